Background: an optimization exercise with open tools, aiming at small area, a short achievable clock period and few clock cycles. Do not read the settings as production practice.
Function was checked by simulation only, so behaviour that the tests miss may differ from the original.
Order is by start time. A run may have started before the one above it ended, and the first run may already hold edits.
The series may have gaps, and a smaller design here may also do less where the tests do not look.
No activity file was given, so power comes from the tool's default toggle rates.

==> design.v <==
module mul32lo(input [31:0] a, input [31:0] b, output [31:0] y);
  wire pp0_0 = a[0] & b[0];
  wire pp0_1 = a[1] & b[0];
  wire pp0_2 = a[2] & b[0];
  wire pp0_3 = a[3] & b[0];
  wire pp0_4 = a[4] & b[0];
  wire pp0_5 = a[5] & b[0];
  wire pp0_6 = a[6] & b[0];
  wire pp0_7 = a[7] & b[0];
  wire pp0_8 = a[8] & b[0];
  wire pp0_9 = a[9] & b[0];
  wire pp0_10 = a[10] & b[0];
  wire pp0_11 = a[11] & b[0];
  wire pp0_12 = a[12] & b[0];
  wire pp0_13 = a[13] & b[0];
  wire pp0_14 = a[14] & b[0];
  wire pp0_15 = a[15] & b[0];
  wire pp0_16 = a[16] & b[0];
  wire pp0_17 = a[17] & b[0];
  wire pp0_18 = a[18] & b[0];
  wire pp0_19 = a[19] & b[0];
  wire pp0_20 = a[20] & b[0];
  wire pp0_21 = a[21] & b[0];
  wire pp0_22 = a[22] & b[0];
  wire pp0_23 = a[23] & b[0];
  wire pp0_24 = a[24] & b[0];
  wire pp0_25 = a[25] & b[0];
  wire pp0_26 = a[26] & b[0];
  wire pp0_27 = a[27] & b[0];
  wire pp0_28 = a[28] & b[0];
  wire pp0_29 = a[29] & b[0];
  wire pp0_30 = a[30] & b[0];
  wire pp0_31 = a[31] & b[0];
  wire pp1_0 = a[0] & b[1];
  wire pp1_1 = a[1] & b[1];
  wire pp1_2 = a[2] & b[1];
  wire pp1_3 = a[3] & b[1];
  wire pp1_4 = a[4] & b[1];
  wire pp1_5 = a[5] & b[1];
  wire pp1_6 = a[6] & b[1];
  wire pp1_7 = a[7] & b[1];
  wire pp1_8 = a[8] & b[1];
  wire pp1_9 = a[9] & b[1];
  wire pp1_10 = a[10] & b[1];
  wire pp1_11 = a[11] & b[1];
  wire pp1_12 = a[12] & b[1];
  wire pp1_13 = a[13] & b[1];
  wire pp1_14 = a[14] & b[1];
  wire pp1_15 = a[15] & b[1];
  wire pp1_16 = a[16] & b[1];
  wire pp1_17 = a[17] & b[1];
  wire pp1_18 = a[18] & b[1];
  wire pp1_19 = a[19] & b[1];
  wire pp1_20 = a[20] & b[1];
  wire pp1_21 = a[21] & b[1];
  wire pp1_22 = a[22] & b[1];
  wire pp1_23 = a[23] & b[1];
  wire pp1_24 = a[24] & b[1];
  wire pp1_25 = a[25] & b[1];
  wire pp1_26 = a[26] & b[1];
  wire pp1_27 = a[27] & b[1];
  wire pp1_28 = a[28] & b[1];
  wire pp1_29 = a[29] & b[1];
  wire pp1_30 = a[30] & b[1];
  wire pp2_0 = a[0] & b[2];
  wire pp2_1 = a[1] & b[2];
  wire pp2_2 = a[2] & b[2];
  wire pp2_3 = a[3] & b[2];
  wire pp2_4 = a[4] & b[2];
  wire pp2_5 = a[5] & b[2];
  wire pp2_6 = a[6] & b[2];
  wire pp2_7 = a[7] & b[2];
  wire pp2_8 = a[8] & b[2];
  wire pp2_9 = a[9] & b[2];
  wire pp2_10 = a[10] & b[2];
  wire pp2_11 = a[11] & b[2];
  wire pp2_12 = a[12] & b[2];
  wire pp2_13 = a[13] & b[2];
  wire pp2_14 = a[14] & b[2];
  wire pp2_15 = a[15] & b[2];
  wire pp2_16 = a[16] & b[2];
  wire pp2_17 = a[17] & b[2];
  wire pp2_18 = a[18] & b[2];
  wire pp2_19 = a[19] & b[2];
  wire pp2_20 = a[20] & b[2];
  wire pp2_21 = a[21] & b[2];
  wire pp2_22 = a[22] & b[2];
  wire pp2_23 = a[23] & b[2];
  wire pp2_24 = a[24] & b[2];
  wire pp2_25 = a[25] & b[2];
  wire pp2_26 = a[26] & b[2];
  wire pp2_27 = a[27] & b[2];
  wire pp2_28 = a[28] & b[2];
  wire pp2_29 = a[29] & b[2];
  wire pp3_0 = a[0] & b[3];
  wire pp3_1 = a[1] & b[3];
  wire pp3_2 = a[2] & b[3];
  wire pp3_3 = a[3] & b[3];
  wire pp3_4 = a[4] & b[3];
  wire pp3_5 = a[5] & b[3];
  wire pp3_6 = a[6] & b[3];
  wire pp3_7 = a[7] & b[3];
  wire pp3_8 = a[8] & b[3];
  wire pp3_9 = a[9] & b[3];
  wire pp3_10 = a[10] & b[3];
  wire pp3_11 = a[11] & b[3];
  wire pp3_12 = a[12] & b[3];
  wire pp3_13 = a[13] & b[3];
  wire pp3_14 = a[14] & b[3];
  wire pp3_15 = a[15] & b[3];
  wire pp3_16 = a[16] & b[3];
  wire pp3_17 = a[17] & b[3];
  wire pp3_18 = a[18] & b[3];
  wire pp3_19 = a[19] & b[3];
  wire pp3_20 = a[20] & b[3];
  wire pp3_21 = a[21] & b[3];
  wire pp3_22 = a[22] & b[3];
  wire pp3_23 = a[23] & b[3];
  wire pp3_24 = a[24] & b[3];
  wire pp3_25 = a[25] & b[3];
  wire pp3_26 = a[26] & b[3];
  wire pp3_27 = a[27] & b[3];
  wire pp3_28 = a[28] & b[3];
  wire pp4_0 = a[0] & b[4];
  wire pp4_1 = a[1] & b[4];
  wire pp4_2 = a[2] & b[4];
  wire pp4_3 = a[3] & b[4];
  wire pp4_4 = a[4] & b[4];
  wire pp4_5 = a[5] & b[4];
  wire pp4_6 = a[6] & b[4];
  wire pp4_7 = a[7] & b[4];
  wire pp4_8 = a[8] & b[4];
  wire pp4_9 = a[9] & b[4];
  wire pp4_10 = a[10] & b[4];
  wire pp4_11 = a[11] & b[4];
  wire pp4_12 = a[12] & b[4];
  wire pp4_13 = a[13] & b[4];
  wire pp4_14 = a[14] & b[4];
  wire pp4_15 = a[15] & b[4];
  wire pp4_16 = a[16] & b[4];
  wire pp4_17 = a[17] & b[4];
  wire pp4_18 = a[18] & b[4];
  wire pp4_19 = a[19] & b[4];
  wire pp4_20 = a[20] & b[4];
  wire pp4_21 = a[21] & b[4];
  wire pp4_22 = a[22] & b[4];
  wire pp4_23 = a[23] & b[4];
  wire pp4_24 = a[24] & b[4];
  wire pp4_25 = a[25] & b[4];
  wire pp4_26 = a[26] & b[4];
  wire pp4_27 = a[27] & b[4];
  wire pp5_0 = a[0] & b[5];
  wire pp5_1 = a[1] & b[5];
  wire pp5_2 = a[2] & b[5];
  wire pp5_3 = a[3] & b[5];
  wire pp5_4 = a[4] & b[5];
  wire pp5_5 = a[5] & b[5];
  wire pp5_6 = a[6] & b[5];
  wire pp5_7 = a[7] & b[5];
  wire pp5_8 = a[8] & b[5];
  wire pp5_9 = a[9] & b[5];
  wire pp5_10 = a[10] & b[5];
  wire pp5_11 = a[11] & b[5];
  wire pp5_12 = a[12] & b[5];
  wire pp5_13 = a[13] & b[5];
  wire pp5_14 = a[14] & b[5];
  wire pp5_15 = a[15] & b[5];
  wire pp5_16 = a[16] & b[5];
  wire pp5_17 = a[17] & b[5];
  wire pp5_18 = a[18] & b[5];
  wire pp5_19 = a[19] & b[5];
  wire pp5_20 = a[20] & b[5];
  wire pp5_21 = a[21] & b[5];
  wire pp5_22 = a[22] & b[5];
  wire pp5_23 = a[23] & b[5];
  wire pp5_24 = a[24] & b[5];
  wire pp5_25 = a[25] & b[5];
  wire pp5_26 = a[26] & b[5];
  wire pp6_0 = a[0] & b[6];
  wire pp6_1 = a[1] & b[6];
  wire pp6_2 = a[2] & b[6];
  wire pp6_3 = a[3] & b[6];
  wire pp6_4 = a[4] & b[6];
  wire pp6_5 = a[5] & b[6];
  wire pp6_6 = a[6] & b[6];
  wire pp6_7 = a[7] & b[6];
  wire pp6_8 = a[8] & b[6];
  wire pp6_9 = a[9] & b[6];
  wire pp6_10 = a[10] & b[6];
  wire pp6_11 = a[11] & b[6];
  wire pp6_12 = a[12] & b[6];
  wire pp6_13 = a[13] & b[6];
  wire pp6_14 = a[14] & b[6];
  wire pp6_15 = a[15] & b[6];
  wire pp6_16 = a[16] & b[6];
  wire pp6_17 = a[17] & b[6];
  wire pp6_18 = a[18] & b[6];
  wire pp6_19 = a[19] & b[6];
  wire pp6_20 = a[20] & b[6];
  wire pp6_21 = a[21] & b[6];
  wire pp6_22 = a[22] & b[6];
  wire pp6_23 = a[23] & b[6];
  wire pp6_24 = a[24] & b[6];
  wire pp6_25 = a[25] & b[6];
  wire pp7_0 = a[0] & b[7];
  wire pp7_1 = a[1] & b[7];
  wire pp7_2 = a[2] & b[7];
  wire pp7_3 = a[3] & b[7];
  wire pp7_4 = a[4] & b[7];
  wire pp7_5 = a[5] & b[7];
  wire pp7_6 = a[6] & b[7];
  wire pp7_7 = a[7] & b[7];
  wire pp7_8 = a[8] & b[7];
  wire pp7_9 = a[9] & b[7];
  wire pp7_10 = a[10] & b[7];
  wire pp7_11 = a[11] & b[7];
  wire pp7_12 = a[12] & b[7];
  wire pp7_13 = a[13] & b[7];
  wire pp7_14 = a[14] & b[7];
  wire pp7_15 = a[15] & b[7];
  wire pp7_16 = a[16] & b[7];
  wire pp7_17 = a[17] & b[7];
  wire pp7_18 = a[18] & b[7];
  wire pp7_19 = a[19] & b[7];
  wire pp7_20 = a[20] & b[7];
  wire pp7_21 = a[21] & b[7];
  wire pp7_22 = a[22] & b[7];
  wire pp7_23 = a[23] & b[7];
  wire pp7_24 = a[24] & b[7];
  wire pp8_0 = a[0] & b[8];
  wire pp8_1 = a[1] & b[8];
  wire pp8_2 = a[2] & b[8];
  wire pp8_3 = a[3] & b[8];
  wire pp8_4 = a[4] & b[8];
  wire pp8_5 = a[5] & b[8];
  wire pp8_6 = a[6] & b[8];
  wire pp8_7 = a[7] & b[8];
  wire pp8_8 = a[8] & b[8];
  wire pp8_9 = a[9] & b[8];
  wire pp8_10 = a[10] & b[8];
  wire pp8_11 = a[11] & b[8];
  wire pp8_12 = a[12] & b[8];
  wire pp8_13 = a[13] & b[8];
  wire pp8_14 = a[14] & b[8];
  wire pp8_15 = a[15] & b[8];
  wire pp8_16 = a[16] & b[8];
  wire pp8_17 = a[17] & b[8];
  wire pp8_18 = a[18] & b[8];
  wire pp8_19 = a[19] & b[8];
  wire pp8_20 = a[20] & b[8];
  wire pp8_21 = a[21] & b[8];
  wire pp8_22 = a[22] & b[8];
  wire pp8_23 = a[23] & b[8];
  wire pp9_0 = a[0] & b[9];
  wire pp9_1 = a[1] & b[9];
  wire pp9_2 = a[2] & b[9];
  wire pp9_3 = a[3] & b[9];
  wire pp9_4 = a[4] & b[9];
  wire pp9_5 = a[5] & b[9];
  wire pp9_6 = a[6] & b[9];
  wire pp9_7 = a[7] & b[9];
  wire pp9_8 = a[8] & b[9];
  wire pp9_9 = a[9] & b[9];
  wire pp9_10 = a[10] & b[9];
  wire pp9_11 = a[11] & b[9];
  wire pp9_12 = a[12] & b[9];
  wire pp9_13 = a[13] & b[9];
  wire pp9_14 = a[14] & b[9];
  wire pp9_15 = a[15] & b[9];
  wire pp9_16 = a[16] & b[9];
  wire pp9_17 = a[17] & b[9];
  wire pp9_18 = a[18] & b[9];
  wire pp9_19 = a[19] & b[9];
  wire pp9_20 = a[20] & b[9];
  wire pp9_21 = a[21] & b[9];
  wire pp9_22 = a[22] & b[9];
  wire pp10_0 = a[0] & b[10];
  wire pp10_1 = a[1] & b[10];
  wire pp10_2 = a[2] & b[10];
  wire pp10_3 = a[3] & b[10];
  wire pp10_4 = a[4] & b[10];
  wire pp10_5 = a[5] & b[10];
  wire pp10_6 = a[6] & b[10];
  wire pp10_7 = a[7] & b[10];
  wire pp10_8 = a[8] & b[10];
  wire pp10_9 = a[9] & b[10];
  wire pp10_10 = a[10] & b[10];
  wire pp10_11 = a[11] & b[10];
  wire pp10_12 = a[12] & b[10];
  wire pp10_13 = a[13] & b[10];
  wire pp10_14 = a[14] & b[10];
  wire pp10_15 = a[15] & b[10];
  wire pp10_16 = a[16] & b[10];
  wire pp10_17 = a[17] & b[10];
  wire pp10_18 = a[18] & b[10];
  wire pp10_19 = a[19] & b[10];
  wire pp10_20 = a[20] & b[10];
  wire pp10_21 = a[21] & b[10];
  wire pp11_0 = a[0] & b[11];
  wire pp11_1 = a[1] & b[11];
  wire pp11_2 = a[2] & b[11];
  wire pp11_3 = a[3] & b[11];
  wire pp11_4 = a[4] & b[11];
  wire pp11_5 = a[5] & b[11];
  wire pp11_6 = a[6] & b[11];
  wire pp11_7 = a[7] & b[11];
  wire pp11_8 = a[8] & b[11];
  wire pp11_9 = a[9] & b[11];
  wire pp11_10 = a[10] & b[11];
  wire pp11_11 = a[11] & b[11];
  wire pp11_12 = a[12] & b[11];
  wire pp11_13 = a[13] & b[11];
  wire pp11_14 = a[14] & b[11];
  wire pp11_15 = a[15] & b[11];
  wire pp11_16 = a[16] & b[11];
  wire pp11_17 = a[17] & b[11];
  wire pp11_18 = a[18] & b[11];
  wire pp11_19 = a[19] & b[11];
  wire pp11_20 = a[20] & b[11];
  wire pp12_0 = a[0] & b[12];
  wire pp12_1 = a[1] & b[12];
  wire pp12_2 = a[2] & b[12];
  wire pp12_3 = a[3] & b[12];
  wire pp12_4 = a[4] & b[12];
  wire pp12_5 = a[5] & b[12];
  wire pp12_6 = a[6] & b[12];
  wire pp12_7 = a[7] & b[12];
  wire pp12_8 = a[8] & b[12];
  wire pp12_9 = a[9] & b[12];
  wire pp12_10 = a[10] & b[12];
  wire pp12_11 = a[11] & b[12];
  wire pp12_12 = a[12] & b[12];
  wire pp12_13 = a[13] & b[12];
  wire pp12_14 = a[14] & b[12];
  wire pp12_15 = a[15] & b[12];
  wire pp12_16 = a[16] & b[12];
  wire pp12_17 = a[17] & b[12];
  wire pp12_18 = a[18] & b[12];
  wire pp12_19 = a[19] & b[12];
  wire pp13_0 = a[0] & b[13];
  wire pp13_1 = a[1] & b[13];
  wire pp13_2 = a[2] & b[13];
  wire pp13_3 = a[3] & b[13];
  wire pp13_4 = a[4] & b[13];
  wire pp13_5 = a[5] & b[13];
  wire pp13_6 = a[6] & b[13];
  wire pp13_7 = a[7] & b[13];
  wire pp13_8 = a[8] & b[13];
  wire pp13_9 = a[9] & b[13];
  wire pp13_10 = a[10] & b[13];
  wire pp13_11 = a[11] & b[13];
  wire pp13_12 = a[12] & b[13];
  wire pp13_13 = a[13] & b[13];
  wire pp13_14 = a[14] & b[13];
  wire pp13_15 = a[15] & b[13];
  wire pp13_16 = a[16] & b[13];
  wire pp13_17 = a[17] & b[13];
  wire pp13_18 = a[18] & b[13];
  wire pp14_0 = a[0] & b[14];
  wire pp14_1 = a[1] & b[14];
  wire pp14_2 = a[2] & b[14];
  wire pp14_3 = a[3] & b[14];
  wire pp14_4 = a[4] & b[14];
  wire pp14_5 = a[5] & b[14];
  wire pp14_6 = a[6] & b[14];
  wire pp14_7 = a[7] & b[14];
  wire pp14_8 = a[8] & b[14];
  wire pp14_9 = a[9] & b[14];
  wire pp14_10 = a[10] & b[14];
  wire pp14_11 = a[11] & b[14];
  wire pp14_12 = a[12] & b[14];
  wire pp14_13 = a[13] & b[14];
  wire pp14_14 = a[14] & b[14];
  wire pp14_15 = a[15] & b[14];
  wire pp14_16 = a[16] & b[14];
  wire pp14_17 = a[17] & b[14];
  wire pp15_0 = a[0] & b[15];
  wire pp15_1 = a[1] & b[15];
  wire pp15_2 = a[2] & b[15];
  wire pp15_3 = a[3] & b[15];
  wire pp15_4 = a[4] & b[15];
  wire pp15_5 = a[5] & b[15];
  wire pp15_6 = a[6] & b[15];
  wire pp15_7 = a[7] & b[15];
  wire pp15_8 = a[8] & b[15];
  wire pp15_9 = a[9] & b[15];
  wire pp15_10 = a[10] & b[15];
  wire pp15_11 = a[11] & b[15];
  wire pp15_12 = a[12] & b[15];
  wire pp15_13 = a[13] & b[15];
  wire pp15_14 = a[14] & b[15];
  wire pp15_15 = a[15] & b[15];
  wire pp15_16 = a[16] & b[15];
  wire pp16_0 = a[0] & b[16];
  wire pp16_1 = a[1] & b[16];
  wire pp16_2 = a[2] & b[16];
  wire pp16_3 = a[3] & b[16];
  wire pp16_4 = a[4] & b[16];
  wire pp16_5 = a[5] & b[16];
  wire pp16_6 = a[6] & b[16];
  wire pp16_7 = a[7] & b[16];
  wire pp16_8 = a[8] & b[16];
  wire pp16_9 = a[9] & b[16];
  wire pp16_10 = a[10] & b[16];
  wire pp16_11 = a[11] & b[16];
  wire pp16_12 = a[12] & b[16];
  wire pp16_13 = a[13] & b[16];
  wire pp16_14 = a[14] & b[16];
  wire pp16_15 = a[15] & b[16];
  wire pp17_0 = a[0] & b[17];
  wire pp17_1 = a[1] & b[17];
  wire pp17_2 = a[2] & b[17];
  wire pp17_3 = a[3] & b[17];
  wire pp17_4 = a[4] & b[17];
  wire pp17_5 = a[5] & b[17];
  wire pp17_6 = a[6] & b[17];
  wire pp17_7 = a[7] & b[17];
  wire pp17_8 = a[8] & b[17];
  wire pp17_9 = a[9] & b[17];
  wire pp17_10 = a[10] & b[17];
  wire pp17_11 = a[11] & b[17];
  wire pp17_12 = a[12] & b[17];
  wire pp17_13 = a[13] & b[17];
  wire pp17_14 = a[14] & b[17];
  wire pp18_0 = a[0] & b[18];
  wire pp18_1 = a[1] & b[18];
  wire pp18_2 = a[2] & b[18];
  wire pp18_3 = a[3] & b[18];
  wire pp18_4 = a[4] & b[18];
  wire pp18_5 = a[5] & b[18];
  wire pp18_6 = a[6] & b[18];
  wire pp18_7 = a[7] & b[18];
  wire pp18_8 = a[8] & b[18];
  wire pp18_9 = a[9] & b[18];
  wire pp18_10 = a[10] & b[18];
  wire pp18_11 = a[11] & b[18];
  wire pp18_12 = a[12] & b[18];
  wire pp18_13 = a[13] & b[18];
  wire pp19_0 = a[0] & b[19];
  wire pp19_1 = a[1] & b[19];
  wire pp19_2 = a[2] & b[19];
  wire pp19_3 = a[3] & b[19];
  wire pp19_4 = a[4] & b[19];
  wire pp19_5 = a[5] & b[19];
  wire pp19_6 = a[6] & b[19];
  wire pp19_7 = a[7] & b[19];
  wire pp19_8 = a[8] & b[19];
  wire pp19_9 = a[9] & b[19];
  wire pp19_10 = a[10] & b[19];
  wire pp19_11 = a[11] & b[19];
  wire pp19_12 = a[12] & b[19];
  wire pp20_0 = a[0] & b[20];
  wire pp20_1 = a[1] & b[20];
  wire pp20_2 = a[2] & b[20];
  wire pp20_3 = a[3] & b[20];
  wire pp20_4 = a[4] & b[20];
  wire pp20_5 = a[5] & b[20];
  wire pp20_6 = a[6] & b[20];
  wire pp20_7 = a[7] & b[20];
  wire pp20_8 = a[8] & b[20];
  wire pp20_9 = a[9] & b[20];
  wire pp20_10 = a[10] & b[20];
  wire pp20_11 = a[11] & b[20];
  wire pp21_0 = a[0] & b[21];
  wire pp21_1 = a[1] & b[21];
  wire pp21_2 = a[2] & b[21];
  wire pp21_3 = a[3] & b[21];
  wire pp21_4 = a[4] & b[21];
  wire pp21_5 = a[5] & b[21];
  wire pp21_6 = a[6] & b[21];
  wire pp21_7 = a[7] & b[21];
  wire pp21_8 = a[8] & b[21];
  wire pp21_9 = a[9] & b[21];
  wire pp21_10 = a[10] & b[21];
  wire pp22_0 = a[0] & b[22];
  wire pp22_1 = a[1] & b[22];
  wire pp22_2 = a[2] & b[22];
  wire pp22_3 = a[3] & b[22];
  wire pp22_4 = a[4] & b[22];
  wire pp22_5 = a[5] & b[22];
  wire pp22_6 = a[6] & b[22];
  wire pp22_7 = a[7] & b[22];
  wire pp22_8 = a[8] & b[22];
  wire pp22_9 = a[9] & b[22];
  wire pp23_0 = a[0] & b[23];
  wire pp23_1 = a[1] & b[23];
  wire pp23_2 = a[2] & b[23];
  wire pp23_3 = a[3] & b[23];
  wire pp23_4 = a[4] & b[23];
  wire pp23_5 = a[5] & b[23];
  wire pp23_6 = a[6] & b[23];
  wire pp23_7 = a[7] & b[23];
  wire pp23_8 = a[8] & b[23];
  wire pp24_0 = a[0] & b[24];
  wire pp24_1 = a[1] & b[24];
  wire pp24_2 = a[2] & b[24];
  wire pp24_3 = a[3] & b[24];
  wire pp24_4 = a[4] & b[24];
  wire pp24_5 = a[5] & b[24];
  wire pp24_6 = a[6] & b[24];
  wire pp24_7 = a[7] & b[24];
  wire pp25_0 = a[0] & b[25];
  wire pp25_1 = a[1] & b[25];
  wire pp25_2 = a[2] & b[25];
  wire pp25_3 = a[3] & b[25];
  wire pp25_4 = a[4] & b[25];
  wire pp25_5 = a[5] & b[25];
  wire pp25_6 = a[6] & b[25];
  wire pp26_0 = a[0] & b[26];
  wire pp26_1 = a[1] & b[26];
  wire pp26_2 = a[2] & b[26];
  wire pp26_3 = a[3] & b[26];
  wire pp26_4 = a[4] & b[26];
  wire pp26_5 = a[5] & b[26];
  wire pp27_0 = a[0] & b[27];
  wire pp27_1 = a[1] & b[27];
  wire pp27_2 = a[2] & b[27];
  wire pp27_3 = a[3] & b[27];
  wire pp27_4 = a[4] & b[27];
  wire pp28_0 = a[0] & b[28];
  wire pp28_1 = a[1] & b[28];
  wire pp28_2 = a[2] & b[28];
  wire pp28_3 = a[3] & b[28];
  wire pp29_0 = a[0] & b[29];
  wire pp29_1 = a[1] & b[29];
  wire pp29_2 = a[2] & b[29];
  wire pp30_0 = a[0] & b[30];
  wire pp30_1 = a[1] & b[30];
  wire pp31_0 = a[0] & b[31];
  wire t1 = pp0_28 ^ pp1_27;
  wire t2 = pp0_28 & pp1_27;
  wire t3 = pp0_29 ^ pp1_28 ^ pp2_27;
  wire t4 = (pp0_29 & pp1_28) | (pp2_27 & (pp0_29 ^ pp1_28));
  wire t5 = pp3_26 ^ pp4_25;
  wire t6 = pp3_26 & pp4_25;
  wire t7 = pp0_30 ^ pp1_29 ^ pp2_28;
  wire t8 = (pp0_30 & pp1_29) | (pp2_28 & (pp0_30 ^ pp1_29));
  wire t9 = pp3_27 ^ pp4_26 ^ pp5_25;
  wire t10 = (pp3_27 & pp4_26) | (pp5_25 & (pp3_27 ^ pp4_26));
  wire t11 = pp6_24 ^ pp7_23;
  wire t12 = pp6_24 & pp7_23;
  wire t13 = pp0_31 ^ pp1_30 ^ pp2_29;
  wire t14 = (pp0_31 & pp1_30) | (pp2_29 & (pp0_31 ^ pp1_30));
  wire t15 = pp3_28 ^ pp4_27 ^ pp5_26;
  wire t16 = (pp3_28 & pp4_27) | (pp5_26 & (pp3_28 ^ pp4_27));
  wire t17 = pp6_25 ^ pp7_24 ^ pp8_23;
  wire t18 = (pp6_25 & pp7_24) | (pp8_23 & (pp6_25 ^ pp7_24));
  wire t19 = pp9_22 ^ pp10_21;
  wire t20 = pp9_22 & pp10_21;
  wire t21 = pp0_19 ^ pp1_18;
  wire t22 = pp0_19 & pp1_18;
  wire t23 = pp0_20 ^ pp1_19 ^ pp2_18;
  wire t24 = (pp0_20 & pp1_19) | (pp2_18 & (pp0_20 ^ pp1_19));
  wire t25 = pp3_17 ^ pp4_16;
  wire t26 = pp3_17 & pp4_16;
  wire t27 = pp0_21 ^ pp1_20 ^ pp2_19;
  wire t28 = (pp0_21 & pp1_20) | (pp2_19 & (pp0_21 ^ pp1_20));
  wire t29 = pp3_18 ^ pp4_17 ^ pp5_16;
  wire t30 = (pp3_18 & pp4_17) | (pp5_16 & (pp3_18 ^ pp4_17));
  wire t31 = pp6_15 ^ pp7_14;
  wire t32 = pp6_15 & pp7_14;
  wire t33 = pp0_22 ^ pp1_21 ^ pp2_20;
  wire t34 = (pp0_22 & pp1_21) | (pp2_20 & (pp0_22 ^ pp1_21));
  wire t35 = pp3_19 ^ pp4_18 ^ pp5_17;
  wire t36 = (pp3_19 & pp4_18) | (pp5_17 & (pp3_19 ^ pp4_18));
  wire t37 = pp6_16 ^ pp7_15 ^ pp8_14;
  wire t38 = (pp6_16 & pp7_15) | (pp8_14 & (pp6_16 ^ pp7_15));
  wire t39 = pp9_13 ^ pp10_12;
  wire t40 = pp9_13 & pp10_12;
  wire t41 = pp0_23 ^ pp1_22 ^ pp2_21;
  wire t42 = (pp0_23 & pp1_22) | (pp2_21 & (pp0_23 ^ pp1_22));
  wire t43 = pp3_20 ^ pp4_19 ^ pp5_18;
  wire t44 = (pp3_20 & pp4_19) | (pp5_18 & (pp3_20 ^ pp4_19));
  wire t45 = pp6_17 ^ pp7_16 ^ pp8_15;
  wire t46 = (pp6_17 & pp7_16) | (pp8_15 & (pp6_17 ^ pp7_16));
  wire t47 = pp9_14 ^ pp10_13 ^ pp11_12;
  wire t48 = (pp9_14 & pp10_13) | (pp11_12 & (pp9_14 ^ pp10_13));
  wire t49 = pp12_11 ^ pp13_10;
  wire t50 = pp12_11 & pp13_10;
  wire t51 = pp0_24 ^ pp1_23 ^ pp2_22;
  wire t52 = (pp0_24 & pp1_23) | (pp2_22 & (pp0_24 ^ pp1_23));
  wire t53 = pp3_21 ^ pp4_20 ^ pp5_19;
  wire t54 = (pp3_21 & pp4_20) | (pp5_19 & (pp3_21 ^ pp4_20));
  wire t55 = pp6_18 ^ pp7_17 ^ pp8_16;
  wire t56 = (pp6_18 & pp7_17) | (pp8_16 & (pp6_18 ^ pp7_17));
  wire t57 = pp9_15 ^ pp10_14 ^ pp11_13;
  wire t58 = (pp9_15 & pp10_14) | (pp11_13 & (pp9_15 ^ pp10_14));
  wire t59 = pp12_12 ^ pp13_11 ^ pp14_10;
  wire t60 = (pp12_12 & pp13_11) | (pp14_10 & (pp12_12 ^ pp13_11));
  wire t61 = pp15_9 ^ pp16_8;
  wire t62 = pp15_9 & pp16_8;
  wire t63 = pp0_25 ^ pp1_24 ^ pp2_23;
  wire t64 = (pp0_25 & pp1_24) | (pp2_23 & (pp0_25 ^ pp1_24));
  wire t65 = pp3_22 ^ pp4_21 ^ pp5_20;
  wire t66 = (pp3_22 & pp4_21) | (pp5_20 & (pp3_22 ^ pp4_21));
  wire t67 = pp6_19 ^ pp7_18 ^ pp8_17;
  wire t68 = (pp6_19 & pp7_18) | (pp8_17 & (pp6_19 ^ pp7_18));
  wire t69 = pp9_16 ^ pp10_15 ^ pp11_14;
  wire t70 = (pp9_16 & pp10_15) | (pp11_14 & (pp9_16 ^ pp10_15));
  wire t71 = pp12_13 ^ pp13_12 ^ pp14_11;
  wire t72 = (pp12_13 & pp13_12) | (pp14_11 & (pp12_13 ^ pp13_12));
  wire t73 = pp15_10 ^ pp16_9 ^ pp17_8;
  wire t74 = (pp15_10 & pp16_9) | (pp17_8 & (pp15_10 ^ pp16_9));
  wire t75 = pp18_7 ^ pp19_6;
  wire t76 = pp18_7 & pp19_6;
  wire t77 = pp0_26 ^ pp1_25 ^ pp2_24;
  wire t78 = (pp0_26 & pp1_25) | (pp2_24 & (pp0_26 ^ pp1_25));
  wire t79 = pp3_23 ^ pp4_22 ^ pp5_21;
  wire t80 = (pp3_23 & pp4_22) | (pp5_21 & (pp3_23 ^ pp4_22));
  wire t81 = pp6_20 ^ pp7_19 ^ pp8_18;
  wire t82 = (pp6_20 & pp7_19) | (pp8_18 & (pp6_20 ^ pp7_19));
  wire t83 = pp9_17 ^ pp10_16 ^ pp11_15;
  wire t84 = (pp9_17 & pp10_16) | (pp11_15 & (pp9_17 ^ pp10_16));
  wire t85 = pp12_14 ^ pp13_13 ^ pp14_12;
  wire t86 = (pp12_14 & pp13_13) | (pp14_12 & (pp12_14 ^ pp13_13));
  wire t87 = pp15_11 ^ pp16_10 ^ pp17_9;
  wire t88 = (pp15_11 & pp16_10) | (pp17_9 & (pp15_11 ^ pp16_10));
  wire t89 = pp18_8 ^ pp19_7 ^ pp20_6;
  wire t90 = (pp18_8 & pp19_7) | (pp20_6 & (pp18_8 ^ pp19_7));
  wire t91 = pp21_5 ^ pp22_4;
  wire t92 = pp21_5 & pp22_4;
  wire t93 = pp0_27 ^ pp1_26 ^ pp2_25;
  wire t94 = (pp0_27 & pp1_26) | (pp2_25 & (pp0_27 ^ pp1_26));
  wire t95 = pp3_24 ^ pp4_23 ^ pp5_22;
  wire t96 = (pp3_24 & pp4_23) | (pp5_22 & (pp3_24 ^ pp4_23));
  wire t97 = pp6_21 ^ pp7_20 ^ pp8_19;
  wire t98 = (pp6_21 & pp7_20) | (pp8_19 & (pp6_21 ^ pp7_20));
  wire t99 = pp9_18 ^ pp10_17 ^ pp11_16;
  wire t100 = (pp9_18 & pp10_17) | (pp11_16 & (pp9_18 ^ pp10_17));
  wire t101 = pp12_15 ^ pp13_14 ^ pp14_13;
  wire t102 = (pp12_15 & pp13_14) | (pp14_13 & (pp12_15 ^ pp13_14));
  wire t103 = pp15_12 ^ pp16_11 ^ pp17_10;
  wire t104 = (pp15_12 & pp16_11) | (pp17_10 & (pp15_12 ^ pp16_11));
  wire t105 = pp18_9 ^ pp19_8 ^ pp20_7;
  wire t106 = (pp18_9 & pp19_8) | (pp20_7 & (pp18_9 ^ pp19_8));
  wire t107 = pp21_6 ^ pp22_5 ^ pp23_4;
  wire t108 = (pp21_6 & pp22_5) | (pp23_4 & (pp21_6 ^ pp22_5));
  wire t109 = pp24_3 ^ pp25_2;
  wire t110 = pp24_3 & pp25_2;
  wire t111 = pp2_26 ^ pp3_25 ^ pp4_24;
  wire t112 = (pp2_26 & pp3_25) | (pp4_24 & (pp2_26 ^ pp3_25));
  wire t113 = pp5_23 ^ pp6_22 ^ pp7_21;
  wire t114 = (pp5_23 & pp6_22) | (pp7_21 & (pp5_23 ^ pp6_22));
  wire t115 = pp8_20 ^ pp9_19 ^ pp10_18;
  wire t116 = (pp8_20 & pp9_19) | (pp10_18 & (pp8_20 ^ pp9_19));
  wire t117 = pp11_17 ^ pp12_16 ^ pp13_15;
  wire t118 = (pp11_17 & pp12_16) | (pp13_15 & (pp11_17 ^ pp12_16));
  wire t119 = pp14_14 ^ pp15_13 ^ pp16_12;
  wire t120 = (pp14_14 & pp15_13) | (pp16_12 & (pp14_14 ^ pp15_13));
  wire t121 = pp17_11 ^ pp18_10 ^ pp19_9;
  wire t122 = (pp17_11 & pp18_10) | (pp19_9 & (pp17_11 ^ pp18_10));
  wire t123 = pp20_8 ^ pp21_7 ^ pp22_6;
  wire t124 = (pp20_8 & pp21_7) | (pp22_6 & (pp20_8 ^ pp21_7));
  wire t125 = pp23_5 ^ pp24_4 ^ pp25_3;
  wire t126 = (pp23_5 & pp24_4) | (pp25_3 & (pp23_5 ^ pp24_4));
  wire t127 = pp26_2 ^ pp27_1 ^ pp28_0;
  wire t128 = (pp26_2 & pp27_1) | (pp28_0 & (pp26_2 ^ pp27_1));
  wire t129 = pp5_24 ^ pp6_23 ^ pp7_22;
  wire t130 = (pp5_24 & pp6_23) | (pp7_22 & (pp5_24 ^ pp6_23));
  wire t131 = pp8_21 ^ pp9_20 ^ pp10_19;
  wire t132 = (pp8_21 & pp9_20) | (pp10_19 & (pp8_21 ^ pp9_20));
  wire t133 = pp11_18 ^ pp12_17 ^ pp13_16;
  wire t134 = (pp11_18 & pp12_17) | (pp13_16 & (pp11_18 ^ pp12_17));
  wire t135 = pp14_15 ^ pp15_14 ^ pp16_13;
  wire t136 = (pp14_15 & pp15_14) | (pp16_13 & (pp14_15 ^ pp15_14));
  wire t137 = pp17_12 ^ pp18_11 ^ pp19_10;
  wire t138 = (pp17_12 & pp18_11) | (pp19_10 & (pp17_12 ^ pp18_11));
  wire t139 = pp20_9 ^ pp21_8 ^ pp22_7;
  wire t140 = (pp20_9 & pp21_8) | (pp22_7 & (pp20_9 ^ pp21_8));
  wire t141 = pp23_6 ^ pp24_5 ^ pp25_4;
  wire t142 = (pp23_6 & pp24_5) | (pp25_4 & (pp23_6 ^ pp24_5));
  wire t143 = pp26_3 ^ pp27_2 ^ pp28_1;
  wire t144 = (pp26_3 & pp27_2) | (pp28_1 & (pp26_3 ^ pp27_2));
  wire t145 = pp29_0 ^ t2 ^ t3;
  wire t146 = (pp29_0 & t2) | (t3 & (pp29_0 ^ t2));
  wire t147 = pp8_22 ^ pp9_21 ^ pp10_20;
  wire t148 = (pp8_22 & pp9_21) | (pp10_20 & (pp8_22 ^ pp9_21));
  wire t149 = pp11_19 ^ pp12_18 ^ pp13_17;
  wire t150 = (pp11_19 & pp12_18) | (pp13_17 & (pp11_19 ^ pp12_18));
  wire t151 = pp14_16 ^ pp15_15 ^ pp16_14;
  wire t152 = (pp14_16 & pp15_15) | (pp16_14 & (pp14_16 ^ pp15_15));
  wire t153 = pp17_13 ^ pp18_12 ^ pp19_11;
  wire t154 = (pp17_13 & pp18_12) | (pp19_11 & (pp17_13 ^ pp18_12));
  wire t155 = pp20_10 ^ pp21_9 ^ pp22_8;
  wire t156 = (pp20_10 & pp21_9) | (pp22_8 & (pp20_10 ^ pp21_9));
  wire t157 = pp23_7 ^ pp24_6 ^ pp25_5;
  wire t158 = (pp23_7 & pp24_6) | (pp25_5 & (pp23_7 ^ pp24_6));
  wire t159 = pp26_4 ^ pp27_3 ^ pp28_2;
  wire t160 = (pp26_4 & pp27_3) | (pp28_2 & (pp26_4 ^ pp27_3));
  wire t161 = pp29_1 ^ pp30_0 ^ t4;
  wire t162 = (pp29_1 & pp30_0) | (t4 & (pp29_1 ^ pp30_0));
  wire t163 = t6 ^ t7 ^ t9;
  wire t164 = (t6 & t7) | (t9 & (t6 ^ t7));
  wire t165 = pp11_20 ^ pp12_19 ^ pp13_18;
  wire t166 = (pp11_20 & pp12_19) | (pp13_18 & (pp11_20 ^ pp12_19));
  wire t167 = pp14_17 ^ pp15_16 ^ pp16_15;
  wire t168 = (pp14_17 & pp15_16) | (pp16_15 & (pp14_17 ^ pp15_16));
  wire t169 = pp17_14 ^ pp18_13 ^ pp19_12;
  wire t170 = (pp17_14 & pp18_13) | (pp19_12 & (pp17_14 ^ pp18_13));
  wire t171 = pp20_11 ^ pp21_10 ^ pp22_9;
  wire t172 = (pp20_11 & pp21_10) | (pp22_9 & (pp20_11 ^ pp21_10));
  wire t173 = pp23_8 ^ pp24_7 ^ pp25_6;
  wire t174 = (pp23_8 & pp24_7) | (pp25_6 & (pp23_8 ^ pp24_7));
  wire t175 = pp26_5 ^ pp27_4 ^ pp28_3;
  wire t176 = (pp26_5 & pp27_4) | (pp28_3 & (pp26_5 ^ pp27_4));
  wire t177 = pp29_2 ^ pp30_1 ^ pp31_0;
  wire t178 = (pp29_2 & pp30_1) | (pp31_0 & (pp29_2 ^ pp30_1));
  wire t179 = t8 ^ t10 ^ t12;
  wire t180 = (t8 & t10) | (t12 & (t8 ^ t10));
  wire t181 = t13 ^ t15 ^ t17;
  wire t182 = (t13 & t15) | (t17 & (t13 ^ t15));
  wire t183 = pp0_13 ^ pp1_12;
  wire t184 = pp0_13 & pp1_12;
  wire t185 = pp0_14 ^ pp1_13 ^ pp2_12;
  wire t186 = (pp0_14 & pp1_13) | (pp2_12 & (pp0_14 ^ pp1_13));
  wire t187 = pp3_11 ^ pp4_10;
  wire t188 = pp3_11 & pp4_10;
  wire t189 = pp0_15 ^ pp1_14 ^ pp2_13;
  wire t190 = (pp0_15 & pp1_14) | (pp2_13 & (pp0_15 ^ pp1_14));
  wire t191 = pp3_12 ^ pp4_11 ^ pp5_10;
  wire t192 = (pp3_12 & pp4_11) | (pp5_10 & (pp3_12 ^ pp4_11));
  wire t193 = pp6_9 ^ pp7_8;
  wire t194 = pp6_9 & pp7_8;
  wire t195 = pp0_16 ^ pp1_15 ^ pp2_14;
  wire t196 = (pp0_16 & pp1_15) | (pp2_14 & (pp0_16 ^ pp1_15));
  wire t197 = pp3_13 ^ pp4_12 ^ pp5_11;
  wire t198 = (pp3_13 & pp4_12) | (pp5_11 & (pp3_13 ^ pp4_12));
  wire t199 = pp6_10 ^ pp7_9 ^ pp8_8;
  wire t200 = (pp6_10 & pp7_9) | (pp8_8 & (pp6_10 ^ pp7_9));
  wire t201 = pp9_7 ^ pp10_6;
  wire t202 = pp9_7 & pp10_6;
  wire t203 = pp0_17 ^ pp1_16 ^ pp2_15;
  wire t204 = (pp0_17 & pp1_16) | (pp2_15 & (pp0_17 ^ pp1_16));
  wire t205 = pp3_14 ^ pp4_13 ^ pp5_12;
  wire t206 = (pp3_14 & pp4_13) | (pp5_12 & (pp3_14 ^ pp4_13));
  wire t207 = pp6_11 ^ pp7_10 ^ pp8_9;
  wire t208 = (pp6_11 & pp7_10) | (pp8_9 & (pp6_11 ^ pp7_10));
  wire t209 = pp9_8 ^ pp10_7 ^ pp11_6;
  wire t210 = (pp9_8 & pp10_7) | (pp11_6 & (pp9_8 ^ pp10_7));
  wire t211 = pp12_5 ^ pp13_4;
  wire t212 = pp12_5 & pp13_4;
  wire t213 = pp0_18 ^ pp1_17 ^ pp2_16;
  wire t214 = (pp0_18 & pp1_17) | (pp2_16 & (pp0_18 ^ pp1_17));
  wire t215 = pp3_15 ^ pp4_14 ^ pp5_13;
  wire t216 = (pp3_15 & pp4_14) | (pp5_13 & (pp3_15 ^ pp4_14));
  wire t217 = pp6_12 ^ pp7_11 ^ pp8_10;
  wire t218 = (pp6_12 & pp7_11) | (pp8_10 & (pp6_12 ^ pp7_11));
  wire t219 = pp9_9 ^ pp10_8 ^ pp11_7;
  wire t220 = (pp9_9 & pp10_8) | (pp11_7 & (pp9_9 ^ pp10_8));
  wire t221 = pp12_6 ^ pp13_5 ^ pp14_4;
  wire t222 = (pp12_6 & pp13_5) | (pp14_4 & (pp12_6 ^ pp13_5));
  wire t223 = pp15_3 ^ pp16_2;
  wire t224 = pp15_3 & pp16_2;
  wire t225 = pp2_17 ^ pp3_16 ^ pp4_15;
  wire t226 = (pp2_17 & pp3_16) | (pp4_15 & (pp2_17 ^ pp3_16));
  wire t227 = pp5_14 ^ pp6_13 ^ pp7_12;
  wire t228 = (pp5_14 & pp6_13) | (pp7_12 & (pp5_14 ^ pp6_13));
  wire t229 = pp8_11 ^ pp9_10 ^ pp10_9;
  wire t230 = (pp8_11 & pp9_10) | (pp10_9 & (pp8_11 ^ pp9_10));
  wire t231 = pp11_8 ^ pp12_7 ^ pp13_6;
  wire t232 = (pp11_8 & pp12_7) | (pp13_6 & (pp11_8 ^ pp12_7));
  wire t233 = pp14_5 ^ pp15_4 ^ pp16_3;
  wire t234 = (pp14_5 & pp15_4) | (pp16_3 & (pp14_5 ^ pp15_4));
  wire t235 = pp17_2 ^ pp18_1 ^ pp19_0;
  wire t236 = (pp17_2 & pp18_1) | (pp19_0 & (pp17_2 ^ pp18_1));
  wire t237 = pp5_15 ^ pp6_14 ^ pp7_13;
  wire t238 = (pp5_15 & pp6_14) | (pp7_13 & (pp5_15 ^ pp6_14));
  wire t239 = pp8_12 ^ pp9_11 ^ pp10_10;
  wire t240 = (pp8_12 & pp9_11) | (pp10_10 & (pp8_12 ^ pp9_11));
  wire t241 = pp11_9 ^ pp12_8 ^ pp13_7;
  wire t242 = (pp11_9 & pp12_8) | (pp13_7 & (pp11_9 ^ pp12_8));
  wire t243 = pp14_6 ^ pp15_5 ^ pp16_4;
  wire t244 = (pp14_6 & pp15_5) | (pp16_4 & (pp14_6 ^ pp15_5));
  wire t245 = pp17_3 ^ pp18_2 ^ pp19_1;
  wire t246 = (pp17_3 & pp18_2) | (pp19_1 & (pp17_3 ^ pp18_2));
  wire t247 = pp20_0 ^ t22 ^ t23;
  wire t248 = (pp20_0 & t22) | (t23 & (pp20_0 ^ t22));
  wire t249 = pp8_13 ^ pp9_12 ^ pp10_11;
  wire t250 = (pp8_13 & pp9_12) | (pp10_11 & (pp8_13 ^ pp9_12));
  wire t251 = pp11_10 ^ pp12_9 ^ pp13_8;
  wire t252 = (pp11_10 & pp12_9) | (pp13_8 & (pp11_10 ^ pp12_9));
  wire t253 = pp14_7 ^ pp15_6 ^ pp16_5;
  wire t254 = (pp14_7 & pp15_6) | (pp16_5 & (pp14_7 ^ pp15_6));
  wire t255 = pp17_4 ^ pp18_3 ^ pp19_2;
  wire t256 = (pp17_4 & pp18_3) | (pp19_2 & (pp17_4 ^ pp18_3));
  wire t257 = pp20_1 ^ pp21_0 ^ t24;
  wire t258 = (pp20_1 & pp21_0) | (t24 & (pp20_1 ^ pp21_0));
  wire t259 = t26 ^ t27 ^ t29;
  wire t260 = (t26 & t27) | (t29 & (t26 ^ t27));
  wire t261 = pp11_11 ^ pp12_10 ^ pp13_9;
  wire t262 = (pp11_11 & pp12_10) | (pp13_9 & (pp11_11 ^ pp12_10));
  wire t263 = pp14_8 ^ pp15_7 ^ pp16_6;
  wire t264 = (pp14_8 & pp15_7) | (pp16_6 & (pp14_8 ^ pp15_7));
  wire t265 = pp17_5 ^ pp18_4 ^ pp19_3;
  wire t266 = (pp17_5 & pp18_4) | (pp19_3 & (pp17_5 ^ pp18_4));
  wire t267 = pp20_2 ^ pp21_1 ^ pp22_0;
  wire t268 = (pp20_2 & pp21_1) | (pp22_0 & (pp20_2 ^ pp21_1));
  wire t269 = t28 ^ t30 ^ t32;
  wire t270 = (t28 & t30) | (t32 & (t28 ^ t30));
  wire t271 = t33 ^ t35 ^ t37;
  wire t272 = (t33 & t35) | (t37 & (t33 ^ t35));
  wire t273 = pp14_9 ^ pp15_8 ^ pp16_7;
  wire t274 = (pp14_9 & pp15_8) | (pp16_7 & (pp14_9 ^ pp15_8));
  wire t275 = pp17_6 ^ pp18_5 ^ pp19_4;
  wire t276 = (pp17_6 & pp18_5) | (pp19_4 & (pp17_6 ^ pp18_5));
  wire t277 = pp20_3 ^ pp21_2 ^ pp22_1;
  wire t278 = (pp20_3 & pp21_2) | (pp22_1 & (pp20_3 ^ pp21_2));
  wire t279 = pp23_0 ^ t34 ^ t36;
  wire t280 = (pp23_0 & t34) | (t36 & (pp23_0 ^ t34));
  wire t281 = t38 ^ t40 ^ t41;
  wire t282 = (t38 & t40) | (t41 & (t38 ^ t40));
  wire t283 = t43 ^ t45 ^ t47;
  wire t284 = (t43 & t45) | (t47 & (t43 ^ t45));
  wire t285 = pp17_7 ^ pp18_6 ^ pp19_5;
  wire t286 = (pp17_7 & pp18_6) | (pp19_5 & (pp17_7 ^ pp18_6));
  wire t287 = pp20_4 ^ pp21_3 ^ pp22_2;
  wire t288 = (pp20_4 & pp21_3) | (pp22_2 & (pp20_4 ^ pp21_3));
  wire t289 = pp23_1 ^ pp24_0 ^ t42;
  wire t290 = (pp23_1 & pp24_0) | (t42 & (pp23_1 ^ pp24_0));
  wire t291 = t44 ^ t46 ^ t48;
  wire t292 = (t44 & t46) | (t48 & (t44 ^ t46));
  wire t293 = t50 ^ t51 ^ t53;
  wire t294 = (t50 & t51) | (t53 & (t50 ^ t51));
  wire t295 = t55 ^ t57 ^ t59;
  wire t296 = (t55 & t57) | (t59 & (t55 ^ t57));
  wire t297 = pp20_5 ^ pp21_4 ^ pp22_3;
  wire t298 = (pp20_5 & pp21_4) | (pp22_3 & (pp20_5 ^ pp21_4));
  wire t299 = pp23_2 ^ pp24_1 ^ pp25_0;
  wire t300 = (pp23_2 & pp24_1) | (pp25_0 & (pp23_2 ^ pp24_1));
  wire t301 = t52 ^ t54 ^ t56;
  wire t302 = (t52 & t54) | (t56 & (t52 ^ t54));
  wire t303 = t58 ^ t60 ^ t62;
  wire t304 = (t58 & t60) | (t62 & (t58 ^ t60));
  wire t305 = t63 ^ t65 ^ t67;
  wire t306 = (t63 & t65) | (t67 & (t63 ^ t65));
  wire t307 = t69 ^ t71 ^ t73;
  wire t308 = (t69 & t71) | (t73 & (t69 ^ t71));
  wire t309 = pp23_3 ^ pp24_2 ^ pp25_1;
  wire t310 = (pp23_3 & pp24_2) | (pp25_1 & (pp23_3 ^ pp24_2));
  wire t311 = pp26_0 ^ t64 ^ t66;
  wire t312 = (pp26_0 & t64) | (t66 & (pp26_0 ^ t64));
  wire t313 = t68 ^ t70 ^ t72;
  wire t314 = (t68 & t70) | (t72 & (t68 ^ t70));
  wire t315 = t74 ^ t76 ^ t77;
  wire t316 = (t74 & t76) | (t77 & (t74 ^ t76));
  wire t317 = t79 ^ t81 ^ t83;
  wire t318 = (t79 & t81) | (t83 & (t79 ^ t81));
  wire t319 = t85 ^ t87 ^ t89;
  wire t320 = (t85 & t87) | (t89 & (t85 ^ t87));
  wire t321 = pp26_1 ^ pp27_0 ^ t78;
  wire t322 = (pp26_1 & pp27_0) | (t78 & (pp26_1 ^ pp27_0));
  wire t323 = t80 ^ t82 ^ t84;
  wire t324 = (t80 & t82) | (t84 & (t80 ^ t82));
  wire t325 = t86 ^ t88 ^ t90;
  wire t326 = (t86 & t88) | (t90 & (t86 ^ t88));
  wire t327 = t92 ^ t93 ^ t95;
  wire t328 = (t92 & t93) | (t95 & (t92 ^ t93));
  wire t329 = t97 ^ t99 ^ t101;
  wire t330 = (t97 & t99) | (t101 & (t97 ^ t99));
  wire t331 = t103 ^ t105 ^ t107;
  wire t332 = (t103 & t105) | (t107 & (t103 ^ t105));
  wire t333 = t1 ^ t94 ^ t96;
  wire t334 = (t1 & t94) | (t96 & (t1 ^ t94));
  wire t335 = t98 ^ t100 ^ t102;
  wire t336 = (t98 & t100) | (t102 & (t98 ^ t100));
  wire t337 = t104 ^ t106 ^ t108;
  wire t338 = (t104 & t106) | (t108 & (t104 ^ t106));
  wire t339 = t110 ^ t111 ^ t113;
  wire t340 = (t110 & t111) | (t113 & (t110 ^ t111));
  wire t341 = t115 ^ t117 ^ t119;
  wire t342 = (t115 & t117) | (t119 & (t115 ^ t117));
  wire t343 = t121 ^ t123 ^ t125;
  wire t344 = (t121 & t123) | (t125 & (t121 ^ t123));
  wire t345 = t5 ^ t112 ^ t114;
  wire t346 = (t5 & t112) | (t114 & (t5 ^ t112));
  wire t347 = t116 ^ t118 ^ t120;
  wire t348 = (t116 & t118) | (t120 & (t116 ^ t118));
  wire t349 = t122 ^ t124 ^ t126;
  wire t350 = (t122 & t124) | (t126 & (t122 ^ t124));
  wire t351 = t128 ^ t129 ^ t131;
  wire t352 = (t128 & t129) | (t131 & (t128 ^ t129));
  wire t353 = t133 ^ t135 ^ t137;
  wire t354 = (t133 & t135) | (t137 & (t133 ^ t135));
  wire t355 = t139 ^ t141 ^ t143;
  wire t356 = (t139 & t141) | (t143 & (t139 ^ t141));
  wire t357 = t11 ^ t130 ^ t132;
  wire t358 = (t11 & t130) | (t132 & (t11 ^ t130));
  wire t359 = t134 ^ t136 ^ t138;
  wire t360 = (t134 & t136) | (t138 & (t134 ^ t136));
  wire t361 = t140 ^ t142 ^ t144;
  wire t362 = (t140 & t142) | (t144 & (t140 ^ t142));
  wire t363 = t146 ^ t147 ^ t149;
  wire t364 = (t146 & t147) | (t149 & (t146 ^ t147));
  wire t365 = t151 ^ t153 ^ t155;
  wire t366 = (t151 & t153) | (t155 & (t151 ^ t153));
  wire t367 = t157 ^ t159 ^ t161;
  wire t368 = (t157 & t159) | (t161 & (t157 ^ t159));
  wire t369 = t19 ^ t148 ^ t150;
  wire t370 = (t19 & t148) | (t150 & (t19 ^ t148));
  wire t371 = t152 ^ t154 ^ t156;
  wire t372 = (t152 & t154) | (t156 & (t152 ^ t154));
  wire t373 = t158 ^ t160 ^ t162;
  wire t374 = (t158 & t160) | (t162 & (t158 ^ t160));
  wire t375 = t164 ^ t165 ^ t167;
  wire t376 = (t164 & t165) | (t167 & (t164 ^ t165));
  wire t377 = t169 ^ t171 ^ t173;
  wire t378 = (t169 & t171) | (t173 & (t169 ^ t171));
  wire t379 = t175 ^ t177 ^ t179;
  wire t380 = (t175 & t177) | (t179 & (t175 ^ t177));
  wire t381 = pp0_9 ^ pp1_8;
  wire t382 = pp0_9 & pp1_8;
  wire t383 = pp0_10 ^ pp1_9 ^ pp2_8;
  wire t384 = (pp0_10 & pp1_9) | (pp2_8 & (pp0_10 ^ pp1_9));
  wire t385 = pp3_7 ^ pp4_6;
  wire t386 = pp3_7 & pp4_6;
  wire t387 = pp0_11 ^ pp1_10 ^ pp2_9;
  wire t388 = (pp0_11 & pp1_10) | (pp2_9 & (pp0_11 ^ pp1_10));
  wire t389 = pp3_8 ^ pp4_7 ^ pp5_6;
  wire t390 = (pp3_8 & pp4_7) | (pp5_6 & (pp3_8 ^ pp4_7));
  wire t391 = pp6_5 ^ pp7_4;
  wire t392 = pp6_5 & pp7_4;
  wire t393 = pp0_12 ^ pp1_11 ^ pp2_10;
  wire t394 = (pp0_12 & pp1_11) | (pp2_10 & (pp0_12 ^ pp1_11));
  wire t395 = pp3_9 ^ pp4_8 ^ pp5_7;
  wire t396 = (pp3_9 & pp4_8) | (pp5_7 & (pp3_9 ^ pp4_8));
  wire t397 = pp6_6 ^ pp7_5 ^ pp8_4;
  wire t398 = (pp6_6 & pp7_5) | (pp8_4 & (pp6_6 ^ pp7_5));
  wire t399 = pp9_3 ^ pp10_2;
  wire t400 = pp9_3 & pp10_2;
  wire t401 = pp2_11 ^ pp3_10 ^ pp4_9;
  wire t402 = (pp2_11 & pp3_10) | (pp4_9 & (pp2_11 ^ pp3_10));
  wire t403 = pp5_8 ^ pp6_7 ^ pp7_6;
  wire t404 = (pp5_8 & pp6_7) | (pp7_6 & (pp5_8 ^ pp6_7));
  wire t405 = pp8_5 ^ pp9_4 ^ pp10_3;
  wire t406 = (pp8_5 & pp9_4) | (pp10_3 & (pp8_5 ^ pp9_4));
  wire t407 = pp11_2 ^ pp12_1 ^ pp13_0;
  wire t408 = (pp11_2 & pp12_1) | (pp13_0 & (pp11_2 ^ pp12_1));
  wire t409 = pp5_9 ^ pp6_8 ^ pp7_7;
  wire t410 = (pp5_9 & pp6_8) | (pp7_7 & (pp5_9 ^ pp6_8));
  wire t411 = pp8_6 ^ pp9_5 ^ pp10_4;
  wire t412 = (pp8_6 & pp9_5) | (pp10_4 & (pp8_6 ^ pp9_5));
  wire t413 = pp11_3 ^ pp12_2 ^ pp13_1;
  wire t414 = (pp11_3 & pp12_2) | (pp13_1 & (pp11_3 ^ pp12_2));
  wire t415 = pp14_0 ^ t184 ^ t185;
  wire t416 = (pp14_0 & t184) | (t185 & (pp14_0 ^ t184));
  wire t417 = pp8_7 ^ pp9_6 ^ pp10_5;
  wire t418 = (pp8_7 & pp9_6) | (pp10_5 & (pp8_7 ^ pp9_6));
  wire t419 = pp11_4 ^ pp12_3 ^ pp13_2;
  wire t420 = (pp11_4 & pp12_3) | (pp13_2 & (pp11_4 ^ pp12_3));
  wire t421 = pp14_1 ^ pp15_0 ^ t186;
  wire t422 = (pp14_1 & pp15_0) | (t186 & (pp14_1 ^ pp15_0));
  wire t423 = t188 ^ t189 ^ t191;
  wire t424 = (t188 & t189) | (t191 & (t188 ^ t189));
  wire t425 = pp11_5 ^ pp12_4 ^ pp13_3;
  wire t426 = (pp11_5 & pp12_4) | (pp13_3 & (pp11_5 ^ pp12_4));
  wire t427 = pp14_2 ^ pp15_1 ^ pp16_0;
  wire t428 = (pp14_2 & pp15_1) | (pp16_0 & (pp14_2 ^ pp15_1));
  wire t429 = t190 ^ t192 ^ t194;
  wire t430 = (t190 & t192) | (t194 & (t190 ^ t192));
  wire t431 = t195 ^ t197 ^ t199;
  wire t432 = (t195 & t197) | (t199 & (t195 ^ t197));
  wire t433 = pp14_3 ^ pp15_2 ^ pp16_1;
  wire t434 = (pp14_3 & pp15_2) | (pp16_1 & (pp14_3 ^ pp15_2));
  wire t435 = pp17_0 ^ t196 ^ t198;
  wire t436 = (pp17_0 & t196) | (t198 & (pp17_0 ^ t196));
  wire t437 = t200 ^ t202 ^ t203;
  wire t438 = (t200 & t202) | (t203 & (t200 ^ t202));
  wire t439 = t205 ^ t207 ^ t209;
  wire t440 = (t205 & t207) | (t209 & (t205 ^ t207));
  wire t441 = pp17_1 ^ pp18_0 ^ t204;
  wire t442 = (pp17_1 & pp18_0) | (t204 & (pp17_1 ^ pp18_0));
  wire t443 = t206 ^ t208 ^ t210;
  wire t444 = (t206 & t208) | (t210 & (t206 ^ t208));
  wire t445 = t212 ^ t213 ^ t215;
  wire t446 = (t212 & t213) | (t215 & (t212 ^ t213));
  wire t447 = t217 ^ t219 ^ t221;
  wire t448 = (t217 & t219) | (t221 & (t217 ^ t219));
  wire t449 = t21 ^ t214 ^ t216;
  wire t450 = (t21 & t214) | (t216 & (t21 ^ t214));
  wire t451 = t218 ^ t220 ^ t222;
  wire t452 = (t218 & t220) | (t222 & (t218 ^ t220));
  wire t453 = t224 ^ t225 ^ t227;
  wire t454 = (t224 & t225) | (t227 & (t224 ^ t225));
  wire t455 = t229 ^ t231 ^ t233;
  wire t456 = (t229 & t231) | (t233 & (t229 ^ t231));
  wire t457 = t25 ^ t226 ^ t228;
  wire t458 = (t25 & t226) | (t228 & (t25 ^ t226));
  wire t459 = t230 ^ t232 ^ t234;
  wire t460 = (t230 & t232) | (t234 & (t230 ^ t232));
  wire t461 = t236 ^ t237 ^ t239;
  wire t462 = (t236 & t237) | (t239 & (t236 ^ t237));
  wire t463 = t241 ^ t243 ^ t245;
  wire t464 = (t241 & t243) | (t245 & (t241 ^ t243));
  wire t465 = t31 ^ t238 ^ t240;
  wire t466 = (t31 & t238) | (t240 & (t31 ^ t238));
  wire t467 = t242 ^ t244 ^ t246;
  wire t468 = (t242 & t244) | (t246 & (t242 ^ t244));
  wire t469 = t248 ^ t249 ^ t251;
  wire t470 = (t248 & t249) | (t251 & (t248 ^ t249));
  wire t471 = t253 ^ t255 ^ t257;
  wire t472 = (t253 & t255) | (t257 & (t253 ^ t255));
  wire t473 = t39 ^ t250 ^ t252;
  wire t474 = (t39 & t250) | (t252 & (t39 ^ t250));
  wire t475 = t254 ^ t256 ^ t258;
  wire t476 = (t254 & t256) | (t258 & (t254 ^ t256));
  wire t477 = t260 ^ t261 ^ t263;
  wire t478 = (t260 & t261) | (t263 & (t260 ^ t261));
  wire t479 = t265 ^ t267 ^ t269;
  wire t480 = (t265 & t267) | (t269 & (t265 ^ t267));
  wire t481 = t49 ^ t262 ^ t264;
  wire t482 = (t49 & t262) | (t264 & (t49 ^ t262));
  wire t483 = t266 ^ t268 ^ t270;
  wire t484 = (t266 & t268) | (t270 & (t266 ^ t268));
  wire t485 = t272 ^ t273 ^ t275;
  wire t486 = (t272 & t273) | (t275 & (t272 ^ t273));
  wire t487 = t277 ^ t279 ^ t281;
  wire t488 = (t277 & t279) | (t281 & (t277 ^ t279));
  wire t489 = t61 ^ t274 ^ t276;
  wire t490 = (t61 & t274) | (t276 & (t61 ^ t274));
  wire t491 = t278 ^ t280 ^ t282;
  wire t492 = (t278 & t280) | (t282 & (t278 ^ t280));
  wire t493 = t284 ^ t285 ^ t287;
  wire t494 = (t284 & t285) | (t287 & (t284 ^ t285));
  wire t495 = t289 ^ t291 ^ t293;
  wire t496 = (t289 & t291) | (t293 & (t289 ^ t291));
  wire t497 = t75 ^ t286 ^ t288;
  wire t498 = (t75 & t286) | (t288 & (t75 ^ t286));
  wire t499 = t290 ^ t292 ^ t294;
  wire t500 = (t290 & t292) | (t294 & (t290 ^ t292));
  wire t501 = t296 ^ t297 ^ t299;
  wire t502 = (t296 & t297) | (t299 & (t296 ^ t297));
  wire t503 = t301 ^ t303 ^ t305;
  wire t504 = (t301 & t303) | (t305 & (t301 ^ t303));
  wire t505 = t91 ^ t298 ^ t300;
  wire t506 = (t91 & t298) | (t300 & (t91 ^ t298));
  wire t507 = t302 ^ t304 ^ t306;
  wire t508 = (t302 & t304) | (t306 & (t302 ^ t304));
  wire t509 = t308 ^ t309 ^ t311;
  wire t510 = (t308 & t309) | (t311 & (t308 ^ t309));
  wire t511 = t313 ^ t315 ^ t317;
  wire t512 = (t313 & t315) | (t317 & (t313 ^ t315));
  wire t513 = t109 ^ t310 ^ t312;
  wire t514 = (t109 & t310) | (t312 & (t109 ^ t310));
  wire t515 = t314 ^ t316 ^ t318;
  wire t516 = (t314 & t316) | (t318 & (t314 ^ t316));
  wire t517 = t320 ^ t321 ^ t323;
  wire t518 = (t320 & t321) | (t323 & (t320 ^ t321));
  wire t519 = t325 ^ t327 ^ t329;
  wire t520 = (t325 & t327) | (t329 & (t325 ^ t327));
  wire t521 = t127 ^ t322 ^ t324;
  wire t522 = (t127 & t322) | (t324 & (t127 ^ t322));
  wire t523 = t326 ^ t328 ^ t330;
  wire t524 = (t326 & t328) | (t330 & (t326 ^ t328));
  wire t525 = t332 ^ t333 ^ t335;
  wire t526 = (t332 & t333) | (t335 & (t332 ^ t333));
  wire t527 = t337 ^ t339 ^ t341;
  wire t528 = (t337 & t339) | (t341 & (t337 ^ t339));
  wire t529 = t145 ^ t334 ^ t336;
  wire t530 = (t145 & t334) | (t336 & (t145 ^ t334));
  wire t531 = t338 ^ t340 ^ t342;
  wire t532 = (t338 & t340) | (t342 & (t338 ^ t340));
  wire t533 = t344 ^ t345 ^ t347;
  wire t534 = (t344 & t345) | (t347 & (t344 ^ t345));
  wire t535 = t349 ^ t351 ^ t353;
  wire t536 = (t349 & t351) | (t353 & (t349 ^ t351));
  wire t537 = t163 ^ t346 ^ t348;
  wire t538 = (t163 & t346) | (t348 & (t163 ^ t346));
  wire t539 = t350 ^ t352 ^ t354;
  wire t540 = (t350 & t352) | (t354 & (t350 ^ t352));
  wire t541 = t356 ^ t357 ^ t359;
  wire t542 = (t356 & t357) | (t359 & (t356 ^ t357));
  wire t543 = t361 ^ t363 ^ t365;
  wire t544 = (t361 & t363) | (t365 & (t361 ^ t363));
  wire t545 = t181 ^ t358 ^ t360;
  wire t546 = (t181 & t358) | (t360 & (t181 ^ t358));
  wire t547 = t362 ^ t364 ^ t366;
  wire t548 = (t362 & t364) | (t366 & (t362 ^ t364));
  wire t549 = t368 ^ t369 ^ t371;
  wire t550 = (t368 & t369) | (t371 & (t368 ^ t369));
  wire t551 = t373 ^ t375 ^ t377;
  wire t552 = (t373 & t375) | (t377 & (t373 ^ t375));
  wire t553 = pp0_6 ^ pp1_5;
  wire t554 = pp0_6 & pp1_5;
  wire t555 = pp0_7 ^ pp1_6 ^ pp2_5;
  wire t556 = (pp0_7 & pp1_6) | (pp2_5 & (pp0_7 ^ pp1_6));
  wire t557 = pp3_4 ^ pp4_3;
  wire t558 = pp3_4 & pp4_3;
  wire t559 = pp0_8 ^ pp1_7 ^ pp2_6;
  wire t560 = (pp0_8 & pp1_7) | (pp2_6 & (pp0_8 ^ pp1_7));
  wire t561 = pp3_5 ^ pp4_4 ^ pp5_3;
  wire t562 = (pp3_5 & pp4_4) | (pp5_3 & (pp3_5 ^ pp4_4));
  wire t563 = pp6_2 ^ pp7_1;
  wire t564 = pp6_2 & pp7_1;
  wire t565 = pp2_7 ^ pp3_6 ^ pp4_5;
  wire t566 = (pp2_7 & pp3_6) | (pp4_5 & (pp2_7 ^ pp3_6));
  wire t567 = pp5_4 ^ pp6_3 ^ pp7_2;
  wire t568 = (pp5_4 & pp6_3) | (pp7_2 & (pp5_4 ^ pp6_3));
  wire t569 = pp8_1 ^ pp9_0 ^ t381;
  wire t570 = (pp8_1 & pp9_0) | (t381 & (pp8_1 ^ pp9_0));
  wire t571 = pp5_5 ^ pp6_4 ^ pp7_3;
  wire t572 = (pp5_5 & pp6_4) | (pp7_3 & (pp5_5 ^ pp6_4));
  wire t573 = pp8_2 ^ pp9_1 ^ pp10_0;
  wire t574 = (pp8_2 & pp9_1) | (pp10_0 & (pp8_2 ^ pp9_1));
  wire t575 = t382 ^ t383 ^ t385;
  wire t576 = (t382 & t383) | (t385 & (t382 ^ t383));
  wire t577 = pp8_3 ^ pp9_2 ^ pp10_1;
  wire t578 = (pp8_3 & pp9_2) | (pp10_1 & (pp8_3 ^ pp9_2));
  wire t579 = pp11_0 ^ t384 ^ t386;
  wire t580 = (pp11_0 & t384) | (t386 & (pp11_0 ^ t384));
  wire t581 = t387 ^ t389 ^ t391;
  wire t582 = (t387 & t389) | (t391 & (t387 ^ t389));
  wire t583 = pp11_1 ^ pp12_0 ^ t388;
  wire t584 = (pp11_1 & pp12_0) | (t388 & (pp11_1 ^ pp12_0));
  wire t585 = t390 ^ t392 ^ t393;
  wire t586 = (t390 & t392) | (t393 & (t390 ^ t392));
  wire t587 = t395 ^ t397 ^ t399;
  wire t588 = (t395 & t397) | (t399 & (t395 ^ t397));
  wire t589 = t183 ^ t394 ^ t396;
  wire t590 = (t183 & t394) | (t396 & (t183 ^ t394));
  wire t591 = t398 ^ t400 ^ t401;
  wire t592 = (t398 & t400) | (t401 & (t398 ^ t400));
  wire t593 = t403 ^ t405 ^ t407;
  wire t594 = (t403 & t405) | (t407 & (t403 ^ t405));
  wire t595 = t187 ^ t402 ^ t404;
  wire t596 = (t187 & t402) | (t404 & (t187 ^ t402));
  wire t597 = t406 ^ t408 ^ t409;
  wire t598 = (t406 & t408) | (t409 & (t406 ^ t408));
  wire t599 = t411 ^ t413 ^ t415;
  wire t600 = (t411 & t413) | (t415 & (t411 ^ t413));
  wire t601 = t193 ^ t410 ^ t412;
  wire t602 = (t193 & t410) | (t412 & (t193 ^ t410));
  wire t603 = t414 ^ t416 ^ t417;
  wire t604 = (t414 & t416) | (t417 & (t414 ^ t416));
  wire t605 = t419 ^ t421 ^ t423;
  wire t606 = (t419 & t421) | (t423 & (t419 ^ t421));
  wire t607 = t201 ^ t418 ^ t420;
  wire t608 = (t201 & t418) | (t420 & (t201 ^ t418));
  wire t609 = t422 ^ t424 ^ t425;
  wire t610 = (t422 & t424) | (t425 & (t422 ^ t424));
  wire t611 = t427 ^ t429 ^ t431;
  wire t612 = (t427 & t429) | (t431 & (t427 ^ t429));
  wire t613 = t211 ^ t426 ^ t428;
  wire t614 = (t211 & t426) | (t428 & (t211 ^ t426));
  wire t615 = t430 ^ t432 ^ t433;
  wire t616 = (t430 & t432) | (t433 & (t430 ^ t432));
  wire t617 = t435 ^ t437 ^ t439;
  wire t618 = (t435 & t437) | (t439 & (t435 ^ t437));
  wire t619 = t223 ^ t434 ^ t436;
  wire t620 = (t223 & t434) | (t436 & (t223 ^ t434));
  wire t621 = t438 ^ t440 ^ t441;
  wire t622 = (t438 & t440) | (t441 & (t438 ^ t440));
  wire t623 = t443 ^ t445 ^ t447;
  wire t624 = (t443 & t445) | (t447 & (t443 ^ t445));
  wire t625 = t235 ^ t442 ^ t444;
  wire t626 = (t235 & t442) | (t444 & (t235 ^ t442));
  wire t627 = t446 ^ t448 ^ t449;
  wire t628 = (t446 & t448) | (t449 & (t446 ^ t448));
  wire t629 = t451 ^ t453 ^ t455;
  wire t630 = (t451 & t453) | (t455 & (t451 ^ t453));
  wire t631 = t247 ^ t450 ^ t452;
  wire t632 = (t247 & t450) | (t452 & (t247 ^ t450));
  wire t633 = t454 ^ t456 ^ t457;
  wire t634 = (t454 & t456) | (t457 & (t454 ^ t456));
  wire t635 = t459 ^ t461 ^ t463;
  wire t636 = (t459 & t461) | (t463 & (t459 ^ t461));
  wire t637 = t259 ^ t458 ^ t460;
  wire t638 = (t259 & t458) | (t460 & (t259 ^ t458));
  wire t639 = t462 ^ t464 ^ t465;
  wire t640 = (t462 & t464) | (t465 & (t462 ^ t464));
  wire t641 = t467 ^ t469 ^ t471;
  wire t642 = (t467 & t469) | (t471 & (t467 ^ t469));
  wire t643 = t271 ^ t466 ^ t468;
  wire t644 = (t271 & t466) | (t468 & (t271 ^ t466));
  wire t645 = t470 ^ t472 ^ t473;
  wire t646 = (t470 & t472) | (t473 & (t470 ^ t472));
  wire t647 = t475 ^ t477 ^ t479;
  wire t648 = (t475 & t477) | (t479 & (t475 ^ t477));
  wire t649 = t283 ^ t474 ^ t476;
  wire t650 = (t283 & t474) | (t476 & (t283 ^ t474));
  wire t651 = t478 ^ t480 ^ t481;
  wire t652 = (t478 & t480) | (t481 & (t478 ^ t480));
  wire t653 = t483 ^ t485 ^ t487;
  wire t654 = (t483 & t485) | (t487 & (t483 ^ t485));
  wire t655 = t295 ^ t482 ^ t484;
  wire t656 = (t295 & t482) | (t484 & (t295 ^ t482));
  wire t657 = t486 ^ t488 ^ t489;
  wire t658 = (t486 & t488) | (t489 & (t486 ^ t488));
  wire t659 = t491 ^ t493 ^ t495;
  wire t660 = (t491 & t493) | (t495 & (t491 ^ t493));
  wire t661 = t307 ^ t490 ^ t492;
  wire t662 = (t307 & t490) | (t492 & (t307 ^ t490));
  wire t663 = t494 ^ t496 ^ t497;
  wire t664 = (t494 & t496) | (t497 & (t494 ^ t496));
  wire t665 = t499 ^ t501 ^ t503;
  wire t666 = (t499 & t501) | (t503 & (t499 ^ t501));
  wire t667 = t319 ^ t498 ^ t500;
  wire t668 = (t319 & t498) | (t500 & (t319 ^ t498));
  wire t669 = t502 ^ t504 ^ t505;
  wire t670 = (t502 & t504) | (t505 & (t502 ^ t504));
  wire t671 = t507 ^ t509 ^ t511;
  wire t672 = (t507 & t509) | (t511 & (t507 ^ t509));
  wire t673 = t331 ^ t506 ^ t508;
  wire t674 = (t331 & t506) | (t508 & (t331 ^ t506));
  wire t675 = t510 ^ t512 ^ t513;
  wire t676 = (t510 & t512) | (t513 & (t510 ^ t512));
  wire t677 = t515 ^ t517 ^ t519;
  wire t678 = (t515 & t517) | (t519 & (t515 ^ t517));
  wire t679 = t343 ^ t514 ^ t516;
  wire t680 = (t343 & t514) | (t516 & (t343 ^ t514));
  wire t681 = t518 ^ t520 ^ t521;
  wire t682 = (t518 & t520) | (t521 & (t518 ^ t520));
  wire t683 = t523 ^ t525 ^ t527;
  wire t684 = (t523 & t525) | (t527 & (t523 ^ t525));
  wire t685 = t355 ^ t522 ^ t524;
  wire t686 = (t355 & t522) | (t524 & (t355 ^ t522));
  wire t687 = t526 ^ t528 ^ t529;
  wire t688 = (t526 & t528) | (t529 & (t526 ^ t528));
  wire t689 = t531 ^ t533 ^ t535;
  wire t690 = (t531 & t533) | (t535 & (t531 ^ t533));
  wire t691 = t367 ^ t530 ^ t532;
  wire t692 = (t367 & t530) | (t532 & (t367 ^ t530));
  wire t693 = t534 ^ t536 ^ t537;
  wire t694 = (t534 & t536) | (t537 & (t534 ^ t536));
  wire t695 = t539 ^ t541 ^ t543;
  wire t696 = (t539 & t541) | (t543 & (t539 ^ t541));
  wire t697 = t379 ^ t538 ^ t540;
  wire t698 = (t379 & t538) | (t540 & (t379 ^ t538));
  wire t699 = t542 ^ t544 ^ t545;
  wire t700 = (t542 & t544) | (t545 & (t542 ^ t544));
  wire t701 = t547 ^ t549 ^ t551;
  wire t702 = (t547 & t549) | (t551 & (t547 ^ t549));
  wire t703 = pp0_4 ^ pp1_3;
  wire t704 = pp0_4 & pp1_3;
  wire t705 = pp0_5 ^ pp1_4 ^ pp2_3;
  wire t706 = (pp0_5 & pp1_4) | (pp2_3 & (pp0_5 ^ pp1_4));
  wire t707 = pp3_2 ^ pp4_1;
  wire t708 = pp3_2 & pp4_1;
  wire t709 = pp2_4 ^ pp3_3 ^ pp4_2;
  wire t710 = (pp2_4 & pp3_3) | (pp4_2 & (pp2_4 ^ pp3_3));
  wire t711 = pp5_1 ^ pp6_0 ^ t553;
  wire t712 = (pp5_1 & pp6_0) | (t553 & (pp5_1 ^ pp6_0));
  wire t713 = pp5_2 ^ pp6_1 ^ pp7_0;
  wire t714 = (pp5_2 & pp6_1) | (pp7_0 & (pp5_2 ^ pp6_1));
  wire t715 = t554 ^ t555 ^ t557;
  wire t716 = (t554 & t555) | (t557 & (t554 ^ t555));
  wire t717 = pp8_0 ^ t556 ^ t558;
  wire t718 = (pp8_0 & t556) | (t558 & (pp8_0 ^ t556));
  wire t719 = t559 ^ t561 ^ t563;
  wire t720 = (t559 & t561) | (t563 & (t559 ^ t561));
  wire t721 = t560 ^ t562 ^ t564;
  wire t722 = (t560 & t562) | (t564 & (t560 ^ t562));
  wire t723 = t565 ^ t567 ^ t569;
  wire t724 = (t565 & t567) | (t569 & (t565 ^ t567));
  wire t725 = t566 ^ t568 ^ t570;
  wire t726 = (t566 & t568) | (t570 & (t566 ^ t568));
  wire t727 = t571 ^ t573 ^ t575;
  wire t728 = (t571 & t573) | (t575 & (t571 ^ t573));
  wire t729 = t572 ^ t574 ^ t576;
  wire t730 = (t572 & t574) | (t576 & (t572 ^ t574));
  wire t731 = t577 ^ t579 ^ t581;
  wire t732 = (t577 & t579) | (t581 & (t577 ^ t579));
  wire t733 = t578 ^ t580 ^ t582;
  wire t734 = (t578 & t580) | (t582 & (t578 ^ t580));
  wire t735 = t583 ^ t585 ^ t587;
  wire t736 = (t583 & t585) | (t587 & (t583 ^ t585));
  wire t737 = t584 ^ t586 ^ t588;
  wire t738 = (t584 & t586) | (t588 & (t584 ^ t586));
  wire t739 = t589 ^ t591 ^ t593;
  wire t740 = (t589 & t591) | (t593 & (t589 ^ t591));
  wire t741 = t590 ^ t592 ^ t594;
  wire t742 = (t590 & t592) | (t594 & (t590 ^ t592));
  wire t743 = t595 ^ t597 ^ t599;
  wire t744 = (t595 & t597) | (t599 & (t595 ^ t597));
  wire t745 = t596 ^ t598 ^ t600;
  wire t746 = (t596 & t598) | (t600 & (t596 ^ t598));
  wire t747 = t601 ^ t603 ^ t605;
  wire t748 = (t601 & t603) | (t605 & (t601 ^ t603));
  wire t749 = t602 ^ t604 ^ t606;
  wire t750 = (t602 & t604) | (t606 & (t602 ^ t604));
  wire t751 = t607 ^ t609 ^ t611;
  wire t752 = (t607 & t609) | (t611 & (t607 ^ t609));
  wire t753 = t608 ^ t610 ^ t612;
  wire t754 = (t608 & t610) | (t612 & (t608 ^ t610));
  wire t755 = t613 ^ t615 ^ t617;
  wire t756 = (t613 & t615) | (t617 & (t613 ^ t615));
  wire t757 = t614 ^ t616 ^ t618;
  wire t758 = (t614 & t616) | (t618 & (t614 ^ t616));
  wire t759 = t619 ^ t621 ^ t623;
  wire t760 = (t619 & t621) | (t623 & (t619 ^ t621));
  wire t761 = t620 ^ t622 ^ t624;
  wire t762 = (t620 & t622) | (t624 & (t620 ^ t622));
  wire t763 = t625 ^ t627 ^ t629;
  wire t764 = (t625 & t627) | (t629 & (t625 ^ t627));
  wire t765 = t626 ^ t628 ^ t630;
  wire t766 = (t626 & t628) | (t630 & (t626 ^ t628));
  wire t767 = t631 ^ t633 ^ t635;
  wire t768 = (t631 & t633) | (t635 & (t631 ^ t633));
  wire t769 = t632 ^ t634 ^ t636;
  wire t770 = (t632 & t634) | (t636 & (t632 ^ t634));
  wire t771 = t637 ^ t639 ^ t641;
  wire t772 = (t637 & t639) | (t641 & (t637 ^ t639));
  wire t773 = t638 ^ t640 ^ t642;
  wire t774 = (t638 & t640) | (t642 & (t638 ^ t640));
  wire t775 = t643 ^ t645 ^ t647;
  wire t776 = (t643 & t645) | (t647 & (t643 ^ t645));
  wire t777 = t644 ^ t646 ^ t648;
  wire t778 = (t644 & t646) | (t648 & (t644 ^ t646));
  wire t779 = t649 ^ t651 ^ t653;
  wire t780 = (t649 & t651) | (t653 & (t649 ^ t651));
  wire t781 = t650 ^ t652 ^ t654;
  wire t782 = (t650 & t652) | (t654 & (t650 ^ t652));
  wire t783 = t655 ^ t657 ^ t659;
  wire t784 = (t655 & t657) | (t659 & (t655 ^ t657));
  wire t785 = t656 ^ t658 ^ t660;
  wire t786 = (t656 & t658) | (t660 & (t656 ^ t658));
  wire t787 = t661 ^ t663 ^ t665;
  wire t788 = (t661 & t663) | (t665 & (t661 ^ t663));
  wire t789 = t662 ^ t664 ^ t666;
  wire t790 = (t662 & t664) | (t666 & (t662 ^ t664));
  wire t791 = t667 ^ t669 ^ t671;
  wire t792 = (t667 & t669) | (t671 & (t667 ^ t669));
  wire t793 = t668 ^ t670 ^ t672;
  wire t794 = (t668 & t670) | (t672 & (t668 ^ t670));
  wire t795 = t673 ^ t675 ^ t677;
  wire t796 = (t673 & t675) | (t677 & (t673 ^ t675));
  wire t797 = t674 ^ t676 ^ t678;
  wire t798 = (t674 & t676) | (t678 & (t674 ^ t676));
  wire t799 = t679 ^ t681 ^ t683;
  wire t800 = (t679 & t681) | (t683 & (t679 ^ t681));
  wire t801 = t680 ^ t682 ^ t684;
  wire t802 = (t680 & t682) | (t684 & (t680 ^ t682));
  wire t803 = t685 ^ t687 ^ t689;
  wire t804 = (t685 & t687) | (t689 & (t685 ^ t687));
  wire t805 = t686 ^ t688 ^ t690;
  wire t806 = (t686 & t688) | (t690 & (t686 ^ t688));
  wire t807 = t691 ^ t693 ^ t695;
  wire t808 = (t691 & t693) | (t695 & (t691 ^ t693));
  wire t809 = t692 ^ t694 ^ t696;
  wire t810 = (t692 & t694) | (t696 & (t692 ^ t694));
  wire t811 = t697 ^ t699 ^ t701;
  wire t812 = (t697 & t699) | (t701 & (t697 ^ t699));
  wire t813 = pp0_3 ^ pp1_2;
  wire t814 = pp0_3 & pp1_2;
  wire t815 = pp2_2 ^ pp3_1 ^ pp4_0;
  wire t816 = (pp2_2 & pp3_1) | (pp4_0 & (pp2_2 ^ pp3_1));
  wire t817 = pp5_0 ^ t704 ^ t705;
  wire t818 = (pp5_0 & t704) | (t705 & (pp5_0 ^ t704));
  wire t819 = t706 ^ t708 ^ t709;
  wire t820 = (t706 & t708) | (t709 & (t706 ^ t708));
  wire t821 = t710 ^ t712 ^ t713;
  wire t822 = (t710 & t712) | (t713 & (t710 ^ t712));
  wire t823 = t714 ^ t716 ^ t717;
  wire t824 = (t714 & t716) | (t717 & (t714 ^ t716));
  wire t825 = t718 ^ t720 ^ t721;
  wire t826 = (t718 & t720) | (t721 & (t718 ^ t720));
  wire t827 = t722 ^ t724 ^ t725;
  wire t828 = (t722 & t724) | (t725 & (t722 ^ t724));
  wire t829 = t726 ^ t728 ^ t729;
  wire t830 = (t726 & t728) | (t729 & (t726 ^ t728));
  wire t831 = t730 ^ t732 ^ t733;
  wire t832 = (t730 & t732) | (t733 & (t730 ^ t732));
  wire t833 = t734 ^ t736 ^ t737;
  wire t834 = (t734 & t736) | (t737 & (t734 ^ t736));
  wire t835 = t738 ^ t740 ^ t741;
  wire t836 = (t738 & t740) | (t741 & (t738 ^ t740));
  wire t837 = t742 ^ t744 ^ t745;
  wire t838 = (t742 & t744) | (t745 & (t742 ^ t744));
  wire t839 = t746 ^ t748 ^ t749;
  wire t840 = (t746 & t748) | (t749 & (t746 ^ t748));
  wire t841 = t750 ^ t752 ^ t753;
  wire t842 = (t750 & t752) | (t753 & (t750 ^ t752));
  wire t843 = t754 ^ t756 ^ t757;
  wire t844 = (t754 & t756) | (t757 & (t754 ^ t756));
  wire t845 = t758 ^ t760 ^ t761;
  wire t846 = (t758 & t760) | (t761 & (t758 ^ t760));
  wire t847 = t762 ^ t764 ^ t765;
  wire t848 = (t762 & t764) | (t765 & (t762 ^ t764));
  wire t849 = t766 ^ t768 ^ t769;
  wire t850 = (t766 & t768) | (t769 & (t766 ^ t768));
  wire t851 = t770 ^ t772 ^ t773;
  wire t852 = (t770 & t772) | (t773 & (t770 ^ t772));
  wire t853 = t774 ^ t776 ^ t777;
  wire t854 = (t774 & t776) | (t777 & (t774 ^ t776));
  wire t855 = t778 ^ t780 ^ t781;
  wire t856 = (t778 & t780) | (t781 & (t778 ^ t780));
  wire t857 = t782 ^ t784 ^ t785;
  wire t858 = (t782 & t784) | (t785 & (t782 ^ t784));
  wire t859 = t786 ^ t788 ^ t789;
  wire t860 = (t786 & t788) | (t789 & (t786 ^ t788));
  wire t861 = t790 ^ t792 ^ t793;
  wire t862 = (t790 & t792) | (t793 & (t790 ^ t792));
  wire t863 = t794 ^ t796 ^ t797;
  wire t864 = (t794 & t796) | (t797 & (t794 ^ t796));
  wire t865 = t798 ^ t800 ^ t801;
  wire t866 = (t798 & t800) | (t801 & (t798 ^ t800));
  wire t867 = t802 ^ t804 ^ t805;
  wire t868 = (t802 & t804) | (t805 & (t802 ^ t804));
  wire t869 = t806 ^ t808 ^ t809;
  wire t870 = (t806 & t808) | (t809 & (t806 ^ t808));
  wire t871 = pp0_2 ^ pp1_1;
  wire t872 = pp0_2 & pp1_1;
  wire t873 = pp2_1 ^ pp3_0 ^ t813;
  wire t874 = (pp2_1 & pp3_0) | (t813 & (pp2_1 ^ pp3_0));
  wire t875 = t703 ^ t814 ^ t815;
  wire t876 = (t703 & t814) | (t815 & (t703 ^ t814));
  wire t877 = t707 ^ t816 ^ t817;
  wire t878 = (t707 & t816) | (t817 & (t707 ^ t816));
  wire t879 = t711 ^ t818 ^ t819;
  wire t880 = (t711 & t818) | (t819 & (t711 ^ t818));
  wire t881 = t715 ^ t820 ^ t821;
  wire t882 = (t715 & t820) | (t821 & (t715 ^ t820));
  wire t883 = t719 ^ t822 ^ t823;
  wire t884 = (t719 & t822) | (t823 & (t719 ^ t822));
  wire t885 = t723 ^ t824 ^ t825;
  wire t886 = (t723 & t824) | (t825 & (t723 ^ t824));
  wire t887 = t727 ^ t826 ^ t827;
  wire t888 = (t727 & t826) | (t827 & (t727 ^ t826));
  wire t889 = t731 ^ t828 ^ t829;
  wire t890 = (t731 & t828) | (t829 & (t731 ^ t828));
  wire t891 = t735 ^ t830 ^ t831;
  wire t892 = (t735 & t830) | (t831 & (t735 ^ t830));
  wire t893 = t739 ^ t832 ^ t833;
  wire t894 = (t739 & t832) | (t833 & (t739 ^ t832));
  wire t895 = t743 ^ t834 ^ t835;
  wire t896 = (t743 & t834) | (t835 & (t743 ^ t834));
  wire t897 = t747 ^ t836 ^ t837;
  wire t898 = (t747 & t836) | (t837 & (t747 ^ t836));
  wire t899 = t751 ^ t838 ^ t839;
  wire t900 = (t751 & t838) | (t839 & (t751 ^ t838));
  wire t901 = t755 ^ t840 ^ t841;
  wire t902 = (t755 & t840) | (t841 & (t755 ^ t840));
  wire t903 = t759 ^ t842 ^ t843;
  wire t904 = (t759 & t842) | (t843 & (t759 ^ t842));
  wire t905 = t763 ^ t844 ^ t845;
  wire t906 = (t763 & t844) | (t845 & (t763 ^ t844));
  wire t907 = t767 ^ t846 ^ t847;
  wire t908 = (t767 & t846) | (t847 & (t767 ^ t846));
  wire t909 = t771 ^ t848 ^ t849;
  wire t910 = (t771 & t848) | (t849 & (t771 ^ t848));
  wire t911 = t775 ^ t850 ^ t851;
  wire t912 = (t775 & t850) | (t851 & (t775 ^ t850));
  wire t913 = t779 ^ t852 ^ t853;
  wire t914 = (t779 & t852) | (t853 & (t779 ^ t852));
  wire t915 = t783 ^ t854 ^ t855;
  wire t916 = (t783 & t854) | (t855 & (t783 ^ t854));
  wire t917 = t787 ^ t856 ^ t857;
  wire t918 = (t787 & t856) | (t857 & (t787 ^ t856));
  wire t919 = t791 ^ t858 ^ t859;
  wire t920 = (t791 & t858) | (t859 & (t791 ^ t858));
  wire t921 = t795 ^ t860 ^ t861;
  wire t922 = (t795 & t860) | (t861 & (t795 ^ t860));
  wire t923 = t799 ^ t862 ^ t863;
  wire t924 = (t799 & t862) | (t863 & (t799 ^ t862));
  wire t925 = t803 ^ t864 ^ t865;
  wire t926 = (t803 & t864) | (t865 & (t803 ^ t864));
  wire t927 = t807 ^ t866 ^ t867;
  wire t928 = (t807 & t866) | (t867 & (t807 ^ t866));
  wire t929 = t811 ^ t868 ^ t869;
  wire t930 = (t811 & t868) | (t869 & (t811 ^ t868));
  wire [31:0] ra = {t928, t926, t924, t922, t920, t918, t916, t914, t912, t910, t908, t906, t904, t902, t900, t898, t896, t894, t892, t890, t888, t886, t884, t882, t880, t878, t876, t874, t872, pp2_0, pp0_1, pp0_0};
  wire [31:0] rb = {t929, t927, t925, t923, t921, t919, t917, t915, t913, t911, t909, t907, t905, t903, t901, t899, t897, t895, t893, t891, t889, t887, t885, t883, t881, t879, t877, t875, t873, t871, pp1_0, 1'b0};
  assign y = ra + rb;
endmodule
module CPU
(
    clk_i,
    rst_i,
    start_i,
    mem_data_i,
    mem_ack_i,
    mem_data_o,
    mem_addr_o,
    mem_enable_o,
    mem_write_o,
    inst_addr_o,
    inst_i,
    wb_en_o,
    wb_addr_o,
    wb_data_o
);
input               clk_i;
input               rst_i;
input               start_i;
input   [255:0]     mem_data_i;
input               mem_ack_i;
output  [255:0]     mem_data_o;
output  [31:0]      mem_addr_o;
output              mem_enable_o;
output              mem_write_o;
output  [31:0]      inst_addr_o;
input   [31:0]      inst_i;
output              wb_en_o;
output  [4:0]       wb_addr_o;
output  [31:0]      wb_data_o;
localparam OP_R = 6'h00, OP_BEQ = 6'h04, OP_ADDI = 6'h08, OP_LW = 6'h23, OP_SW = 6'h2b;
localparam A_ADD = 3'd0, A_SUB = 3'd1, A_AND = 3'd2, A_OR = 3'd3, A_MUL = 3'd4;
wire        mem_stall;       
wire        lu_stall;        
reg  [31:0] pc;
wire [31:0] pc4 = pc + 32'd4;
wire [5:0]  if_op = inst_i[31:26];
wire        if_jump = !(if_op == OP_R || if_op == OP_BEQ || if_op == OP_ADDI ||
                        if_op == OP_LW || if_op == OP_SW);
reg  [31:0] ifid_inst;
reg  [31:0] ifid_pc4;
wire [5:0]  id_op = ifid_inst[31:26];
wire [4:0]  id_rs = ifid_inst[25:21];
wire [4:0]  id_rt = ifid_inst[20:16];
wire [4:0]  id_rd = ifid_inst[15:11];
wire [5:0]  id_funct = ifid_inst[5:0];
wire        id_rtype = (id_op == OP_R);
wire        id_addi  = (id_op == OP_ADDI);
wire        id_lw    = (id_op == OP_LW);
wire        id_sw    = (id_op == OP_SW);
wire        id_beq   = (id_op == OP_BEQ);
wire        id_regwrite = id_rtype | id_addi | id_lw;
wire [4:0]  id_dst   = id_rtype ? id_rd : id_rt;
wire        id_use_rs = id_rtype | id_addi | id_lw | id_sw | id_beq;
wire        id_use_rt = id_rtype | id_sw | id_beq;
wire [31:0] id_imm   = {{16{ifid_inst[15]}}, ifid_inst[15:0]};
reg  [2:0]  id_aluop;
always @(*) begin
    id_aluop = A_ADD;
    if (id_rtype) begin
        case (id_funct)
            6'b100010: id_aluop = A_SUB;
            6'b100100: id_aluop = A_AND;
            6'b100101: id_aluop = A_OR;
            6'b011000: id_aluop = A_MUL;
            default:   id_aluop = A_ADD;
        endcase
    end
end
reg  [31:0] rf [1:31];
reg         memwb_wen;
reg  [4:0]  memwb_rd;
reg  [31:0] memwb_data;
wire [31:0] rf_rs = (id_rs == 5'd0) ? 32'd0 :
                    (memwb_wen && memwb_rd == id_rs) ? memwb_data : rf[id_rs];
wire [31:0] rf_rt = (id_rt == 5'd0) ? 32'd0 :
                    (memwb_wen && memwb_rd == id_rt) ? memwb_data : rf[id_rt];
genvar gi, gw;
generate
    for (gi = 1; gi < 32; gi = gi + 1) begin : g_rf
        always @(posedge clk_i)
            if (memwb_wen && memwb_rd == gi)
                rf[gi] <= memwb_data;
    end
endgenerate
wire        id_taken = id_beq && (rf_rs == rf_rt);
wire [31:0] id_target = ifid_pc4 + {id_imm[29:0], 2'b00};
reg         idex_regwrite, idex_lw, idex_sw, idex_alusrc;
reg  [2:0]  idex_aluop;
reg  [4:0]  idex_dst, idex_rs, idex_rt;
reg  [31:0] idex_a, idex_b, idex_imm;
assign lu_stall = idex_lw && (idex_dst != 5'd0) &&
                  ((id_use_rs && id_rs == idex_dst) || (id_use_rt && id_rt == idex_dst));
reg         exmem_regwrite, exmem_lw, exmem_sw;
reg  [4:0]  exmem_dst;
reg  [31:0] exmem_alu, exmem_sd;
wire        fwd_m_a = exmem_regwrite && (exmem_dst != 5'd0) && (exmem_dst == idex_rs);
wire        fwd_m_b = exmem_regwrite && (exmem_dst != 5'd0) && (exmem_dst == idex_rt);
wire        fwd_w_a = memwb_wen && (memwb_rd == idex_rs);
wire        fwd_w_b = memwb_wen && (memwb_rd == idex_rt);
wire [31:0] ex_a = fwd_m_a ? exmem_alu : fwd_w_a ? memwb_data : idex_a;
wire [31:0] ex_b = fwd_m_b ? exmem_alu : fwd_w_b ? memwb_data : idex_b;
wire [31:0] ex_op2 = idex_alusrc ? idex_imm : ex_b;
wire [31:0] ex_mul;
mul32lo u_mul (.a(ex_a), .b(ex_b), .y(ex_mul));
reg  [31:0] ex_res;
always @(*) begin
    case (idex_aluop)
        A_SUB:   ex_res = ex_a - ex_b;
        A_AND:   ex_res = ex_a & ex_b;
        A_OR:    ex_res = ex_a | ex_b;
        A_MUL:   ex_res = ex_mul;
        default: ex_res = ex_a + ex_op2;
    endcase
end
always @(posedge clk_i or negedge rst_i) begin
    if (!rst_i) begin
        pc <= 32'd0;
    end else if (!start_i) begin
        if (!mem_stall) pc <= 32'd0;
    end else if (!mem_stall && !lu_stall) begin
        if (id_taken)
            pc <= id_target;
        else if (if_jump)
            pc <= {pc4[31:28], inst_i[25:0], 2'b00};
        else
            pc <= pc4;
    end
end
always @(posedge clk_i or negedge rst_i) begin
    if (!rst_i) begin
        ifid_inst <= 32'd0;
    end else if (!mem_stall && !lu_stall) begin
        ifid_inst <= id_taken ? 32'd0 : inst_i;
    end
end
always @(posedge clk_i) begin
    if (!mem_stall && !lu_stall)
        ifid_pc4 <= pc4;
end
always @(posedge clk_i or negedge rst_i) begin
    if (!rst_i) begin
        idex_regwrite <= 1'b0;
        idex_lw       <= 1'b0;
        idex_sw       <= 1'b0;
    end else if (!mem_stall) begin
        idex_regwrite <= id_regwrite && !lu_stall;
        idex_lw       <= id_lw && !lu_stall;
        idex_sw       <= id_sw && !lu_stall;
    end
end
always @(posedge clk_i) begin
    if (!mem_stall) begin
        idex_alusrc <= id_addi | id_lw | id_sw;
        idex_aluop  <= id_aluop;
        idex_dst    <= id_dst;
        idex_rs     <= id_rs;
        idex_rt     <= id_rt;
        idex_a      <= rf_rs;
        idex_b      <= rf_rt;
        idex_imm    <= id_imm;
    end else begin
        idex_a      <= ex_a;
        idex_b      <= ex_b;
    end
end
always @(posedge clk_i or negedge rst_i) begin
    if (!rst_i) begin
        exmem_regwrite <= 1'b0;
        exmem_lw       <= 1'b0;
        exmem_sw       <= 1'b0;
    end else if (!mem_stall) begin
        exmem_regwrite <= idex_regwrite;
        exmem_lw       <= idex_lw;
        exmem_sw       <= idex_sw;
    end
end
always @(posedge clk_i) begin
    if (!mem_stall) begin
        exmem_dst <= idex_dst;
        exmem_alu <= ex_res;
        exmem_sd  <= ex_b;
    end
end
wire [4:0]  m_idx = exmem_alu[9:5];
wire [2:0]  m_off = exmem_alu[4:2];
wire [21:0] m_tag = exmem_alu[31:10];
wire        m_req = exmem_lw | exmem_sw;
reg  [21:0] tag_q [0:31];
reg  [31:0] valid_q, dirty_q;
wire [255:0] line_q [0:31];
wire [255:0] line_rd = line_q[m_idx];
wire [21:0]  tag_rd  = tag_q[m_idx];
wire         valid_rd = valid_q[m_idx];
wire         dirty_rd = dirty_q[m_idx];
wire         hit = valid_rd && (tag_rd == m_tag);
localparam S_IDLE = 2'd0, S_WBACK = 2'd1, S_READ = 2'd2;
reg  [1:0]   state;
reg          mem_en_q, mem_we_q;
reg  [26:0]  mem_line_q;
reg  [255:0] mem_data_q;
wire         fill = (state == S_READ) && mem_ack_i;
wire         m_miss = m_req && !hit;
assign mem_stall = m_req && !(state == S_IDLE && hit) && !fill;
always @(posedge clk_i or negedge rst_i) begin
    if (!rst_i) begin
        state    <= S_IDLE;
        mem_en_q <= 1'b0;
        mem_we_q <= 1'b0;
    end else begin
        case (state)
            S_IDLE:
                if (m_miss) begin
                    mem_en_q <= 1'b1;
                    if (valid_rd && dirty_rd) begin
                        mem_we_q <= 1'b1;
                        state    <= S_WBACK;
                    end else begin
                        mem_we_q <= 1'b0;
                        state    <= S_READ;
                    end
                end
            S_WBACK:
                if (mem_ack_i) begin
                    mem_we_q <= 1'b0;
                    state    <= S_READ;
                end
            S_READ:
                if (mem_ack_i) begin
                    mem_en_q <= 1'b0;
                    state    <= S_IDLE;
                end
            default: state <= S_IDLE;
        endcase
    end
end
always @(posedge clk_i) begin
    if (state == S_IDLE) begin
        mem_line_q <= (valid_rd && dirty_rd) ? {tag_rd, m_idx} : exmem_alu[31:5];
        mem_data_q <= line_rd;
    end else if (state == S_WBACK && mem_ack_i) begin
        mem_line_q <= exmem_alu[31:5];
    end
end
assign mem_enable_o = mem_en_q;
assign mem_write_o  = mem_we_q;
assign mem_addr_o   = {mem_line_q, 5'b0};
assign mem_data_o   = mem_data_q;
wire [31:0]  m_wdata [0:7];
wire [7:0]   m_wsel;
generate
    for (gw = 0; gw < 8; gw = gw + 1) begin : g_wd
        wire st_word = exmem_sw && (m_off == gw);
        assign m_wdata[gw] = (fill && !st_word) ? mem_data_i[gw*32 +: 32] : exmem_sd;
        assign m_wsel[gw]  = fill || (exmem_sw && state == S_IDLE && hit && m_off == gw);
    end
    for (gi = 0; gi < 32; gi = gi + 1) begin : g_line
        wire sel = (m_idx == gi);
        for (gw = 0; gw < 8; gw = gw + 1) begin : g_word
            reg [31:0] d;
            always @(posedge clk_i)
                if (sel && m_wsel[gw])
                    d <= m_wdata[gw];
            assign line_q[gi][gw*32 +: 32] = d;
        end
        always @(posedge clk_i)
            if (sel && fill)
                tag_q[gi] <= m_tag;
    end
endgenerate
always @(posedge clk_i or negedge rst_i) begin
    if (!rst_i) begin
        valid_q <= 32'd0;
        dirty_q <= 32'd0;
    end else if (fill) begin
        valid_q[m_idx] <= 1'b1;
        dirty_q[m_idx] <= exmem_sw;
    end else if (exmem_sw && state == S_IDLE && hit) begin
        dirty_q[m_idx] <= 1'b1;
    end
end
wire [255:0] ld_line = fill ? mem_data_i : line_rd;
wire [31:0]  ld_word = ld_line[m_off*32 +: 32];
always @(posedge clk_i or negedge rst_i) begin
    if (!rst_i)
        memwb_wen <= 1'b0;
    else
        memwb_wen <= exmem_regwrite && (exmem_dst != 5'd0) && !mem_stall;
end
always @(posedge clk_i) begin
    memwb_rd   <= exmem_dst;
    memwb_data <= exmem_lw ? ld_word : exmem_alu;
end
assign inst_addr_o = pc;
assign wb_en_o     = memwb_wen;
assign wb_addr_o   = memwb_rd;
assign wb_data_o   = memwb_data;
endmodule
==> run.sh <==
#!/bin/bash
# synth_recipe.tcl (not shown) runs the flow's synth.tcl, then flattens the netlist and writes it again
# the make line also repeats each setting of config.mk as NAME=value (left out here)
make -C /OpenROAD-flow-scripts/flow DESIGN_CONFIG=/design/flow/config.mk WORK_HOME=/design/flow/orfs CLKGATE_MAP_FILE= SYNTH_SCRIPT=/design/flow/synth_recipe.tcl finish
==> config.mk <==
export PLATFORM = sky130hd
export DESIGN_NAME = CPU
export DESIGN_NICKNAME = CPU
export VERILOG_FILES = /design/flow/design.v
export SDC_FILE = /design/flow/constraint.sdc
export NUM_CORES = 4
export LEC_CHECK = 0
export ABC_CLOCK_PERIOD_IN_PS = 5000
export CAP_MARGIN = 20
export CELL_PAD_IN_SITES_DETAIL_PLACEMENT = 2
export CELL_PAD_IN_SITES_GLOBAL_PLACEMENT = 2
export CORE_MARGIN = 2
export CORE_UTILIZATION = 50
export PLACE_DENSITY = 0.6
export SLEW_MARGIN = 20
export SYNTH_MEMORY_MAX_BITS = 16384
==> constraint.sdc <==
create_clock -name core_clock -period 20.0 [get_ports {clk_i}]
set_input_delay 4.0000 -clock core_clock [delete_from_list [all_inputs] [get_ports {clk_i}]]
set_output_delay 4.0000 -clock core_clock [all_outputs]
set_load 0.01 [all_outputs]
==> results.cfg, run 1 <==
[logic_synthesis]
synthArstFlopShare_pct = 1.32
ys_seq_elements = 10500
avgSynthCellArea_um2 = 16.5
ys.flop_type = edfxtp_1
netlist_instances = 25200
synth.distinct_cells = 107
yosysWarnings = 35
ys_seq_area_share_pct = 75.8
netlist.area_leader.share_pct = 74.5
netlist_area_um2 = 415000
synth.area.top_cells = edfxtp_1 75%, a22oi_1 4.9%, fa_1 2.0%
yosysTopAreaCell = edfxtp_1
synth-edff-count = 10300

[die]
start_util_pct = 50.2
rows = 334
die_x_um = 915
die_h_um = 915
ioPinCount = 652

[run_status]
error = [ERROR DPL-0033] detailed placement checks failed during check placement.
outcome = aborted with a tool error
haltStage = detailed placement (3_5_place_dp)

[placement]
port_buffers = 646
gp_congestion = 0.992
dp_hpwl_um = 1750000
## kinds of logic after synthesis
kind of cell	after synthesis	synth area share [%]
and+or+nand+nor	4471	5.37
adders and majority gates	544	2.37
xor gates and xnor gates	270	0.583
muxes	616	1.82
other	1	0.000903
AOI/OAI and AO/OA	6451	11.9
DFF	10500	75.8
buffers and inverters	2272	2.13
## how the worst max path moves through the flow
stage          slack (ns)  cells past startpoint            end          from
2_1_floorplan        7.92                      6       mem_we_q      state[1]
3_3_place_gp         9.02                     29  exmem_alu[31]  exmem_dst[0]
## metrics by stage
stage	setup slack (ns)	instances	hold WS, ns
after global placement	9.02	36300	0.434
after floorplan	7.92	25200	0.423
## synthesized netlist by cell type (all sizes together), types with 21 or more instances
master / number
a2111oi: 103
a211oi: 29
a21o: 65
a21oi: 595
a221oi: 836
a222oi: 293
a22o: 887
a22oi: 2732
a2bb2oi: 44
a31o: 49
a31oi: 75
a32oi: 27
and2: 58
and3: 294
buf: 575
clkbuf: 1147
dfrtp: 139
dfxtp: 101
edfxtp: 10300
fa: 409
ha: 127
inv: 532
mux2: 319
mux2i: 219
mux4: 78
nand2: 808
nand2b: 36
nand3: 471
nand4: 903
nor2: 1200
nor2b: 52
nor3: 375
nor3b: 21
nor4: 80
o211ai: 66
o21a: 26
o21ai: 329
o21bai: 25
o221ai: 29
o22ai: 84
o31ai: 24
or4: 39
xnor2: 203
xor2: 63
Testbench counts, summed over its fixed seeds: cycles 142,849.
==> inputs of run 2 (changes only) <==
--- a/design.v
+++ b/design.v
@@ -1,3 +1,3 @@
-module mul32lo(input [31:0] a, input [31:0] b, output [31:0] y);
+module mul32cs(input [31:0] a, input [31:0] b, output [31:0] ra, output [31:0] rb);
   wire pp0_0 = a[0] & b[0];
   wire pp0_1 = a[1] & b[0];
@@ -1458,7 +1458,6 @@
   wire t929 = t811 ^ t868 ^ t869;
   wire t930 = (t811 & t868) | (t869 & (t811 ^ t868));
-  wire [31:0] ra = {t928, t926, t924, t922, t920, t918, t916, t914, t912, t910, t908, t906, t904, t902, t900, t898, t896, t894, t892, t890, t888, t886, t884, t882, t880, t878, t876, t874, t872, pp2_0, pp0_1, pp0_0};
-  wire [31:0] rb = {t929, t927, t925, t923, t921, t919, t917, t915, t913, t911, t909, t907, t905, t903, t901, t899, t897, t895, t893, t891, t889, t887, t885, t883, t881, t879, t877, t875, t873, t871, pp1_0, 1'b0};
-  assign y = ra + rb;
+  assign ra = {t928, t926, t924, t922, t920, t918, t916, t914, t912, t910, t908, t906, t904, t902, t900, t898, t896, t894, t892, t890, t888, t886, t884, t882, t880, t878, t876, t874, t872, pp2_0, pp0_1, pp0_0};
+  assign rb = {t929, t927, t925, t923, t921, t919, t917, t915, t913, t911, t909, t907, t905, t903, t901, t899, t897, t895, t893, t891, t889, t887, t885, t883, t881, t879, t877, t875, t873, t871, pp1_0, 1'b0};
 endmodule
 module CPU
@@ -1496,4 +1495,5 @@
 localparam A_ADD = 3'd0, A_SUB = 3'd1, A_AND = 3'd2, A_OR = 3'd3, A_MUL = 3'd4;
 wire        mem_stall;       
+wire        ex_hold;         
 wire        lu_stall;        
 reg  [31:0] pc;
@@ -1502,4 +1502,6 @@
 wire        if_jump = !(if_op == OP_R || if_op == OP_BEQ || if_op == OP_ADDI ||
                         if_op == OP_LW || if_op == OP_SW);
+wire        if_bself = (if_op == OP_BEQ) && (inst_i[25:21] == inst_i[20:16]);
+wire [31:0] if_btarget = pc4 + {{14{inst_i[15]}}, inst_i[15:0], 2'b00};
 reg  [31:0] ifid_inst;
 reg  [31:0] ifid_pc4;
@@ -1550,22 +1552,30 @@
 wire        id_taken = id_beq && (rf_rs == rf_rt);
 wire [31:0] id_target = ifid_pc4 + {id_imm[29:0], 2'b00};
-reg         idex_regwrite, idex_lw, idex_sw, idex_alusrc;
+reg         idex_regwrite, idex_lw, idex_sw, idex_mul, idex_alusrc;
 reg  [2:0]  idex_aluop;
 reg  [4:0]  idex_dst, idex_rs, idex_rt;
 reg  [31:0] idex_a, idex_b, idex_imm;
-assign lu_stall = idex_lw && (idex_dst != 5'd0) &&
+reg         idex_fm_a, idex_fm_b, idex_fw_a, idex_fw_b, idex_fr_a, idex_fr_b;
+assign lu_stall = (idex_lw || idex_mul) && (idex_dst != 5'd0) &&
                   ((id_use_rs && id_rs == idex_dst) || (id_use_rt && id_rt == idex_dst));
-reg         exmem_regwrite, exmem_lw, exmem_sw;
+reg         exmem_regwrite, exmem_lw, exmem_sw, exmem_mul;
+reg  [31:0] exmem_ra, exmem_rb;
 reg  [4:0]  exmem_dst;
-reg  [31:0] exmem_alu, exmem_sd;
-wire        fwd_m_a = exmem_regwrite && (exmem_dst != 5'd0) && (exmem_dst == idex_rs);
-wire        fwd_m_b = exmem_regwrite && (exmem_dst != 5'd0) && (exmem_dst == idex_rt);
-wire        fwd_w_a = memwb_wen && (memwb_rd == idex_rs);
-wire        fwd_w_b = memwb_wen && (memwb_rd == idex_rt);
-wire [31:0] ex_a = fwd_m_a ? exmem_alu : fwd_w_a ? memwb_data : idex_a;
-wire [31:0] ex_b = fwd_m_b ? exmem_alu : fwd_w_b ? memwb_data : idex_b;
+reg  [31:0] exmem_alu;
+reg  [31:0] exmem_addr, exmem_sd;
+reg         exmem_msw;
+reg         exmem_hit;
+reg  [31:0] exmem_sel;    
+reg  [31:0] exmem_selh;   
+reg  [31:0] exmem_wsel;   
+wire        id_fm_a = idex_regwrite && (idex_dst != 5'd0) && (idex_dst == id_rs);
+wire        id_fm_b = idex_regwrite && (idex_dst != 5'd0) && (idex_dst == id_rt);
+wire        id_fw_a = exmem_regwrite && (exmem_dst != 5'd0) && (exmem_dst == id_rs);
+wire        id_fw_b = exmem_regwrite && (exmem_dst != 5'd0) && (exmem_dst == id_rt);
+wire [31:0] ex_a = ({32{idex_fm_a}} & exmem_alu) | ({32{idex_fw_a}} & memwb_data) | ({32{idex_fr_a}} & idex_a);
+wire [31:0] ex_b = ({32{idex_fm_b}} & exmem_alu) | ({32{idex_fw_b}} & memwb_data) | ({32{idex_fr_b}} & idex_b);
 wire [31:0] ex_op2 = idex_alusrc ? idex_imm : ex_b;
-wire [31:0] ex_mul;
-mul32lo u_mul (.a(ex_a), .b(ex_b), .y(ex_mul));
+wire [31:0] ex_ra, ex_rb;
+mul32cs u_mul (.a(ex_a), .b(ex_b), .ra(ex_ra), .rb(ex_rb));
 reg  [31:0] ex_res;
 always @(*) begin
@@ -1574,5 +1584,4 @@
         A_AND:   ex_res = ex_a & ex_b;
         A_OR:    ex_res = ex_a | ex_b;
-        A_MUL:   ex_res = ex_mul;
         default: ex_res = ex_a + ex_op2;
     endcase
@@ -1583,7 +1592,9 @@
     end else if (!start_i) begin
         if (!mem_stall) pc <= 32'd0;
-    end else if (!mem_stall && !lu_stall) begin
+    end else if (!mem_stall && !ex_hold && !lu_stall) begin
         if (id_taken)
             pc <= id_target;
+        else if (if_bself)
+            pc <= if_btarget;
         else if (if_jump)
             pc <= {pc4[31:28], inst_i[25:0], 2'b00};
@@ -1595,10 +1606,10 @@
     if (!rst_i) begin
         ifid_inst <= 32'd0;
-    end else if (!mem_stall && !lu_stall) begin
-        ifid_inst <= id_taken ? 32'd0 : inst_i;
+    end else if (!mem_stall && !ex_hold && !lu_stall) begin
+        ifid_inst <= (id_taken || if_bself) ? 32'd0 : inst_i;
     end
 end
 always @(posedge clk_i) begin
-    if (!mem_stall && !lu_stall)
+    if (!mem_stall && !ex_hold && !lu_stall)
         ifid_pc4 <= pc4;
 end
@@ -1608,12 +1619,14 @@
         idex_lw       <= 1'b0;
         idex_sw       <= 1'b0;
-    end else if (!mem_stall) begin
+        idex_mul      <= 1'b0;
+    end else if (!mem_stall && !ex_hold) begin
         idex_regwrite <= id_regwrite && !lu_stall;
         idex_lw       <= id_lw && !lu_stall;
         idex_sw       <= id_sw && !lu_stall;
+        idex_mul      <= (id_aluop == A_MUL) && !lu_stall;
     end
 end
 always @(posedge clk_i) begin
-    if (!mem_stall) begin
+    if (!mem_stall && !ex_hold) begin
         idex_alusrc <= id_addi | id_lw | id_sw;
         idex_aluop  <= id_aluop;
@@ -1624,7 +1637,19 @@
         idex_b      <= rf_rt;
         idex_imm    <= id_imm;
+        idex_fm_a   <= id_fm_a;
+        idex_fm_b   <= id_fm_b;
+        idex_fw_a   <= id_fw_a && !id_fm_a;
+        idex_fw_b   <= id_fw_b && !id_fm_b;
+        idex_fr_a   <= !id_fw_a && !id_fm_a;
+        idex_fr_b   <= !id_fw_b && !id_fm_b;
     end else begin
         idex_a      <= ex_a;
         idex_b      <= ex_b;
+        idex_fm_a   <= 1'b0;
+        idex_fm_b   <= 1'b0;
+        idex_fw_a   <= 1'b0;
+        idex_fw_b   <= 1'b0;
+        idex_fr_a   <= 1'b1;
+        idex_fr_b   <= 1'b1;
     end
 end
@@ -1634,8 +1659,10 @@
         exmem_lw       <= 1'b0;
         exmem_sw       <= 1'b0;
+        exmem_mul      <= 1'b0;
     end else if (!mem_stall) begin
-        exmem_regwrite <= idex_regwrite;
-        exmem_lw       <= idex_lw;
-        exmem_sw       <= idex_sw;
+        exmem_regwrite <= idex_regwrite && !ex_hold;
+        exmem_lw       <= idex_lw && !ex_hold;
+        exmem_sw       <= idex_sw && !ex_hold;
+        exmem_mul      <= idex_mul && !ex_hold;
     end
 end
@@ -1644,27 +1671,72 @@
         exmem_dst <= idex_dst;
         exmem_alu <= ex_res;
-        exmem_sd  <= ex_b;
+        exmem_ra  <= ex_ra;
+        exmem_rb  <= ex_rb;
     end
 end
-wire [4:0]  m_idx = exmem_alu[9:5];
-wire [2:0]  m_off = exmem_alu[4:2];
-wire [21:0] m_tag = exmem_alu[31:10];
-wire        m_req = exmem_lw | exmem_sw;
+wire [4:0]  m_idx = exmem_addr[9:5];
+wire [2:0]  m_off = exmem_addr[4:2];
+wire [21:0] m_tag = exmem_addr[31:10];
 reg  [21:0] tag_q [0:31];
 reg  [31:0] valid_q, dirty_q;
 wire [255:0] line_q [0:31];
-wire [255:0] line_rd = line_q[m_idx];
-wire [21:0]  tag_rd  = tag_q[m_idx];
-wire         valid_rd = valid_q[m_idx];
-wire         dirty_rd = dirty_q[m_idx];
-wire         hit = valid_rd && (tag_rd == m_tag);
-localparam S_IDLE = 2'd0, S_WBACK = 2'd1, S_READ = 2'd2;
+reg  [255:0] line_rd;
+integer li;
+always @(*) begin
+    line_rd = 256'd0;
+    for (li = 0; li < 32; li = li + 1)
+        line_rd = line_rd | {{128{exmem_selh[li]}} & line_q[li][255:128],
+                             {128{exmem_sel[li]}} & line_q[li][127:0]};
+end
+localparam S_IDLE = 2'd0, S_WBACK = 2'd2, S_READ = 2'd3;
 reg  [1:0]   state;
 reg          mem_en_q, mem_we_q;
-reg  [26:0]  mem_line_q;
-reg  [255:0] mem_data_q;
+reg  [21:0]  exmem_vtag;    
 wire         fill = (state == S_READ) && mem_ack_i;
-wire         m_miss = m_req && !hit;
-assign mem_stall = m_req && !(state == S_IDLE && hit) && !fill;
+wire         busy = (state != S_IDLE);
+assign mem_stall = exmem_lw && !exmem_hit && !fill;
+wire [31:0] e_addr = ex_a + idex_imm;
+wire [4:0]  e_idx  = e_addr[9:5];
+wire [21:0] e_tag  = e_addr[31:10];
+wire        e_req  = idex_lw | idex_sw;
+wire        m_pend = exmem_lw | exmem_sw | busy;
+wire        e_same = m_pend && (e_idx == m_idx);
+assign ex_hold = e_req && busy && !fill;
+wire        e_adv  = !mem_stall && !ex_hold && e_req;
+wire [21:0] e_ltag  = e_same ? m_tag : tag_q[e_idx];
+wire        e_valid = e_same | valid_q[e_idx];
+wire        e_dirty = e_same ? (exmem_msw | (dirty_q[e_idx] & !busy)) : dirty_q[e_idx];
+wire [31:0] e_match;
+generate
+    for (gi = 0; gi < 32; gi = gi + 1) begin : g_match
+        assign e_match[gi] = valid_q[gi] && (tag_q[gi] == e_tag);
+    end
+endgenerate
+wire        e_hit   = e_same ? (m_tag == e_tag) : e_match[e_idx];
+wire        e_wback = e_valid && e_dirty;
+wire        e_miss_in = e_adv && !e_hit;
+always @(posedge clk_i or negedge rst_i) begin
+    if (!rst_i) begin
+        exmem_hit <= 1'b0;
+    end else if (e_adv) begin
+        exmem_hit <= e_hit;
+    end
+end
+always @(posedge clk_i)
+    if (e_adv) begin
+        exmem_sel  <= 32'd1 << e_idx;
+        exmem_addr <= e_addr;
+        exmem_sd   <= ex_b;
+        exmem_msw  <= idex_sw;
+        exmem_vtag <= e_ltag;
+    end
+always @(posedge clk_i or negedge rst_i)
+    if (!rst_i) begin
+        exmem_wsel <= 32'd0;
+        exmem_selh <= 32'd0;
+    end else if (e_adv) begin
+        exmem_wsel <= 32'd1 << e_idx;
+        exmem_selh <= 32'd1 << e_idx;
+    end
 always @(posedge clk_i or negedge rst_i) begin
     if (!rst_i) begin
@@ -1672,17 +1744,10 @@
         mem_en_q <= 1'b0;
         mem_we_q <= 1'b0;
+    end else if (e_miss_in) begin
+        mem_en_q <= 1'b1;
+        mem_we_q <= e_wback;
+        state    <= e_wback ? S_WBACK : S_READ;
     end else begin
         case (state)
-            S_IDLE:
-                if (m_miss) begin
-                    mem_en_q <= 1'b1;
-                    if (valid_rd && dirty_rd) begin
-                        mem_we_q <= 1'b1;
-                        state    <= S_WBACK;
-                    end else begin
-                        mem_we_q <= 1'b0;
-                        state    <= S_READ;
-                    end
-                end
             S_WBACK:
                 if (mem_ack_i) begin
@@ -1699,26 +1764,19 @@
     end
 end
-always @(posedge clk_i) begin
-    if (state == S_IDLE) begin
-        mem_line_q <= (valid_rd && dirty_rd) ? {tag_rd, m_idx} : exmem_alu[31:5];
-        mem_data_q <= line_rd;
-    end else if (state == S_WBACK && mem_ack_i) begin
-        mem_line_q <= exmem_alu[31:5];
-    end
-end
 assign mem_enable_o = mem_en_q;
 assign mem_write_o  = mem_we_q;
-assign mem_addr_o   = {mem_line_q, 5'b0};
-assign mem_data_o   = mem_data_q;
+assign mem_addr_o   = {(mem_we_q ? {exmem_vtag, m_idx} : exmem_addr[31:5]), 5'b0};
+assign mem_data_o   = line_rd;
 wire [31:0]  m_wdata [0:7];
 wire [7:0]   m_wsel;
+wire         st_hit = exmem_sw && exmem_hit;
 generate
     for (gw = 0; gw < 8; gw = gw + 1) begin : g_wd
-        wire st_word = exmem_sw && (m_off == gw);
-        assign m_wdata[gw] = (fill && !st_word) ? mem_data_i[gw*32 +: 32] : exmem_sd;
-        assign m_wsel[gw]  = fill || (exmem_sw && state == S_IDLE && hit && m_off == gw);
+        wire st_word = exmem_msw && (m_off == gw);
+        assign m_wdata[gw] = (state == S_READ && !st_word) ? mem_data_i[gw*32 +: 32] : exmem_sd;
+        assign m_wsel[gw]  = fill || (st_hit && m_off == gw);
     end
     for (gi = 0; gi < 32; gi = gi + 1) begin : g_line
-        wire sel = (m_idx == gi);
+        wire sel = exmem_wsel[gi];
         for (gw = 0; gw < 8; gw = gw + 1) begin : g_word
             reg [31:0] d;
@@ -1739,24 +1797,33 @@
     end else if (fill) begin
         valid_q[m_idx] <= 1'b1;
-        dirty_q[m_idx] <= exmem_sw;
-    end else if (exmem_sw && state == S_IDLE && hit) begin
+        dirty_q[m_idx] <= exmem_msw;
+    end else if (st_hit) begin
         dirty_q[m_idx] <= 1'b1;
     end
 end
-wire [255:0] ld_line = fill ? mem_data_i : line_rd;
-wire [31:0]  ld_word = ld_line[m_off*32 +: 32];
+wire [31:0]  mem_word  = mem_data_i[m_off*32 +: 32];
+wire [31:0]  line_word = line_rd[m_off*32 +: 32];
 always @(posedge clk_i or negedge rst_i) begin
     if (!rst_i)
         memwb_wen <= 1'b0;
     else
-        memwb_wen <= exmem_regwrite && (exmem_dst != 5'd0) && !mem_stall;
+        memwb_wen <= wb_next;
 end
+wire [31:0]  m_res = exmem_lw ? line_word : exmem_mul ? (exmem_ra + exmem_rb) : exmem_alu;
+wire         wb_next = exmem_regwrite && (exmem_dst != 5'd0) && !mem_stall;
 always @(posedge clk_i) begin
     memwb_rd   <= exmem_dst;
-    memwb_data <= exmem_lw ? ld_word : exmem_alu;
+    memwb_data <= (state == S_READ && exmem_lw) ? mem_word : m_res;
 end
+reg  [4:0]   wb_addr_q;
+reg  [31:0]  wb_data_q;
+always @(posedge clk_i)
+    if (wb_next) begin
+        wb_addr_q <= exmem_dst;
+        wb_data_q <= (state == S_READ && exmem_lw) ? mem_word : m_res;
+    end
 assign inst_addr_o = pc;
 assign wb_en_o     = memwb_wen;
-assign wb_addr_o   = memwb_rd;
-assign wb_data_o   = memwb_data;
+assign wb_addr_o   = wb_addr_q;
+assign wb_data_o   = wb_data_q;
 endmodule
==> flow/run.sh (new file) <==
#!/bin/bash
set -euo pipefail
export SETUP_SLACK_MARGIN=${FLOW_SETUP_MARGIN:-12}
bash standard.sh > standard.log 2>&1
==> standard.sh (new file) <==
#!/bin/bash
# synth_recipe.tcl (not shown) runs the flow's synth.tcl, then flattens the netlist and writes it again
# the make line also repeats each setting of config.mk as NAME=value (left out here)
make -C /OpenROAD-flow-scripts/flow DESIGN_CONFIG=/design/flow/config.mk WORK_HOME=/design/flow/orfs CLKGATE_MAP_FILE= SYNTH_SCRIPT=/design/flow/synth_recipe.tcl "${@:-finish}"
--- a/config.mk
+++ b/config.mk
@@ -11,6 +11,6 @@
 export CELL_PAD_IN_SITES_GLOBAL_PLACEMENT = 2
 export CORE_MARGIN = 2
-export CORE_UTILIZATION = 50
-export PLACE_DENSITY = 0.6
+export CORE_UTILIZATION = 35
+export PLACE_DENSITY = 0.5
 export SLEW_MARGIN = 20
 export SYNTH_MEMORY_MAX_BITS = 16384
removed: run.sh
==> results.cfg, run 2 <==
[logic_synthesis]
netlist_top_cells_count = 10200 x edfxtp_1, 3908 x a22oi_1, 1205 x clkbuf_1
netlist_instances = 26500
yosysWarnings = 35
netlist.area_leader.share_pct = 72.1
avgSynthCellArea_um2 = 16.0
synthArstFlopShare_pct = 1.66
yosysTopAreaCell = edfxtp_1
ys_seq_area_share_pct = 73.6
ys_seq_elements = 10500
synth-edff-count = 10200
synth.area.top_cells = edfxtp_1 72%, a22oi_1 6.9%, fa_1 1.9%
ys.flop_type = edfxtp_1
netlist_area_um2 = 425000
synth.distinct_cells = 111
yosysMostFrequentCell = edfxtp_1

[critical_path]
end_kind = output port
crit_buf_inv = 6
worstPathArrival_ns = 4.17
critPathSlowestCell = or4_4
cpPeakStageDelay_ns = 0.73
cpMostUsedCell = buf_16
cp.required_ns = 16.00
path_max_fanout = 24
setup.worst_path.start_class = register
path_delay_family = buffers and inverters
path_cells = buf_4 -> buf_16 -> buf_16 -> buf_12 -> buf_8 -> a22oi_2 -> nand3_1 -> or4_4 -> clkbuf_2
path_class = register to output port

[sta]
fin_setup_tns_ns = 0
max_freq_mhz = 122
hold_viol_final = 0
slew_violations = 0
finalSetupViolCount = 0
finalCritPeriodShare_pct = 40.9
fin_crit_ns = 8.17
relSlewSlack_pct = 10.1
finClkSkew_ns = 0.159
rsz0062_at_grt = yes
tightest_slew_ns = 1.34

[placement]
place_area_um2 = 456000
gp_congestion = 0.939
port_buffers = 646
dp_hpwl_um = 1480000

[final_layout]
top_regs = g_line.g_word.d (8192), rf (992), tag_q (704)
regMostFlops = g_line.g_word.d
final_area_um2 = 521000
area_delta_synth_final_pct = 22.7
largest_reg_flops = 8192
mostFrequentLayoutCell = edfxtp_1
drive_above_1_share_pct = 19.7
final_cell_mix = 10200 x edfxtp_1, 3797 x a22oi_1, 1483 x buf_4, 1305 x clkbuf_16, 950 x nand3_1
nets = 29800

[clock_network]
cts.clk_slew.worst_paths_ns = 0.06
clockRootBuffer = clkbuf_16
cts_max_path_buffers = 6
clk-insertion-delay-late_ns = 1.34
tritoncts = built
cts_buffers = 1279
htree_levels = 7
cts.sinks = 10500

[die]
die-area_um2 = 1220000
die_h_um = 1110
rows = 404
die_x_um = 1110
core_area_um2 = 1210000
start_util_pct = 35.1
ioPinCount = 652

[grt]
grt_pass1_vias = 302000
antenna_found_initial = 443
grt.total_usage_pct = 41.9
grt_overflow = 0
grt_max_degree = 67
grt_pass1_wl_um = 3350000

[detailed_routing]
firstDrtPassIters = 9
num_vias = 322000
post_drt_wl_per_cell_um = 57.1
drc = 0
wirelength_um = 2660000
antenna_left = 0
via_per_inst = 6.92
drt_iter0_drc = 58700

[flow_run]
cap_violations = 0

[power_and_ir_drop]
powerDensity_nw_per_um2 = 157
ir_drop_v = 0.000350
leakage_nw = 171

[hold_path]
hold_path_class = register to register

[run_status]
outcome = no timing/DRC/antenna violations
run 2: worst paths after layout:
| kind | slack [ns] | depth (start not counted) | start | to |
|---|---|---|---|---|
| min in group asynchronous | 2.72 | 1 | rst_i | pc[0] |
| max in group asynchronous | 15.29 | 3 | rst_i | exmem_wsel[7] |
| hold / removal | 0.47 | 1 | valid_q[6] | valid_q[6] |
| setup reg to reg | 11.89 | 25 | idex_fr_b | exmem_alu[31] |
| hold reg to reg | 0.47 | 1 | valid_q[6] | valid_q[6] |
| setup / recovery | 11.83 | 9 | exmem_sel[12] | mem_data_o[98] |
run 2: area by class of cell:
| class | instances | area, um^2 |
|---|---|---|
| Fill cell | 115000 | 689000 |
| Sequential cell | 10500 | 313000 |
| Inverter | 589 | 2310 |
| Timing Repair Buffer | 2947 | 36700 |
| Antenna cell | 747 | 1870 |
| Clock buffer | 1614 | 33700 |
| Clock inverter | 552 | 4590 |
| Tap cell | 16000 | 20100 |
| Multi-Input combinational cell | 13600 | 109000 |
run 2: cells by family after synthesis:
kind of cell	count (synthesis)	synth area share, %
multiplexers	520	1.78
buffers and inverters	2383	2.19
adder cells (fa/ha/maj)	596	2.48
AO/OA/AOI/OAI	6748	11.9
XOR/XNOR	952	2.11
AND/OR/NAND/NOR	4797	5.91
other	1	0.000883
flip-flops	10500	73.6
run 2: through the flow:
stage          util, %  total power, mW  setup slack [ns]  hold WS (ns)  instances
2_1_floorplan        -             38.2             12.41         0.428      26500
3_3_place_gp      37.6             55.2              8.29         0.441      42400
3_5_place_dp      37.7             55.4              9.47         0.449      42500
4_1_cts           42.7             80.8             11.80         0.468      45700
5_1_grt           43.0             83.1             11.89         0.491      46200
6_report          43.1             82.0             11.83         0.466      46600
run 2: repair_timing:
action	CTS	global route
setup buffers	840	117
pin swaps	395	180
gates cloned	233	13
setup endpoints to repair	358	217
resized for setup	2385	318
hold buffers	0	0
run 2: report_power, final:
group / internal, mW / leakage (nW) / switching [mW]
registers: 25.7 / 95.1 / 0.301
logic: 10.1 / 57.4 / 23.4
clock network: 12.8 / 18.7 / 9.74
run 2: per-layer routing:
layer  GRT usage (%)  wire length [um]  part of all wire [%]  vias up
li1                -                 -                     -   113000
met1            56.3           1020000                    38   178000
met2            62.2           1150000                    43    24900
met3            10.4            303000                    11     5213
met4            23.9            182000                   6.8      172
met5               0              1830                 0.069        -
Testbench counts for the RTL of run 2, summed over its fixed seeds: cycles 130,011.

[static timing again, ports no longer ideal]
The flow's constraints put no driver on any port. The routed layout listed below was extracted and timed again, unchanged, in two steps. Step 1 assumes that a clkbuf_16 drives the clock port and a buf_2 every other input. Step 2 also shifts input and output timing later by t, the mid clock arrival at the registers, as if the neighbouring blocks saw the same clock. Slacks: ideal ports / drivers / drivers and shift; pairs: ideal ports / drivers.
run: run 2
t, ns: 1.437
setup WS [ns]: 11.825 / 11.652 / 10.605
worst setup path after step 2: input to register
After both steps run 2 still meets setup and hold. The setup slack of run 2 moves by -0.173 ns with the drivers and by -1.220 ns with both steps.
